This is an optimization exercise on Yosys and OpenROAD, whose aim is small area, not a production implementation.
At most, simulation tests tie the RTL to the original design; equivalence was not proved.
The runs stand in the order in which they began. Some may have run side by side, so a run need not build on the results above it, and the first need not be the original design.
Some runs may be left out. An edit can pass the tests and still lose a function that they never use.
For runs 4 to 9, only the layout was checked, not whether the RTL still works.
Power figures rest on the tool's default switching activity, not on a simulated workload.

File: design/flow/design.v
module dataGenerator(
    input wire [31:0] pattern,
    input wire        clk,
    input wire        enable_gener,
    input wire        reset,
    output reg [63:0] dataout,
    output reg        dataout_available
);
reg [3:0] id;
reg [7:0] channel;
reg [15:0] amplitude;
reg [35:0] timestamp;
wire [3:0] max_id;
wire [7:0] max_channel;
wire [35:0] max_timestamp;
assign max_id = 4'hF;
assign max_channel = 8'hFF;
assign max_timestamp = 36'hFFFFFFFFF;
reg [63:0] d_out;
reg        d_avail;
always @(posedge clk) begin
    d_out = dataout;
    d_avail = dataout_available;
    if (reset) begin
        d_avail = 0;
        case (pattern)
            3'b000: begin
                d_out[7:0] = -8'h8;;
                d_out[15:8] = -8'h7;
                d_out[23:16] = -8'h6;
                d_out[31:24] = -8'h5; 
                d_out[39:32] = -8'h4; 
                d_out[47:40] = -8'h3; 
                d_out[55:48] = -8'h2; 
                d_out[63:56] = -8'h1; 
            end
            3'b001: d_out = -64'b1;
            3'b010: d_out = 64'b1000000000000000000000000000000000000000000000000000000000000000;
            3'b011: begin
                id = 4'b1;
                channel = 8'b1;
                amplitude = 16'h123;
                timestamp = 36'b1;
            end
        endcase
    end
    if (enable_gener) begin
        d_avail = 1;
        case (pattern)
            3'b000: begin
                d_out[7:0] = d_out[7:0] + 4'b1000;
                d_out[15:8] = d_out[15:8] + 4'b1000;
                d_out[23:16] = d_out[23:16] + 4'b1000;
                d_out[31:24] = d_out[31:24] + 4'b1000;
                d_out[39:32] = d_out[39:32] + 4'b1000;
                d_out[47:40] = d_out[47:40] + 4'b1000;
                d_out[55:48] = d_out[55:48] + 4'b1000;
                d_out[63:56] = d_out[63:56] + 4'b1000;
            end
            3'b001: d_out = d_out + 64'b1;
            3'b010: d_out = {d_out[62:0], d_out[63]};
            3'b011: begin
                d_out = {timestamp[35:0], amplitude[15:0], channel[7:0], id[3:0]};
                amplitude = {amplitude[14:0], amplitude[11] ^ amplitude[5] ^ amplitude[3]};
                if (timestamp == max_timestamp) begin
                    timestamp = 36'b1;
                end else begin
                    timestamp = timestamp + 36'b1;
                end
                if (channel == max_channel) begin
                    channel = 8'b1;
                    id = id + 4'b1;
                end else begin
                    channel = channel + 8'b1;
                end
                if (id == max_id) begin
                    id = 4'b1;
                end
            end
        endcase
    end else begin
        d_avail = 0;
    end
    dataout <= d_out;
    dataout_available <= d_avail;
end
endmodule
module checkData(
    input wire [63:0] data_to_check,
    input wire [31:0] pattern,
    input wire        clk,
    input wire        reset_err_counter,
    input wire        reset_pattern,
    input wire        check_for_errors,
    input wire        enable_pattern,
    output reg [31:0] error_count
);
wire [63:0] correct_data;
always @(posedge clk) begin
    if (reset_err_counter) begin
        error_count <= 32'b0;
    end
    if (check_for_errors) begin
        if (pattern != 3'b011) begin
            if(data_to_check != correct_data) begin
                error_count <= error_count + 1;
            end
        end else begin
            if(data_to_check[27:0] != correct_data[27:0]) begin
                error_count <= error_count + 1;
            end
        end
    end
end
dataGenerator dataGenCheck(
    .clk(clk),
    .enable_gener(enable_pattern),
    .pattern(pattern),
    .reset(reset_pattern),
    .dataout(correct_data)
);
endmodule
module ok_stream_tester(
	input  wire        clk,
	input  wire        rst,
	input  wire        start_timer,
	input  wire        stop_timer,
	input  wire        reset_pattern,
	input  wire [31:0] pattern,
	input  wire        src_almost_full,
	output wire [63:0] src_data,
	output wire        src_valid,
	input  wire        snk_empty,
	output wire        snk_rd_en,
	input  wire        snk_valid,
	input  wire [63:0] snk_data,
	output reg  [63:0] clk_counts,
	output reg         timer_on,
	output wire [31:0] error_count
);
wire [63:0] generated_data;
wire [63:0] data_to_check;
wire        enable_gener;
assign enable_gener  = timer_on & ~src_almost_full;
assign src_data      = {generated_data[31:0], generated_data[63:32]};
assign snk_rd_en     = ~snk_empty;
assign data_to_check = {snk_data[31:0], snk_data[63:32]};
always @(posedge clk) begin
	if (rst) begin
		clk_counts <= 64'd0;
		timer_on   <= 0;
	end
	if (start_timer) begin
		timer_on   <= 1;
		clk_counts <= clk_counts + 1;
	end
	if (timer_on) begin
		clk_counts <= clk_counts + 1;
	end
	if (stop_timer) begin
		timer_on   <= 0;
	end
end
dataGenerator generateData (
	.pattern(pattern),
	.clk(clk),
	.enable_gener(enable_gener),
	.reset(reset_pattern),
	.dataout(generated_data),
	.dataout_available(src_valid)
);
checkData checkDataFromPipeIn (
	.data_to_check(data_to_check),
	.pattern(pattern),
	.clk(clk),
	.reset_err_counter(rst),
	.reset_pattern(reset_pattern),
	.check_for_errors(snk_valid),
	.enable_pattern(snk_rd_en),
	.error_count(error_count)
);
endmodule
File: design/flow/config.mk
export PLATFORM = sky130hd
export DESIGN_NAME = ok_stream_tester
export DESIGN_NICKNAME = ok_stream_tester
export VERILOG_FILES = /design/flow/design.v
export SDC_FILE = /design/flow/constraint.sdc
export NUM_CORES = 4
export LEC_CHECK = 0
export CAP_MARGIN = 20
export CORE_MARGIN = 2
export CORE_UTILIZATION = 40
export SLEW_MARGIN = 20
File: design/flow/constraint.sdc
create_clock -name core_clock -period 10.0 [get_ports {clk}]
set_input_delay 2.0000 -clock core_clock [delete_from_list [all_inputs] [get_ports {clk}]]
set_output_delay 2.0000 -clock core_clock [all_outputs]
set_load 0.01 [all_outputs]
File: design/flow/run.sh
#!/bin/bash
# synth_recipe.tcl (not shown) runs the flow's synth.tcl, then flattens the netlist and writes it again
# the make line also repeats each setting of config.mk as NAME=value (left out here)
make -C /OpenROAD-flow-scripts/flow DESIGN_CONFIG=/design/flow/config.mk WORK_HOME=/design/flow/orfs CLKGATE_MAP_FILE= SYNTH_SCRIPT=/design/flow/synth_recipe.tcl finish
==> flow_metrics.env, run 1 <==
export IMPL_outcome="timing/DRC/antenna clean"
export IMPL_cp_end_kind="register"
export IMPL_critPathMaxFanout=68
export IMPL_post_cts_repair_setup_buffers=0
export IMPL_grt_overflow=0
export IMPL_drt_antenna_violating_nets=0
export IMPL_vias_in_the_first_global_route=25021
export IMPL_cts_root_buffer_cell="clkbuf_16"
export IMPL_count_of_pins_on_the_block_boundary=267
export IMPL_cellPowerDensity_nw_per_um2=122
export IMPL_cp_data_required_time_ns=10.49
export IMPL_final_common_cell="nand2_1"
export IMPL_wl_um=105000
export IMPL_fmax_ghz=0.135
export IMPL_slew_viol_final=0
export IMPL_grt_use_total_pct=33.1
export IMPL_holdCritStartpoint="generateData.amplitude[2]"
export IMPL_numClockSinks=354
export IMPL_vdd_drop_max_mv=0.122
export IMPL_drtPass1Iterations=6
export IMPL_totalNegativeSetupSlack_ns=0
export IMPL_timing_critical_path_slowest_cell_delay_ns=1.03
export IMPL_synthArstFlopShare_pct=0
export IMPL_worst_slew_pin_transition_ns=1.29
export IMPL_m1WireLength_um=43000
export IMPL_yosys_warnings=3
export IMPL_starting_density_of_the_core_pct=40.4
export IMPL_clkSlewWorstSetupHoldPaths_ns=0.06
export IMPL_max_slew_margin_rel_pct=13.5
export IMPL_htreeDepth=2
export IMPL_detail_route_drc_violations=0
export IMPL_arrival_ns=7.90
export IMPL_whs_endpoint="generateData.amplitude[2]"
export IMPL_first_pass_grt_wire_length_um=156000
export IMPL_total_number_of_vias=26824
export IMPL_number_of_antenna_violations_at_the_first_check_in_global_routing=2
export IMPL_post_synth_inst_count=3174
export IMPL_cells_traversed_along_the_worst_timing_path="clkdlybuf4s50_1 -> nor4_2 -> and4_1 -> and2_4 -> a21oi_1 -> inv_1 -> ha_1 -> and2_1 -> nand2_1 -> a211oi_2 -> nand4_4 -> or3_1 -> or4_1 -> o21ai_1 -> a21oi_1"
export IMPL_finish_net_count=3469
export IMPL_most_common_layout_cells="383 x nand2_1, 334 x a21oi_1, 330 x nor2_1"
export IMPL_grt_start_max_net_pins=75
export IMPL_period_needed_ns=7.41
export IMPL_synthesis_nets=3304
export IMPL_clock_insertion_delay_worst_skew_ns=0.60
export IMPL_synth_seq_cells=354
export IMPL_critical_path_slowest_cell="and4_1"
export IMPL_met2RoutedLength_um=44000
export IMPL_die_x_um=248
export IMPL_min_delay_path_class="reg -> reg"
export IMPL_place_congestion=0.985
export IMPL_cts_resized=0
export IMPL_viasPerCell=6.47
export IMPL_maxUsedRoutingLayer="met5"
export IMPL_floorplan_die_area_um2=61400
export IMPL_unrepaired_setup_endpoints_after_global_routing="false"
export IMPL_die_height_um=248
export IMPL_timing_reg2reg_worst_path_depth=9
export IMPL_crit_path_start_kind="input port"
export IMPL_fin_crit_sh_pct=74.1
export IMPL_initialDrtViolationCount=3375
export IMPL_setup_worst_path_class="in -> reg"
export IMPL_synth_edf_count=64
export IMPL_routedWlPerCell_um=25.4
export IMPL_detailed_place_hpwl_um=72800
export IMPL_regToRegEndpoint="checkDataFromPipeIn.error_count[6]"
export IMPL_placement_rows=89
export IMPL_tritoncts_num_buffers=44
export IMPL_wl_met3_um=12200
export IMPL_rrSetupSlack_ns=6.31
export IMPL_synth_area_per_cell_um2=7.49
export IMPL_core_area_um2=58900
export IMPL_synth_flop_cell="dfxtp_1"
export IMPL_final_core_area_utilization_pct=48.6
export IMPL_flow_area_growth_from_synthesis_pct=20.4
export IMPL_post_route_cells_drive_above_1_share_pct=6.11
export IMPL_ctsHoldBuffers=0
export IMPL_ys_types=97
export IMPL_port_buffers=266
export IMPL_tritoncts="built"
export IMPL_timing_hold_violations_final=0
export IMPL_crit_top_cell="a21oi_1"
export IMPL_post_synth_instance_area_um2=23800
export IMPL_critPathLaunch="pattern[26]"
export IMPL_critical_path_reg2reg_startpoint="checkDataFromPipeIn.dataGenCheck.dataout[35]"
export IMPL_static_leakage_power_uw=0.0104
export IMPL_min_path_cells=2
export IMPL_report_final_setup_viol=0
export IMPL_clock_path_buffers=3
export IMPL_finalClockSkew_ns=0.0167
export IMPL_timing_max_cap_violations=0
export IMPL_yosysSeqAreaShare_pct=32.5
-- layer usage --
| metal | track usage, % | vias up |
|---|---|---|
| met5 | 0 | - |
| met4 | 18.0 | 2 |
| li1 | - | 12008 |
| met1 | 44.6 | 12754 |
| met2 | 48.6 | 1694 |
| met3 | 7.64 | 366 |
-- cell families after synthesis --
family	after synthesis	synth area share (%)
multiplexers	47	2.01
XOR/XNOR	205	7.55
buffers and inverters	256	4.23
flip-flops	354	32.5
AO/OA/AOI/OAI	991	25.6
AND/OR/NAND/NOR	1295	26.7
adder cells (fa/ha/maj)	26	1.37
-- where the power goes --
part / switching, uW / total (uW) / internal [uW]
registers: 45.2 / 1540 / 1490
clock network: 685 / 1690 / 1010
logic: 121 / 255 / 134
-- cells in the mapped netlist (64+ instances only) --
master / instances / area (um2)
nand2_1: 387 / 1450
and3_1: 66 / 413
clkbuf_1: 150 / 563
xnor2_1: 85 / 744
nor2_1: 336 / 1260
o21ai_0: 273 / 1370
a21oi_1: 334 / 1670
xor2_1: 120 / 1050
edfxtp_1: 64 / 1920
nor3_1: 74 / 370
dfxtp_1: 290 / 5810
nand3_1: 127 / 636
nand4_1: 85 / 532
-- flip-flops by register name, summed over array words and instances (netlist names) --
register and count:
generateData.amplitude 16, checkDataFromPipeIn.dataGenCheck.timestamp 36, generateData.dataout 64, checkDataFromPipeIn.dataGenCheck.dataout 64
generateData.timestamp 36, generateData.channel 8, clk_counts 64, timer_on 1
checkDataFromPipeIn.error_count 32, checkDataFromPipeIn.dataGenCheck.id 4, generateData.id 4, generateData.dataout_available 1
checkDataFromPipeIn.dataGenCheck.channel 8, checkDataFromPipeIn.dataGenCheck.amplitude 16
-- worst max-delay path by stage --
stage | end | slack (ns) | cells after the start
2_1_floorplan | generateData.dataout[63] | 3.92 | 20
3_3_place_gp | generateData.dataout[63] | 2.33 | 15
3_5_place_dp | generateData.dataout[56] | 2.19 | 15
4_1_cts | generateData.dataout[56] | 2.77 | 15
5_1_grt | generateData.dataout[62] | 2.30 | 15
6_report | generateData.dataout[63] | 2.59 | 15
-- through the flow --
step,cells,instance area [um2],power (uW),hold slack [ns],setup WS [ns]
after floorplan,3174,23800,1660,0.431,3.92
after CTS,4145,28600,3500,0.462,2.77
final,4146,28600,3490,0.460,2.59
after global placement,4066,27100,1820,0.450,2.33
after global routing,4145,28600,3580,0.493,2.30
after detailed placement,4066,27100,1820,0.454,2.19
-- critical path: cells and delay by family --
kind            cells  cell delay [ns]
fa+ha+maj           1             0.27
simple gates        8             3.92
compound gates      4             0.97
buf+inv             2             0.62
-- cell type report --
type,count,area [um2]
tap,773,967
inverter,57,214
clock inverter,9,145
antenna,1,2.50
clock buffer,70,1330
sequential,354,7730
multi-input combinational,2564,15200
fill,5766,30300
timing repair buffer,318,3050
==> run 2, diff against run 1 <==
==> design/flow/design.v (replaced) <==
module dataGenerator(
    input  wire        clk,
    input  wire [3:0]  psel,      
    input  wire        restart,
    input  wire        advance,
    output reg  [63:0] v
);
wire p0 = psel[0];
wire p1 = psel[1];
wire p2 = psel[2];
wire p3 = psel[3];
wire [64:0] c;
assign c[0] = advance & p1;
genvar i;
generate
    for (i = 1; i <= 64; i = i + 1) begin : chain
        if (i % 8 == 0 && i < 64)
            assign c[i] = c[i-1] & v[i-1] & ~p0;
        else if (i % 8 == 3)
            assign c[i] = (c[i-1] & v[i-1]) | (advance & p0);
        else if (i == 4 || i == 28)
            assign c[i] = (c[i-1] & v[i-1]) | (advance & p3);
        else
            assign c[i] = c[i-1] & v[i-1];
    end
endgenerate
wire [63:0] t = v ^ c[63:0];
wire       ch_max   = c[12];           
wire       ts_max   = c[64];           
wire       marker   = ~|v[3:0];        
wire [3:0] id       = v[3:0];
wire [3:0] id_next  = ch_max ? ((id == 4'hE) ? 4'h1 : id + 4'h1) : id;
reg [63:0] n;
always @* begin
    n = t;
    if (advance & p2)
        n = {v[62:0], v[63]};
    if (advance & p3) begin
        n[3:0]   = id_next;
        n[4]     = t[4] | ch_max;
        n[12]    = (v[23] ^ v[17] ^ v[15]) | marker;
        n[27:13] = v[26:12];
        n[28]    = t[28] | ts_max;
    end
end
reg [63:0] k;
always @* begin
    k = 64'd0;
    if (advance) begin
        if (p0) k = 64'h0706050403020100;
        if (p2) k = 64'h0000000000000001;
        if (p3) k = {36'h000000001, 16'h0123, 8'h01, 4'h1};
    end else begin
        if (p0) k = 64'hFFFEFDFCFBFAF9F8;
        if (p1) k = 64'hFFFFFFFFFFFFFFFF;
        if (p2) k = 64'h8000000000000000;
        if (p3) k = {36'hFFFFFFFFF, 16'h8091, 8'hFF, 4'h0};
    end
end
always @(posedge clk)
    v <= (restart & (|psel)) ? k : n;
endmodule
module checkData(
    input  wire        clk,
    input  wire [63:0] data_to_check,
    input  wire [3:0]  psel,
    input  wire        reset_err_counter,
    input  wire        reset_pattern,
    input  wire        check_for_errors,
    input  wire        enable_pattern,
    output reg  [31:0] error_count
);
wire [63:0] correct_data;
wire [63:0] diff = data_to_check ^ correct_data;
wire mismatch = (|diff[27:0]) | (~psel[3] & (|diff[63:28]));
wire inc = check_for_errors & mismatch;
always @(posedge clk) begin
    if (inc)
        error_count <= error_count + 32'd1;
    else if (reset_err_counter)
        error_count <= 32'd0;
end
dataGenerator dataGenCheck(
    .clk(clk),
    .psel(psel),
    .restart(reset_pattern),
    .advance(enable_pattern),
    .v(correct_data)
);
endmodule
module ok_stream_tester(
	input  wire        clk,
	input  wire        rst,
	input  wire        start_timer,
	input  wire        stop_timer,
	input  wire        reset_pattern,
	input  wire [31:0] pattern,
	input  wire        src_almost_full,
	output wire [63:0] src_data,
	output reg         src_valid,
	input  wire        snk_empty,
	output wire        snk_rd_en,
	input  wire        snk_valid,
	input  wire [63:0] snk_data,
	output reg  [63:0] clk_counts,
	output reg         timer_on,
	output wire [31:0] error_count
);
wire [63:0] generated_data;
wire        enable_gener = timer_on & ~src_almost_full;
wire        count        = start_timer | timer_on;
wire        known = ~|pattern[31:2];
wire [3:0]  psel  = {4{known}} & {pattern[1:0] == 2'd3, pattern[1:0] == 2'd2,
                                  pattern[1:0] == 2'd1, pattern[1:0] == 2'd0};
assign src_data  = {generated_data[31:0], generated_data[63:32]};
assign snk_rd_en = ~snk_empty;
always @(posedge clk) begin
	if (count)
		clk_counts <= clk_counts + 64'd1;
	else if (rst)
		clk_counts <= 64'd0;
	timer_on  <= ~stop_timer & (start_timer | (timer_on & ~rst));
	src_valid <= enable_gener;
end
dataGenerator generateData (
	.clk(clk),
	.psel(psel),
	.restart(reset_pattern),
	.advance(enable_gener),
	.v(generated_data)
);
checkData checkDataFromPipeIn (
	.clk(clk),
	.data_to_check({snk_data[31:0], snk_data[63:32]}),
	.psel(psel),
	.reset_err_counter(rst),
	.reset_pattern(reset_pattern),
	.check_for_errors(snk_valid),
	.enable_pattern(snk_rd_en),
	.error_count(error_count)
);
endmodule
==> run 2 against run 1 <==
Net effect:
- the layout now fails its checks (negative setup slack)
- critical path depth is 75 higher
- clock power is about 40% lower
- sequential share of layout area is 0.50 points higher
- worst setup slack worse by 8.0 ns
- power is 31% lower
- sequential cell count is 128 lower
- register-to-register slack worse by 10 ns
- clock skew is 0.0071 ns higher
- count of clock-buffer cells in the layout is 38 lower
- worst hold slack better by 0.058 ns
- synthesized area is 42% lower
- largest cell class unchanged
==> flow_metrics.env, run 2 <==
export IMPL_outcome="finished with violations"
export IMPL_setup_worst_path_class="in -> reg"
export IMPL_netlist_area_leader_share_pct=22.5
export IMPL_static_leakage_power_uw=0.00697
export IMPL_ys_types=51
export IMPL_routedWlPerCell_um=19.1
export IMPL_count_of_pins_on_the_block_boundary=267
export IMPL_final_common_cell="clkdlybuf4s50_1"
export IMPL_synth_edf_count=104
export IMPL_standard_cell_area_after_detailed_placement_um2=18600
export IMPL_critPathMaxFanout=2
export IMPL_synth_seq_cells=226
export IMPL_post_synth_top_count_cell="nand2_1"
export IMPL_crit_top_cell="ha_4"
export IMPL_ys_top_cells_by_area="edfxtp_1 23%, dfxtp_1 18%, ha_1 12%"
export IMPL_timing_critical_path_slowest_cell_delay_ns=0.23
export IMPL_cts_root_buffer_cell="clkbuf_16"
export IMPL_grt_use_total_pct=23.6
export IMPL_starting_density_of_the_core_pct=40.3
export IMPL_count_of_fill_cells_added_during_filler_insertion=2973
export IMPL_crit_path_start_kind="input port"
export IMPL_cp_data_required_time_ns=10.42
export IMPL_reg_largest_list="checkDataFromPipeIn.dataGenCheck.v: 64 flops, clk_counts: 64 flops, generateData.v: 64 flops"
export IMPL_total_non_filler_cell_area_in_the_finished_layout_um2=20200
export IMPL_wl_um=43500
export IMPL_port_buffers=266
export IMPL_min_delay_path_class="reg -> reg"
export IMPL_cp_end_kind="register"
export IMPL_cellPowerDensity_nw_per_um2=119
export IMPL_violations="negative setup slack"
export IMPL_post_route_cells_drive_above_1_share_pct=23.5
export IMPL_initialDrtViolationCount=696
export IMPL_tritoncts_num_buffers=28
export IMPL_flow_area_growth_from_synthesis_pct=45.9
export IMPL_critPathLaunch="pattern[31]"
export IMPL_sequential_cell_area_um2=5570
export IMPL_clkSlewWorstSetupHoldPaths_ns=0.06
export IMPL_detail_route_drc_violations=0
export IMPL_fin_ws_ns=-5.46
export IMPL_finalClockSkew_ns=0.0237
export IMPL_fin_crit_sh_pct=155
export IMPL_unrepaired_setup_endpoints_after_global_routing="true"
export IMPL_timing_hold_violations_final=0
export IMPL_synthArstFlopShare_pct=0
export IMPL_drt_antenna_violating_nets=0
export IMPL_tritoncts="built"
export IMPL_multi_input_comb_area_um2=9780
export IMPL_ys_top_cells_by_count="187 x nand2_1, 143 x nor2_1, 130 x ha_1"
export IMPL_finish_net_count=2032
export IMPL_slew_viol_final=0
export IMPL_fmax_ghz=0.0647
export IMPL_floorplan_die_area_um2=36200
export IMPL_vdd_drop_max_mv=0.124
export IMPL_die_height_um=190
export IMPL_vias_in_the_first_global_route=12666
export IMPL_clock_path_buffers=3
export IMPL_most_common_layout_cells="231 x clkdlybuf4s50_1, 182 x nand2_1, 139 x nor2_1"
export IMPL_final_core_area_utilization_pct=58.9
export IMPL_report_final_setup_viol=58
export IMPL_ctsHoldBuffers=0
export IMPL_viasPerCell=5.55
export IMPL_drtPass1Iterations=5
export IMPL_arrival_ns=15.88
export IMPL_placement_rows=68
export IMPL_yosys_warnings=3
export IMPL_critical_path_slowest_cell="or2_4"
export IMPL_first_pass_grt_wire_length_um=68900
export IMPL_detailed_place_hpwl_um=29300
export IMPL_place_congestion=0.829
export IMPL_total_number_of_vias=12616
export IMPL_post_synth_inst_count=1505
export IMPL_clock_insertion_delay_worst_skew_ns=0.56
export IMPL_grt_overflow=0
export IMPL_yosysSeqAreaShare_pct=40.1
export IMPL_number_of_antenna_violations_at_the_first_check_in_global_routing=2
export IMPL_max_slew_margin_rel_pct=25.8
export IMPL_holdCritStartpoint="generateData.v[31]"
export IMPL_synth_area_per_cell_um2=9.21
export IMPL_worst_slew_pin_transition_ns=1.11
export IMPL_synthesis_nets=1739
export IMPL_numClockSinks=226
export IMPL_die_x_um=190
export IMPL_synth_flop_cell="dfxtp_1"
export IMPL_total_power_uw=2400
export IMPL_synth_area_leader_cell="edfxtp_1"
export IMPL_grt_start_max_net_pins=75
export IMPL_critical_path_reg2reg_startpoint="checkDataFromPipeIn.dataGenCheck.v[0]"
export IMPL_htreeDepth=1
export IMPL_post_synth_instance_area_um2=13900
export IMPL_period_needed_ns=15.46
export IMPL_timing_max_cap_violations=0
export IMPL_core_area_um2=34400
[run 2: area by class of cell]
| cell class | count | area share, % |
|---|---|---|
| Clock inverter | 19 | 0.822 |
| Multi-Input combinational cell | 1165 | 48.3 |
| Timing Repair Buffer | 354 | 16.4 |
| Tap cell | 455 | 2.81 |
| Antenna cell | 1 | 0.0124 |
| Sequential cell | 226 | 27.5 |
| Inverter | 23 | 0.427 |
| Clock buffer | 32 | 3.64 |
[run 2: layer usage]
layer / share of wire, % / track usage [%] / wire (um)
met4: 2.0 / 5.61 / 866
met2: 47 / 39.0 / 20400
met1: 44 / 31.8 / 19300
met3: 6.6 / 4.61 / 2880
met5: 0.028 / 0 / 12
[run 2: power by group]
part | switching, uW | internal (uW) | leakage (uW)
Clock | 417 | 602 | 0.000444
Sequential | 58.6 | 1020 | 0.00215
Combinational | 137 | 162 | 0.00438
Total | 613 | 1790 | 0.00697
[run 2: worst paths after layout]
kind / to / slack, ns / cells past startpoint
max reg2reg: checkDataFromPipeIn.dataGenCheck.v[28] / -3.99 / 85
min: generateData.v[32] / 0.52 / 2
min reg2reg: generateData.v[32] / 0.52 / 2
max: checkDataFromPipeIn.dataGenCheck.v[28] / -5.46 / 90
[run 2: repair_timing]
| action | 4_1_cts | 5_1_grt |
|---|---|---|
| resized for setup | 209 | 52 |
| setup buffers | 9 | 2 |
| pin swaps | 49 | 46 |
| setup endpoints to repair | 62 | 61 |
[run 2: cells by family (layout without fill, tap and decap cells)]
logic type / after synthesis / in the layout / share of synthesized area, %
other: 0 / 1 / 0
XOR/XNOR: 156 / 156 / 9.85
flip-flops: 226 / 226 / 40.1
buffers and inverters: 114 / 428 / 3.18
AO/OA/AOI/OAI: 309 / 309 / 14.6
adder cells (fa/ha/maj): 130 / 130 / 11.7
AND/OR/NAND/NOR: 555 / 555 / 19.4
multiplexers: 15 / 15 / 1.08
[run 2: per-stage QoR]
step           cells  hold WS (ns)  setup slack, ns  TNS [ns]
3_3_place_gp    2212         0.491            -6.34   -224.43
2_1_floorplan   1505         0.513            -5.89   -191.55
3_5_place_dp    2212         0.500            -6.47   -228.72
6_report        2275         0.518            -5.46   -158.42
4_1_cts         2272         0.506            -5.55   -164.57
5_1_grt         2274         0.538            -5.73   -175.35
[run 2: worst max-delay path: cells and delay by family]
family | cells | cell delay, ns
AND/OR/NAND/NOR | 21 | 3.40
adder cells (fa/ha/maj) | 64 | 9.74
AO/OA/AOI/OAI | 4 | 0.59
buffers and inverters | 1 | 0.07
==> run 3, diff against run 2 <==
--- a/design/flow/design.v
+++ b/design/flow/design.v
@@ -10,15 +10,31 @@
 wire p2 = psel[2];
 wire p3 = psel[3];
+wire a0 = advance & p0;
+wire a1 = advance & p1;
+wire a3 = advance & p3;
+wire [3:0] blk_ones;
+genvar i, b;
+generate
+    for (b = 0; b < 4; b = b + 1) begin : ones
+        assign blk_ones[b] = &v[16*b+15:16*b];
+    end
+endgenerate
+wire [4:0] cb;                                  
+assign cb[0] = a1;
+assign cb[1] = cb[0] & blk_ones[0];
+assign cb[2] = (cb[1] & blk_ones[1]) | (a3 & (&v[31:28]));
+assign cb[3] = cb[2] & blk_ones[2];
+assign cb[4] = cb[3] & blk_ones[3];
 wire [64:0] c;
-assign c[0] = advance & p1;
-genvar i;
 generate
-    for (i = 1; i <= 64; i = i + 1) begin : chain
-        if (i % 8 == 0 && i < 64)
+    for (i = 0; i <= 64; i = i + 1) begin : chain
+        if (i % 16 == 0)
+            assign c[i] = cb[i/16];
+        else if (i % 8 == 0)
             assign c[i] = c[i-1] & v[i-1] & ~p0;
         else if (i % 8 == 3)
-            assign c[i] = (c[i-1] & v[i-1]) | (advance & p0);
+            assign c[i] = (c[i-1] & v[i-1]) | a0;
         else if (i == 4 || i == 28)
-            assign c[i] = (c[i-1] & v[i-1]) | (advance & p3);
+            assign c[i] = (c[i-1] & v[i-1]) | a3;
         else
             assign c[i] = c[i-1] & v[i-1];
@@ -69,5 +85,5 @@
     input  wire        check_for_errors,
     input  wire        enable_pattern,
-    output reg  [31:0] error_count
+    output wire [31:0] error_count
 );
 wire [63:0] correct_data;
@@ -75,10 +91,10 @@
 wire mismatch = (|diff[27:0]) | (~psel[3] & (|diff[63:28]));
 wire inc = check_for_errors & mismatch;
-always @(posedge clk) begin
-    if (inc)
-        error_count <= error_count + 32'd1;
-    else if (reset_err_counter)
-        error_count <= 32'd0;
-end
+skip_counter #(.W(32)) errors (
+    .clk(clk),
+    .inc(inc),
+    .clr(reset_err_counter),
+    .q(error_count)
+);
 dataGenerator dataGenCheck(
     .clk(clk),
@@ -103,5 +119,5 @@
 	input  wire        snk_valid,
 	input  wire [63:0] snk_data,
-	output reg  [63:0] clk_counts,
+	output wire [63:0] clk_counts,
 	output reg         timer_on,
 	output wire [31:0] error_count
@@ -115,9 +131,11 @@
 assign src_data  = {generated_data[31:0], generated_data[63:32]};
 assign snk_rd_en = ~snk_empty;
+skip_counter #(.W(64)) timer (
+	.clk(clk),
+	.inc(count),
+	.clr(rst),
+	.q(clk_counts)
+);
 always @(posedge clk) begin
-	if (count)
-		clk_counts <= clk_counts + 64'd1;
-	else if (rst)
-		clk_counts <= 64'd0;
 	timer_on  <= ~stop_timer & (start_timer | (timer_on & ~rst));
 	src_valid <= enable_gener;
@@ -141,2 +159,28 @@
 );
 endmodule
+module skip_counter #(
+	parameter W = 64,
+	parameter B = 16
+) (
+	input  wire         clk,
+	input  wire         inc,
+	input  wire         clr,
+	output reg  [W-1:0] q
+);
+wire [W/B:0] cb;
+wire [W:0]   c;
+assign cb[0] = inc;
+genvar i, b;
+generate
+	for (b = 0; b < W/B; b = b + 1) begin : blk
+		assign cb[b+1] = cb[b] & (&q[B*b+B-1:B*b]);
+		assign c[B*b] = cb[b];
+		for (i = B*b + 1; i < B*b + B; i = i + 1) begin : bt
+			assign c[i] = c[i-1] & q[i-1];
+		end
+	end
+endgenerate
+wire keep = inc | ~clr;
+always @(posedge clk)
+	q <= (q ^ c[W-1:0]) & {W{keep}};
+endmodule
==> run 3 against run 2 <==
Net effect:
- global-route usage down 2.6 points
- sequential share of layout area is 0.44 points higher
- design area down 19%
- now clean on timing, DRC and antenna
- worst setup slack gained 8.2 ns
- utilization down 6.5 points
- via count decreased by 15%
- critical endpoint is now checkDataFromPipeIn.dataGenCheck.v[31]
- clock power is about 10% lower
- clock skew fell by 0.014 ns
==> flow_metrics.env, run 3 <==
export IMPL_final_common_cell="clkdlybuf4s50_1"
export IMPL_cts_resized=0
export IMPL_ys_top_cells_by_area="dfxtp_1 34%, ha_1 21%, xor2_1 4.2%"
export IMPL_vdd_drop_max_mv=0.137
export IMPL_core_area_um2=31500
export IMPL_ys_types=58
export IMPL_number_of_antenna_violations_at_the_first_check_in_global_routing=2
export IMPL_critPathMaxFanout=9
export IMPL_ys_top_cells_by_count="218 x dfxtp_1, 210 x ha_1, 106 x nand2_1"
export IMPL_standard_cell_area_after_detailed_placement_um2=15700
export IMPL_fmax_ghz=0.138
export IMPL_viasPerCell=5.41
export IMPL_count_of_pins_on_the_block_boundary=267
export IMPL_totalNegativeSetupSlack_ns=0
export IMPL_vias_in_the_first_global_route=10310
export IMPL_place_congestion=0.816
export IMPL_unrepaired_setup_endpoints_after_global_routing="false"
export IMPL_wl_um=35800
export IMPL_post_synth_top_count_cell="dfxtp_1"
export IMPL_port_buffers=266
export IMPL_outcome="timing/DRC/antenna clean"
export IMPL_grt_overflow=0
export IMPL_placement_rows=65
export IMPL_clock_path_buffers=3
export IMPL_tritoncts_num_buffers=27
export IMPL_detailed_place_hpwl_um=25800
export IMPL_initialDrtViolationCount=572
export IMPL_worst_slew_pin_transition_ns=0.835
export IMPL_die_height_um=183
export IMPL_grt_start_max_net_pins=75
export IMPL_finalClockSkew_ns=0.00991
export IMPL_post_synth_inst_count=1322
export IMPL_diodes=0
export IMPL_arrival_ns=7.66
export IMPL_synth_area_leader_cell="dfxtp_1"
export IMPL_period_needed_ns=7.27
export IMPL_reg_largest_list="checkDataFromPipeIn.dataGenCheck.v: 64 flops, generateData.v: 64 flops, timer.q: 64 flops"
export IMPL_clock_insertion_delay_worst_skew_ns=0.53
export IMPL_synthArstFlopShare_pct=0
export IMPL_timing_max_cap_violations=0
export IMPL_count_of_fill_cells_added_during_filler_insertion=2881
export IMPL_report_final_setup_viol=0
export IMPL_yosys_warnings=4
export IMPL_starting_density_of_the_core_pct=40.6
export IMPL_die_x_um=183
export IMPL_tritoncts="built"
export IMPL_total_number_of_vias=10676
export IMPL_flow_area_growth_from_synthesis_pct=29.1
export IMPL_synth_edf_count=8
export IMPL_cellPowerDensity_nw_per_um2=123
export IMPL_timing_reg2reg_worst_path_depth=26
export IMPL_ctsHoldBuffers=0
export IMPL_post_synth_instance_area_um2=12800
export IMPL_cp_data_required_time_ns=10.39
export IMPL_synthesis_nets=1636
export IMPL_post_cts_repair_setup_buffers=0
export IMPL_first_pass_grt_wire_length_um=56600
export IMPL_cts_root_buffer_cell="clkbuf_16"
export IMPL_setup_worst_path_class="in -> reg"
export IMPL_detail_route_drc_violations=0
export IMPL_crit_path_start_kind="input port"
export IMPL_drtPass1Iterations=5
export IMPL_grt_use_total_pct=21.0
export IMPL_numClockSinks=226
export IMPL_slew_viol_final=0
export IMPL_floorplan_die_area_um2=33400
export IMPL_synth_area_per_cell_um2=9.66
export IMPL_clkSlewWorstSetupHoldPaths_ns=0.06
export IMPL_min_path_cells=2
export IMPL_post_route_cells_drive_above_1_share_pct=5.98
export IMPL_synth_flop_cell="dfxtp_1"
export IMPL_netlist_area_leader_share_pct=34.2
export IMPL_total_non_filler_cell_area_in_the_finished_layout_um2=16500
export IMPL_routedWlPerCell_um=18.1
export IMPL_timing_hold_violations_final=0
export IMPL_most_common_layout_cells="266 x clkdlybuf4s50_1, 218 x dfxtp_1, 210 x ha_1"
export IMPL_max_slew_margin_rel_pct=44.4
export IMPL_static_leakage_power_uw=0.00758
export IMPL_min_delay_path_class="reg -> reg"
export IMPL_finish_net_count=1870
export IMPL_fin_crit_sh_pct=72.7
export IMPL_yosysSeqAreaShare_pct=36.1
export IMPL_htreeDepth=1
export IMPL_synth_seq_cells=226
export IMPL_cp_end_kind="register"
export IMPL_drt_antenna_violating_nets=0
==> run 3: cell types whose count changed after synthesis, sizes merged, moves of 38 or more <==
cell and change:
dfxtp +96, nor2 -102, nor2b +56, clkbuf -50, nand3 +55, ha +80
edfxtp -96, o221ai -55, a22oi -45, a31oi +38, xnor2 -82, nand2 -81
a21oi -61
==> run 3: cell type report <==
type	count	area, um2	area share (%)
repair buffers	277	2750	16.7
flip-flops and latches	226	4600	27.9
clock buffers	40	786	4.77
well taps	402	503	3.05
multi-input cells	986	7670	46.5
clock inverters	6	30.0	0.182
inverters	38	143	0.866
==> run 3: cells by family after synthesis <==
logic type | synth area share [%]
fa+ha+maj | 20.6
simple gates | 20.7
mux | 3.53
compound gates | 9.42
buf+inv | 4.12
flops | 36.1
xor+xnor | 5.63
==> run 3: worst paths after layout <==
check	startpoint	slack (ns)	end
worst max-delay path	pattern[20]	2.73	checkDataFromPipeIn.dataGenCheck.v[31]
worst min-delay path	generateData.v[24]	0.52	generateData.v[25]
worst max register to register	checkDataFromPipeIn.dataGenCheck.v[1]	4.74	checkDataFromPipeIn.dataGenCheck.v[63]
worst min register to register	generateData.v[24]	0.52	generateData.v[25]
==> run 3: power breakdown <==
group / total (uW) / internal [uW] / switching, uW
combinational: 165 / 92.3 / 72.9
clock: 917 / 537 / 380
sequential: 940 / 923 / 16.9
==> run 3: routing by layer <==
metal  routed length [um]  global-route usage (%)  up-vias
met3                 2830                    5.95       52
met5                   16                   0.148        -
li1                     -                       -     5266
met4                  871                    5.94        2
met1                16100                    28.0     5025
met2                16000                    33.2      331
==> run 3: through the flow <==
stage               utilization (%)  std cells  setup WS (ns)  power (uW)  hold WS (ns)
floorplan                         -       1322           3.41        1020         0.491
global placement               49.8       1929           2.34        1120         0.492
detailed placement             49.8       1929           2.28        1130         0.499
CTS                            52.4       1975           2.78        2050         0.525
global route                   52.4       1975           2.49        2100         0.544
finish                         52.4       1975           2.73        2020         0.521
==> run 3: worst max-delay path: stages <==
cell             delay [ns]
clkdlybuf4s50_1        0.51
nor4_4                 0.07
and4_1                 0.37
nand2_1                0.37
nor2_1                 0.17
and3_1                 0.22
ha_1                   0.18
ha_1                   0.18
ha_1                   0.18
or2_2                  0.30
ha_1                   0.19
ha_1                   0.18
ha_1                   0.18
ha_1                   0.18
ha_1                   0.17
and2_1                 0.13
ha_1                   0.18
ha_1                   0.18
ha_1                   0.18
or2_2                  0.29
ha_1                   0.21
a21o_1                 0.17
ha_1                   0.19
ha_1                   0.18
ha_1                   0.18
xor2_1                 0.14
nand3_1                0.08
nand3_1                0.10
==> run 4, diff against run 3 <==
--- a/design/flow/design.v
+++ b/design/flow/design.v
@@ -12,4 +12,5 @@
 wire a0 = advance & p0;
 wire a1 = advance & p1;
+wire a2 = advance & p2;
 wire a3 = advance & p3;
 wire [3:0] blk_ones;
@@ -21,10 +22,11 @@
 endgenerate
 wire [4:0] cb;                                  
-assign cb[0] = a1;
-assign cb[1] = cb[0] & blk_ones[0];
-assign cb[2] = (cb[1] & blk_ones[1]) | (a3 & (&v[31:28]));
-assign cb[3] = cb[2] & blk_ones[2];
+assign cb[0] = a1 | (a2 & v[63]);
+assign cb[1] = (cb[0] & blk_ones[0]) | (a2 & v[15]);
+assign cb[2] = (cb[1] & blk_ones[1]) | (a2 & v[31]) | (a3 & (&v[31:28]));
+assign cb[3] = (cb[2] & blk_ones[2]) | (a2 & v[47]);
 assign cb[4] = cb[3] & blk_ones[3];
-wire [64:0] c;
+wire [64:0] c;                                  
+wire [63:0] ci = c[63:0] | ({64{a2}} & v);     
 generate
     for (i = 0; i <= 64; i = i + 1) begin : chain
@@ -32,14 +34,14 @@
             assign c[i] = cb[i/16];
         else if (i % 8 == 0)
-            assign c[i] = c[i-1] & v[i-1] & ~p0;
+            assign c[i] = ci[i-1] & v[i-1] & ~p0;
         else if (i % 8 == 3)
-            assign c[i] = (c[i-1] & v[i-1]) | a0;
+            assign c[i] = (ci[i-1] & v[i-1]) | a0;
         else if (i == 4 || i == 28)
-            assign c[i] = (c[i-1] & v[i-1]) | a3;
+            assign c[i] = (ci[i-1] & v[i-1]) | a3;
         else
-            assign c[i] = c[i-1] & v[i-1];
+            assign c[i] = ci[i-1] & v[i-1];
     end
 endgenerate
-wire [63:0] t = v ^ c[63:0];
+wire [63:0] t = v ^ ci;
 wire       ch_max   = c[12];           
 wire       ts_max   = c[64];           
@@ -50,6 +52,4 @@
 always @* begin
     n = t;
-    if (advance & p2)
-        n = {v[62:0], v[63]};
     if (advance & p3) begin
         n[3:0]   = id_next;
==> design/flow/flow/run.sh (new file) <==
#!/bin/bash
# Standard ORFS layout with smaller port buffers and a leaner clock tree.
set -euo pipefail
export BUFFER_PORTS_ARGS="-buffer_cell sky130_fd_sc_hd__buf_1"
export CTS_ARGS="-sink_clustering_enable -repair_clock_nets -dont_use_dummy_load"
bash standard.sh > standard.log 2>&1
==> design/flow/standard.sh (new file) <==
#!/bin/bash
# synth_recipe.tcl (not shown) runs the flow's synth.tcl, then flattens the netlist and writes it again
# the make line also repeats each setting of config.mk as NAME=value (left out here)
make -C /OpenROAD-flow-scripts/flow DESIGN_CONFIG=/design/flow/config.mk WORK_HOME=/design/flow/orfs CLKGATE_MAP_FILE= SYNTH_SCRIPT=/design/flow/synth_recipe.tcl "${@:-finish}"
--- a/design/flow/config.mk
+++ b/design/flow/config.mk
@@ -8,4 +8,4 @@
 export CAP_MARGIN = 20
 export CORE_MARGIN = 2
-export CORE_UTILIZATION = 40
+export CORE_UTILIZATION = 70
 export SLEW_MARGIN = 20
removed: design/flow/run.sh
==> run 4 against run 3 <==
Net effect:
- still clean
- final cell count decreased by 10%
- combinational power is 2% lower
- synthesized area fell by 1.5%
- sequential cell count unchanged
- count of clock-buffer cells in the layout fell by 16
- sequential power grew 3.9%
- fmax is 13% lower
- critical path type unchanged
- largest cell class unchanged
- largest power group unchanged
==> flow_metrics.env, run 4 <==
export IMPL_synth_area_per_cell_um2=9.64
export IMPL_ys_types=57
export IMPL_grt_use_total_pct=33.0
export IMPL_vias_in_the_first_global_route=10483
export IMPL_starting_density_of_the_core_pct=70.7
export IMPL_post_cts_repair_setup_buffers=0
export IMPL_holdWs_ns=0.542
export IMPL_cp_data_required_time_ns=10.37
export IMPL_post_synth_instance_area_um2=12600
export IMPL_cts_resized=0
export IMPL_count_of_fill_cells_added_during_filler_insertion=1253
export IMPL_grt_overflow=0
export IMPL_synth_seq_cells=226
export IMPL_synth_edf_count=8
export IMPL_ys_top_cells_by_count="218 x dfxtp_1, 210 x ha_1, 162 x nand2_1"
export IMPL_fmax_ghz=0.120
export IMPL_min_path_cells=2
export IMPL_totalNegativeSetupSlack_ns=0
export IMPL_post_synth_top_count_cell="dfxtp_1"
export IMPL_clock_path_buffers=3
export IMPL_cts_root_buffer_cell="clkbuf_16"
export IMPL_reg_largest_list="checkDataFromPipeIn.dataGenCheck.v: 64 flops, generateData.v: 64 flops, timer.q: 64 flops"
export IMPL_detailed_place_hpwl_um=23400
export IMPL_crit_path_start_kind="input port"
export IMPL_crit_top_cell="ha_1"
export IMPL_count_of_pins_on_the_block_boundary=267
export IMPL_timing_critical_path_slowest_cell_delay_ns=0.77
export IMPL_post_synth_inst_count=1304
export IMPL_regToRegEndpoint="generateData.v[63]"
export IMPL_clkSlewWorstSetupHoldPaths_ns=0.06
export IMPL_vdd_drop_max_mv=0.129
export IMPL_synth_area_leader_cell="dfxtp_1"
export IMPL_drtPass1Iterations=7
export IMPL_clock_insertion_delay_worst_skew_ns=0.51
export IMPL_timing_reg2reg_worst_path_depth=39
export IMPL_timing_max_cap_violations=0
export IMPL_ctsHoldBuffers=0
export IMPL_worst_slew_pin_transition_ns=1.09
export IMPL_unrepaired_setup_endpoints_after_global_routing="false"
export IMPL_core_area_um2=17800
export IMPL_cellPowerDensity_nw_per_um2=132
export IMPL_report_final_setup_viol=0
export IMPL_first_pass_grt_wire_length_um=52500
export IMPL_routedWlPerCell_um=18.1
export IMPL_post_route_cells_drive_above_1_share_pct=4.02
export IMPL_period_needed_ns=8.31
export IMPL_number_of_antenna_violations_at_the_first_check_in_global_routing=2
export IMPL_holdCritStartpoint="timer_on"
export IMPL_critPathMaxFanout=10
export IMPL_finish_net_count=1857
export IMPL_placement_rows=49
export IMPL_wl_um=32100
export IMPL_static_leakage_power_uw=0.00785
export IMPL_most_common_layout_cells="266 x buf_1, 218 x dfxtp_1, 210 x ha_1"
export IMPL_htreeDepth=1
export IMPL_rrSetupSlack_ns=3.00
export IMPL_die_height_um=138
export IMPL_initialDrtViolationCount=816
export IMPL_setup_worst_path_class="in -> reg"
export IMPL_final_common_cell="buf_1"
export IMPL_yosysSeqAreaShare_pct=36.6
export IMPL_netlist_area_leader_share_pct=34.7
export IMPL_viasPerCell=6.09
export IMPL_max_slew_margin_rel_pct=26.9
export IMPL_whs_endpoint="timer_on"
export IMPL_floorplan_die_area_um2=19100
export IMPL_ys_top_cells_by_area="dfxtp_1 35%, ha_1 21%, a21o_1 5.1%"
export IMPL_critical_path_slowest_cell="or3_1"
export IMPL_synthArstFlopShare_pct=0
export IMPL_yosys_warnings=4
export IMPL_tritoncts_num_buffers=24
export IMPL_numClockSinks=226
export IMPL_grt_start_max_net_pins=68
export IMPL_total_number_of_vias=10779
export IMPL_slew_viol_final=0
export IMPL_detail_route_drc_violations=0
export IMPL_synth_flop_cell="dfxtp_1"
export IMPL_timing_hold_violations_final=0
export IMPL_place_congestion=0.880
export IMPL_min_delay_path_class="reg -> reg"
export IMPL_finalClockSkew_ns=0.0300
export IMPL_critical_path_reg2reg_startpoint="timer_on"
export IMPL_port_buffers=266
export IMPL_fin_crit_sh_pct=83.1
export IMPL_arrival_ns=8.68
export IMPL_cp_end_kind="register"
export IMPL_drt_antenna_violating_nets=0
export IMPL_die_x_um=138
export IMPL_outcome="timing/DRC/antenna clean"
export IMPL_flow_area_growth_from_synthesis_pct=14.0
export IMPL_tritoncts="built"
export IMPL_synthesis_nets=1618
-- run 4: cell count changes after synthesis, sizes merged, moves of 20 or more --
cell    delta
a21o      +82
a31oi     -72
nand3     -67
nand2     +57
xor2      -37
xnor2     +30
inv       -28
buf       -27
mux2i     -26
and2      +22
clkbuf    +22
a211o     +20
-- run 4: logic make-up after synthesis --
family                     after synthesis  synth area share [%]
AOI/OAI and AO/OA                      244                  13.3
adders and majority gates              210                  20.9
xor gates and xnor gates                75                  5.22
muxes                                   20                  1.60
and+or+nand+nor                        453                  19.9
buffers and inverters                   76                  2.45
DFF                                    226                  36.6
-- run 4: cell type report --
| cell class | count | area (um2) | share of cell area (%) |
|---|---|---|---|
| multi-input cells | 1002 | 7690 | 53.7 |
| flip-flops and latches | 226 | 4600 | 32.1 |
| repair buffers | 280 | 1110 | 7.75 |
| clock buffers | 24 | 601 | 4.19 |
| well taps | 229 | 287 | 2.00 |
| inverters | 9 | 33.8 | 0.236 |
| diodes | 1 | 2.50 | 0.0175 |
-- run 4: power by group --
group	total, uW	internal [uW]	switching (uW)
sequential	977	937	40.2
combinational	161	76.2	85.3
clock	749	420	329
-- run 4: through the flow --
stage | setup WS, ns | cells | power [uW] | utilization (%) | area (um2)
final | 1.69 | 1771 | 1890 | 80.6 | 14300
after global routing | 1.32 | 1770 | 1950 | 80.6 | 14300
after floorplan | 1.66 | 1304 | 1090 | - | 12600
after detailed placement | 1.27 | 1745 | 1150 | 77.1 | 13700
after global placement | 1.40 | 1745 | 1150 | 77.1 | 13700
after CTS | 1.74 | 1769 | 1890 | 80.5 | 14300
-- run 4: worst max-delay path, delay by kind of cell --
kind	cells	cell delay, ns
AOI/OAI and AO/OA	14	2.58
and+or+nand+nor	5	1.62
buffers and inverters	1	0.20
adders and majority gates	12	2.30
-- run 4: how the worst max path moves through the flow --
stage	from	to	slack, ns	depth (start not counted)
floorplan	pattern[1]	checkDataFromPipeIn.dataGenCheck.v[14]	1.66	38
global placement	pattern[0]	checkDataFromPipeIn.dataGenCheck.v[31]	1.40	39
detailed placement	src_almost_full	generateData.v[63]	1.27	40
CTS	pattern[0]	checkDataFromPipeIn.dataGenCheck.v[31]	1.74	39
global route	pattern[0]	checkDataFromPipeIn.dataGenCheck.v[63]	1.32	39
finish	pattern[9]	checkDataFromPipeIn.dataGenCheck.v[14]	1.69	32
-- run 4: metal layers --
layer | track usage (%) | up-vias | routed length [um]
met1 | 43.2 | 5099 | 13500
met4 | 10.5 | 2 | 867
met2 | 55.1 | 421 | 15100
met3 | 6.86 | 73 | 2610
met5 | 0 | - | 10
li1 | - | 5184 | -
==> run 5, diff against run 4 <==
==> design/flow/run.sh (new file) <==
#!/bin/bash
# synth_recipe.tcl (not shown) runs the flow's synth.tcl, then flattens the netlist and writes it again
# the make line also repeats each setting of config.mk as NAME=value (left out here)
make -C /OpenROAD-flow-scripts/flow DESIGN_CONFIG=/design/flow/config.mk WORK_HOME=/design/flow/orfs CLKGATE_MAP_FILE= SYNTH_SCRIPT=/design/flow/synth_recipe.tcl finish
removed: design/flow/flow/run.sh
removed: design/flow/standard.sh
==> run 5 against run 4 <==
Net effect:
- sequential cell count unchanged
- largest cell class unchanged
- clock skew down 0.015 ns
- highest routed layer unchanged
- synthesized cell count unchanged
- global-route usage up 7.7 points
- final cell count up 0.90%
==> flow_metrics.env, run 5 <==
export IMPL_detailed_place_hpwl_um=25900
export IMPL_cp_end_kind="register"
export IMPL_final_core_area_utilization_pct=90.8
export IMPL_synthArstFlopShare_pct=0
export IMPL_number_of_antenna_violations_at_the_first_check_in_global_routing=2
export IMPL_flow_area_growth_from_synthesis_pct=28.3
export IMPL_starting_density_of_the_core_pct=70.7
export IMPL_placement_rows=49
export IMPL_place_congestion=0.908
export IMPL_vdd_drop_max_mv=0.120
export IMPL_cp_num_cells=38
export IMPL_critPathMaxFanout=34
export IMPL_tritoncts_num_buffers=24
export IMPL_ctsHoldBuffers=0
export IMPL_first_pass_grt_wire_length_um=63300
export IMPL_synth_seq_cells=226
export IMPL_initialDrtViolationCount=1222
export IMPL_yosys_warnings=4
export IMPL_synth_edf_count=8
export IMPL_globalRouteMet1Util_pct=45.9
export IMPL_totalNegativeSetupSlack_ns=0
export IMPL_groute_layer_met3_usage_pct=9.77
export IMPL_fmax_ghz=0.109
export IMPL_die_x_um=138
export IMPL_tritoncts="built"
export IMPL_post_route_cells_drive_above_1_share_pct=4.63
export IMPL_finalClockSkew_ns=0.0152
export IMPL_count_of_pins_on_the_block_boundary=267
export IMPL_total_non_filler_cell_area_in_the_finished_layout_um2=16100
export IMPL_synth_flop_cell="dfxtp_1"
export IMPL_timing_hold_violations_final=0
export IMPL_ys_top_cells_by_area="dfxtp_1 35%, ha_1 21%, a21o_1 5.1%"
export IMPL_core_area_um2=17800
export IMPL_grt_start_max_net_pins=64
export IMPL_clock_path_buffers=3
export IMPL_worst_slew_pin_transition_ns=1.02
export IMPL_synth_area_leader_cell="dfxtp_1"
export IMPL_fin_crit_sh_pct=92.0
export IMPL_wl_um=40400
export IMPL_post_layout_nonfiller_instances=1787
export IMPL_reg_largest_list="checkDataFromPipeIn.dataGenCheck.v: 64 flops, generateData.v: 64 flops, timer.q: 64 flops"
export IMPL_htreeDepth=1
export IMPL_worst_path_buf_inv=2
export IMPL_drt_antenna_violating_nets=0
export IMPL_die_height_um=138
export IMPL_dp_cells=1745
export IMPL_slew_viol_final=0
export IMPL_cts_resized=0
export IMPL_static_leakage_power_uw=0.00857
export IMPL_holdWs_ns=0.517
export IMPL_routedWlPerCell_um=22.6
export IMPL_timing_max_cap_violations=0
export IMPL_post_synth_instance_area_um2=12600
export IMPL_numClockSinks=226
export IMPL_outcome="timing/DRC/antenna clean"
export IMPL_final_common_cell="clkdlybuf4s50_1"
export IMPL_viasPerCell=6.55
export IMPL_drtPass1Iterations=5
export IMPL_min_delay_path_class="reg -> reg"
export IMPL_post_synth_inst_count=1304
export IMPL_grtUsageMet2_pct=71.7
export IMPL_total_number_of_vias=11697
export IMPL_post_cts_repair_setup_buffers=0
export IMPL_vias_in_the_first_global_route=11882
export IMPL_timing_critical_path_slowest_cell_delay_ns=0.84
export IMPL_floorplan_die_area_um2=19100
export IMPL_ys_top_cells_by_count="218 x dfxtp_1, 210 x ha_1, 162 x nand2_1"
export IMPL_period_needed_ns=9.20
export IMPL_arrival_ns=9.61
export IMPL_finish_net_count=1857
export IMPL_port_buffers=266
export IMPL_clkSlewWorstSetupHoldPaths_ns=0.06
export IMPL_netlist_area_leader_share_pct=34.7
export IMPL_setup_worst_path_class="in -> reg"
export IMPL_yosysSeqAreaShare_pct=36.6
export IMPL_crit_path_start_kind="input port"
export IMPL_detail_route_drc_violations=0
export IMPL_clock_insertion_delay_worst_skew_ns=0.53
export IMPL_cellPowerDensity_nw_per_um2=128
export IMPL_synthesis_nets=1618
export IMPL_ys_types=57
export IMPL_min_path_cells=2
export IMPL_timing_reg2reg_worst_path_depth=38
export IMPL_cts_root_buffer_cell="clkbuf_16"
export IMPL_cp_data_required_time_ns=10.41
export IMPL_standard_cell_area_after_detailed_placement_um2=15400
export IMPL_post_synth_top_count_cell="dfxtp_1"
export IMPL_report_final_setup_viol=0
export IMPL_synth_area_per_cell_um2=9.64
export IMPL_grt_overflow=0
export IMPL_critical_path_top_delay_family="compound AO/OA/AOI/OAI gates"
export IMPL_globalRoute_busiestLayer="met2"
export IMPL_unrepaired_setup_endpoints_after_global_routing="false"
export IMPL_grt_use_total_pct=40.7
export IMPL_crit_top_cell="ha_1"
export IMPL_most_common_layout_cells="266 x clkdlybuf4s50_1, 218 x dfxtp_1, 210 x ha_1"
export IMPL_critical_path_slowest_cell="clkdlybuf4s50_1"
export IMPL_max_slew_margin_rel_pct=31.6
run 5: worst paths after layout:
path	from	slack (ns)	end
max	pattern[0]	0.80	generateData.v[31]
min	timer.q[63]	0.52	timer.q[63]
max reg2reg	timer_on	2.83	generateData.v[63]
min reg2reg	timer.q[63]	0.52	timer.q[63]
run 5: area by class of cell:
cell class	instances	area, um2
diodes	2	5.00
clock buffers	31	657
clock inverters	8	82.6
fillers	775	1640
inverters	9	33.8
multi-input cells	1002	7690
flip-flops and latches	226	4600
well taps	229	287
repair buffers	280	2780
run 5: cells by family (layout without fill, tap and decap cells):
kind of cell | Yosys count | in the layout | synth area share (%)
AO/OA/AOI/OAI | 244 | 244 | 13.3
buffers and inverters | 76 | 328 | 2.45
AND/OR/NAND/NOR | 453 | 453 | 19.9
adder cells (fa/ha/maj) | 210 | 210 | 20.9
flip-flops | 226 | 226 | 36.6
other | 0 | 2 | 0
XOR/XNOR | 75 | 75 | 5.22
multiplexers | 20 | 20 | 1.60
run 5: through the flow:
stage / setup slack [ns] / power [uW]
2_1_floorplan: 1.66 / 1090
3_3_place_gp: 0.965 / 1200
3_5_place_dp: 0.714 / 1210
4_1_cts: 0.943 / 2060
5_1_grt: 0.471 / 2110
6_report: 0.797 / 2070
run 5: worst min-delay path, delay by kind of cell (launching register included):
kind / cells / cell delay [ns]
XOR/XNOR: 1 / 0.07
flip-flops: 1 / 0.34
AND/OR/NAND/NOR: 1 / 0.07
run 5: report_power, final:
part	internal [uW]	switching, uW
combinational	124	98.2
clock	488	377
sequential	936	42.5
run 5: per-layer routing:
metal / vias up / share of wire, %
met1: 5531 / 36
met5: - / 0.032
met3: 188 / 10
met4: 2 / 5.4
li1: 5187 / -
met2: 789 / 49
==> run 6, diff against run 5 <==
==> design/flow/flow/run.sh (new file) <==
#!/bin/bash
# Standard ORFS layout with smaller port buffers and a leaner clock tree.
set -euo pipefail
export BUFFER_PORTS_ARGS="-buffer_cell sky130_fd_sc_hd__buf_1"
export CTS_ARGS="-sink_clustering_enable -repair_clock_nets -dont_use_dummy_load -buf_list sky130_fd_sc_hd__clkbuf_8"
bash standard.sh > standard.log 2>&1
==> design/flow/standard.sh (new file) <==
#!/bin/bash
# synth_recipe.tcl (not shown) runs the flow's synth.tcl, then flattens the netlist and writes it again
# the make line also repeats each setting of config.mk as NAME=value (left out here)
make -C /OpenROAD-flow-scripts/flow DESIGN_CONFIG=/design/flow/config.mk WORK_HOME=/design/flow/orfs CLKGATE_MAP_FILE= SYNTH_SCRIPT=/design/flow/synth_recipe.tcl "${@:-finish}"
--- a/design/flow/config.mk
+++ b/design/flow/config.mk
@@ -8,4 +8,4 @@
 export CAP_MARGIN = 20
 export CORE_MARGIN = 2
-export CORE_UTILIZATION = 70
+export CORE_UTILIZATION = 40
 export SLEW_MARGIN = 20
removed: design/flow/run.sh
==> run 6 against run 5 <==
Net effect:
- still clean
- count of clock-buffer cells in the layout increased by 13
- critical path depth unchanged
- design area decreased by 9.8%
- via count decreased by 11%
- power decreased by 9.2%
- combinational power decreased by 29%
- fmax increased by 12%
- die area increased by 73%
- clock power decreased by 15%
- register-to-register slack improved by 0.29 ns
- utilization decreased by 43 points
- final cell count increased by 9.6%
- highest routed layer is now met4
==> flow_metrics.env, run 6 <==
export IMPL_totalNegativeSetupSlack_ns=0
export IMPL_synthArstFlopShare_pct=0
export IMPL_power_switching_uw=477
export IMPL_report_final_setup_viol=0
export IMPL_internal_power_uw=1400
export IMPL_cellPowerDensity_nw_per_um2=129
export IMPL_detailed_place_hpwl_um=25600
export IMPL_post_place_ws_ns=1.24
export IMPL_tritoncts_num_buffers=44
export IMPL_synth_flop_cell="dfxtp_1"
export IMPL_place_congestion=0.827
export IMPL_starting_density_of_the_core_pct=40.9
export IMPL_p_sw_share_pct=25.4
export IMPL_finalClockSkew_ns=0.0638
export IMPL_timing_critical_path_slowest_cell_delay_ns=0.45
export IMPL_setup_worst_path_class="in -> reg"
export IMPL_numClockSinks=226
export IMPL_drtPass1Iterations=5
export IMPL_viasPerCell=5.32
export IMPL_ys_types=57
export IMPL_cp_end_kind="register"
export IMPL_flow_area_growth_from_synthesis_pct=15.7
export IMPL_cts_root_buffer_cell="clkbuf_8"
export IMPL_detail_route_drc_violations=0
export IMPL_final_common_cell="buf_1"
export IMPL_cts_resized=0
export IMPL_crit_path_start_kind="input port"
export IMPL_routedWlPerCell_um=17.5
export IMPL_post_synth_instance_area_um2=12600
export IMPL_htreeDepth=2
export IMPL_cp_data_required_time_ns=10.45
export IMPL_fmax_ghz=0.122
export IMPL_synthesis_nets=1618
export IMPL_arrival_ns=8.67
export IMPL_slew_viol_final=0
export IMPL_count_of_fill_cells_added_during_filler_insertion=3000
export IMPL_combPwrFrac_pct=8.4
export IMPL_outcome="timing/DRC/antenna clean"
export IMPL_first_pass_grt_wire_length_um=54900
export IMPL_timing_hold_violations_final=0
export IMPL_core_area_um2=30700
export IMPL_sequential_cell_area_um2=4600
export IMPL_number_of_antenna_violations_at_the_first_check_in_global_routing=0
export IMPL_holdCritStartpoint="timer.q[63]"
export IMPL_post_synth_inst_count=1304
export IMPL_post_synth_top_count_cell="dfxtp_1"
export IMPL_synth_edf_count=8
export IMPL_critical_path_reg2reg_startpoint="generateData.v[0]"
export IMPL_synth_seq_cells=226
export IMPL_timing_max_cap_violations=0
export IMPL_critPathLaunch="pattern[0]"
export IMPL_standard_cell_area_after_detailed_placement_um2=13900
export IMPL_clkSlewWorstSetupHoldPaths_ns=0.05
export IMPL_critPathMaxFanout=16
export IMPL_reg_largest_list="checkDataFromPipeIn.dataGenCheck.v: 64 flops, generateData.v: 64 flops, timer.q: 64 flops"
export IMPL_count_of_pins_on_the_block_boundary=267
export IMPL_most_common_layout_cells="266 x buf_1, 218 x dfxtp_1, 210 x ha_1"
export IMPL_post_cts_repair_setup_buffers=0
export IMPL_grt_use_total_pct=20.7
export IMPL_ys_top_cells_by_area="dfxtp_1 35%, ha_1 21%, a21o_1 5.1%"
export IMPL_unrepaired_setup_endpoints_after_global_routing="false"
export IMPL_static_leakage_power_uw=0.00788
export IMPL_min_delay_path_class="reg -> reg"
export IMPL_diodes=0
export IMPL_multi_input_comb_area_um2=7690
export IMPL_yosys_warnings=4
export IMPL_fin_crit_sh_pct=82.2
export IMPL_grt_overflow=0
export IMPL_crit_top_cell="ha_1"
export IMPL_netlist_area_leader_share_pct=34.7
export IMPL_critical_path_slowest_cell="nand2b_1"
export IMPL_ctsHoldBuffers=0
export IMPL_yosysSeqAreaShare_pct=36.6
export IMPL_initialDrtViolationCount=591
export IMPL_seqPwrFrac_pct=52.4
export IMPL_placement_rows=64
export IMPL_vias_in_the_first_global_route=9983
export IMPL_period_needed_ns=8.22
export IMPL_ys_top_cells_by_count="218 x dfxtp_1, 210 x ha_1, 162 x nand2_1"
export IMPL_fin_ws_ns=1.78
export IMPL_worst_slew_pin_transition_ns=0.891
export IMPL_finish_net_count=1878
export IMPL_drt_antenna_violating_nets=0
export IMPL_clock_insertion_delay_worst_skew_ns=0.55
export IMPL_total_non_filler_cell_area_in_the_finished_layout_um2=14600
export IMPL_port_buffers=266
export IMPL_grt_start_max_net_pins=64
export IMPL_tritoncts="built"
export IMPL_synth_area_per_cell_um2=9.64
export IMPL_total_power_uw=1880
export IMPL_clock_path_buffers=3
export IMPL_wl_um=34200
export IMPL_total_number_of_vias=10411
export IMPL_vdd_drop_max_mv=0.103
export IMPL_pwr_share_clk_pct=39.2
export IMPL_synth_area_leader_cell="dfxtp_1"
export IMPL_floorplan_die_area_um2=32900
export IMPL_post_route_cells_drive_above_1_share_pct=5.25
export IMPL_max_slew_margin_rel_pct=40.4
export IMPL_die_height_um=181
export IMPL_die_x_um=181
==> run 6: cell count changes in the layout (fill, tap and decap cells not counted) <==
cell	change
clkdlybuf4s50_1	-266
clkbuf_8	+41
buf_12	+1
inv_6	-1
clkinvlp_4	-1
buf_8	-1
clkbuf_1	-4
buf_4	+1
buf_1	+266
clkbuf_16	-24
bufinv_16	-1
clkinv_2	-4
diode_2	-2
clkinv_8	-1
==> run 6: critical path: cells and delay by family <==
kind / cells / cell delay [ns]
adders and majority gates: 15 / 2.63
buffers and inverters: 2 / 0.28
and+or+nand+nor: 4 / 1.13
muxes: 1 / 0.08
AOI/OAI and AO/OA: 16 / 2.57
==> run 6: path summary, 6_finish.rpt <==
check | slack (ns) | to | depth (start not counted)
setup reg to reg | 3.12 | generateData.v[63] | 37
hold / removal | 0.50 | timer.q[63] | 2
hold reg to reg | 0.50 | timer.q[63] | 2
setup / recovery | 1.78 | generateData.v[63] | 38
==> run 6: cells by family (layout without fill, tap and decap cells) <==
group | count (synthesis) | in the layout | share of synthesized area, %
mux | 20 | 20 | 1.60
buf+inv | 76 | 334 | 2.45
fa+ha+maj | 210 | 210 | 20.9
flops | 226 | 226 | 36.6
compound gates | 244 | 244 | 13.3
xor+xnor | 75 | 75 | 5.22
simple gates | 453 | 453 | 19.9
==> run 6: area by class of cell <==
type / count / area share (%)
multi-input cells: 1002 / 52.8
repair buffers: 281 / 7.75
well taps: 396 / 3.40
inverters: 9 / 0.232
clock buffers: 44 / 4.16
flip-flops and latches: 226 / 31.6
==> run 6: power groups by stage <==
| stage | clock network, uW | registers [uW] | logic [uW] |
|---|---|---|---|
| final | 736 | 983 | 157 |
| after global routing | 808 | 985 | 177 |
| after CTS | 763 | 982 | 159 |
| after detailed placement | 0 | 1000 | 158 |
| after global placement | 0 | 999 | 154 |
| after floorplan | 0 | 992 | 95.0 |
==> run 6: routing by layer <==
metal / vias to the layer above / global-route usage [%] / share of wire [%]
met5: - / 0 / 0
li1: 5207 / - / -
met2: 334 / 33.1 / 45
met4: 0 / 6.24 / 2.6
met1: 4808 / 27.6 / 44
met3: 62 / 5.18 / 7.7
==> run 6: metrics by stage <==
step	instances	util [%]	hold slack (ns)
floorplan	1304	-	0.508
global placement	1913	45.3	0.490
detailed placement	1913	45.3	0.495
CTS	1957	47.3	0.511
global route	1958	47.3	0.541
finish	1958	47.3	0.502
==> run 7, diff against run 6 <==
==> design/flow/flow/run.sh (replaced) <==
#!/bin/bash
# Standard ORFS layout with smaller port buffers and a leaner clock tree.
set -euo pipefail
export BUFFER_PORTS_ARGS="-buffer_cell sky130_fd_sc_hd__buf_1"
export CTS_ARGS="-sink_clustering_enable -repair_clock_nets -dont_use_dummy_load -buf_list sky130_fd_sc_hd__clkbuf_4"
bash standard.sh > standard.log 2>&1
==> run 7 against run 6 <==
Net effect:
- still clean on timing, DRC and antenna
- critical path depth unchanged
- clock power fell by 9.5%
- synthesized cell count unchanged
- utilization is 0.29 points lower
- wire length rose by 1.2%
- worst setup slack gained 0.085 ns
- critical path type unchanged
- critical endpoint is now generateData.v[47]
==> flow_metrics.env, run 7 <==
export IMPL_reg_largest_list="checkDataFromPipeIn.dataGenCheck.v: 64 flops, generateData.v: 64 flops, timer.q: 64 flops"
export IMPL_clock_path_buffers=3
export IMPL_cp_data_required_time_ns=10.56
export IMPL_setup_worst_path_class="in -> reg"
export IMPL_cellPowerDensity_nw_per_um2=125
export IMPL_synth_seq_cells=226
export IMPL_holdCritStartpoint="timer.q[63]"
export IMPL_wl_um=34600
export IMPL_first_pass_grt_wire_length_um=55300
export IMPL_crit_top_cell="ha_1"
export IMPL_final_common_cell="buf_1"
export IMPL_drtPass1Iterations=5
export IMPL_post_synth_inst_count=1304
export IMPL_flow_area_growth_from_synthesis_pct=15.0
export IMPL_synthArstFlopShare_pct=0
export IMPL_yosys_warnings=4
export IMPL_routedWlPerCell_um=17.5
export IMPL_grt_overflow=0
export IMPL_synth_flop_cell="dfxtp_1"
export IMPL_post_route_cells_drive_above_1_share_pct=6.68
export IMPL_clkSlewWorstSetupHoldPaths_ns=0.06
export IMPL_most_common_layout_cells="266 x buf_1, 218 x dfxtp_1, 210 x ha_1"
export IMPL_worst_slew_pin_transition_ns=0.887
export IMPL_timing_reg2reg_worst_path_depth=38
export IMPL_fin_crit_sh_pct=81.3
export IMPL_ys_top_cells_by_area="dfxtp_1 35%, ha_1 21%, a21o_1 5.1%"
export IMPL_tritoncts="built"
export IMPL_synth_edf_count=8
export IMPL_finalClockSkew_ns=0.0643
export IMPL_yosysSeqAreaShare_pct=36.6
export IMPL_cts_root_buffer_cell="clkbuf_4"
export IMPL_fmax_ghz=0.123
export IMPL_number_of_antenna_violations_at_the_first_check_in_global_routing=1
export IMPL_numClockSinks=226
export IMPL_initialDrtViolationCount=580
export IMPL_ys_types=57
export IMPL_critPathLaunch="pattern[0]"
export IMPL_place_congestion=0.827
export IMPL_floorplan_die_area_um2=32900
export IMPL_final_core_area_utilization_pct=47.0
export IMPL_cts_resized=0
export IMPL_synthesis_nets=1618
export IMPL_cp_end_kind="register"
export IMPL_vdd_drop_max_mv=0.0863
export IMPL_starting_density_of_the_core_pct=40.9
export IMPL_critPathMaxFanout=31
export IMPL_timing_critical_path_slowest_cell_delay_ns=0.45
export IMPL_post_synth_instance_area_um2=12600
export IMPL_port_buffers=266
export IMPL_period_needed_ns=8.13
export IMPL_timing_hold_violations_final=0
export IMPL_viasPerCell=5.35
export IMPL_htreeDepth=3
export IMPL_post_synth_top_count_cell="dfxtp_1"
export IMPL_synth_area_per_cell_um2=9.64
export IMPL_timing_max_cap_violations=0
export IMPL_ys_top_cells_by_count="218 x dfxtp_1, 210 x ha_1, 162 x nand2_1"
export IMPL_grt_use_total_pct=21.0
export IMPL_count_of_pins_on_the_block_boundary=267
export IMPL_crit_path_start_kind="input port"
export IMPL_finish_net_count=1902
export IMPL_min_path_cells=2
export IMPL_synth_area_leader_cell="dfxtp_1"
export IMPL_grt_start_max_net_pins=64
export IMPL_drt_antenna_violating_nets=0
export IMPL_critical_path_reg2reg_startpoint="timer_on"
export IMPL_netlist_area_leader_share_pct=34.7
export IMPL_placement_rows=64
export IMPL_totalNegativeSetupSlack_ns=0
export IMPL_unrepaired_setup_endpoints_after_global_routing="false"
export IMPL_die_x_um=181
export IMPL_arrival_ns=8.69
export IMPL_ctsHoldBuffers=0
export IMPL_die_height_um=181
export IMPL_min_delay_path_class="reg -> reg"
export IMPL_core_area_um2=30700
export IMPL_post_cts_repair_setup_buffers=0
export IMPL_vias_in_the_first_global_route=10220
export IMPL_total_number_of_vias=10605
export IMPL_detailed_place_hpwl_um=25600
export IMPL_static_leakage_power_uw=0.00788
export IMPL_clock_insertion_delay_worst_skew_ns=0.68
export IMPL_report_final_setup_viol=0
export IMPL_slew_viol_final=0
export IMPL_critical_path_slowest_cell="nand2b_1"
export IMPL_outcome="timing/DRC/antenna clean"
export IMPL_tritoncts_num_buffers=68
export IMPL_max_slew_margin_rel_pct=40.6
export IMPL_detail_route_drc_violations=0
[run 7: cell counts after synthesis]
No cell type changed its count.
[run 7: report_power, final]
| part | internal (uW) | total [uW] | switching (uW) |
|---|---|---|---|
| logic | 75.5 | 158 | 82.4 |
| clock network | 308 | 666 | 359 |
| registers | 938 | 983 | 45.0 |
[run 7: final cells by class]
| cell class | count | area [um2] |
|---|---|---|
| well taps | 396 | 495 |
| repair buffers | 281 | 1130 |
| multi-input cells | 1002 | 7690 |
| inverters | 9 | 33.8 |
| clock buffers | 68 | 510 |
| fillers | 3028 | 16300 |
| flip-flops and latches | 226 | 4600 |
| diodes | 2 | 5.00 |
[run 7: stage by stage]
| step | total power (uW) | instance area (um2) | setup WS (ns) | instances | hold WS [ns] |
|---|---|---|---|---|---|
| 2_1_floorplan | 1090 | 12600 | 1.66 | 1304 | 0.508 |
| 3_3_place_gp | 1150 | 13900 | 1.31 | 1913 | 0.490 |
| 3_5_place_dp | 1160 | 13900 | 1.24 | 1913 | 0.495 |
| 4_1_cts | 1840 | 14400 | 1.91 | 1981 | 0.512 |
| 5_1_grt | 1900 | 14500 | 1.53 | 1984 | 0.542 |
| 6_report | 1810 | 14500 | 1.87 | 1984 | 0.503 |
[run 7: cell families (layout without fill, tap and decap cells)]
kind of cell | after synthesis | in the layout | share of synthesized area [%]
buf+inv | 76 | 358 | 2.45
xor+xnor | 75 | 75 | 5.22
simple gates | 453 | 453 | 19.9
flops | 226 | 226 | 36.6
other cells | 0 | 2 | 0
mux | 20 | 20 | 1.60
compound gates | 244 | 244 | 13.3
fa+ha+maj | 210 | 210 | 20.9
[run 7: final timing paths]
kind / end / slack (ns)
min reg2reg: timer.q[63] / 0.50
max: generateData.v[47] / 1.87
max reg2reg: generateData.v[63] / 3.09
min: timer.q[63] / 0.50
[run 7: layer usage]
layer	GRT usage [%]	wire length, um
met5	0	0
met3	5.95	2560
met4	8.33	1060
met1	26.9	15300
met2	33.5	15800
[run 7: critical path, delay by kind of cell]
kind                       cells  cell delay [ns]
AOI/OAI and AO/OA             16             2.69
adders and majority gates     15             2.64
buffers and inverters          3             0.55
muxes                          1             0.08
and+or+nand+nor                3             0.69
==> run 8, diff against run 7 <==
==> design/flow/flow/run.sh (replaced) <==
#!/bin/bash
# Standard ORFS layout with smaller port buffers and a leaner clock tree.
set -euo pipefail
export BUFFER_PORTS_ARGS="-buffer_cell sky130_fd_sc_hd__buf_1"
export CTS_ARGS="-sink_clustering_enable -repair_clock_nets -dont_use_dummy_load -buf_list sky130_fd_sc_hd__clkbuf_16 -sink_clustering_size 30 -sink_clustering_max_diameter 80"
bash standard.sh > standard.log 2>&1
==> run 8 against run 7 <==
Net effect:
- power shrank 3.8%
- utilization shrank 0.37 points
- still clean
- combinational power is essentially flat
- critical endpoint unchanged
- count of clock-buffer cells in the layout shrank 52
==> flow_metrics.env, run 8 <==
export IMPL_outcome="timing/DRC/antenna clean"
export IMPL_drt_antenna_violating_nets=0
export IMPL_maxUsedRoutingLayer="met4"
export IMPL_whs_endpoint="timer.q[63]"
export IMPL_clock_path_buffers=3
export IMPL_critical_path_slowest_cell="nand2b_1"
export IMPL_met2RoutedLength_um=15500
export IMPL_crit_path_start_kind="input port"
export IMPL_core_area_um2=30700
export IMPL_static_leakage_power_uw=0.00776
export IMPL_cp_data_required_time_ns=10.39
export IMPL_placement_rows=64
export IMPL_holdCritStartpoint="timer.q[63]"
export IMPL_grt_use_total_pct=20.4
export IMPL_setup_worst_path_class="in -> reg"
export IMPL_timing_max_cap_violations=0
export IMPL_wl_met3_um=2360
export IMPL_standard_cell_area_after_detailed_placement_um2=13900
export IMPL_synth_edf_count=8
export IMPL_ys_top_cells_by_count="218 x dfxtp_1, 210 x ha_1, 162 x nand2_1"
export IMPL_yosys_warnings=4
export IMPL_critical_path_reg2reg_startpoint="generateData.v[0]"
export IMPL_number_of_antenna_violations_at_the_first_check_in_global_routing=0
export IMPL_initialDrtViolationCount=589
export IMPL_final_common_cell="buf_1"
export IMPL_ctsHoldBuffers=0
export IMPL_synth_seq_cells=226
export IMPL_synthesis_nets=1618
export IMPL_numClockSinks=226
export IMPL_period_needed_ns=8.25
export IMPL_ys_top_cells_by_area="dfxtp_1 35%, ha_1 21%, a21o_1 5.1%"
export IMPL_floorplan_die_area_um2=32900
export IMPL_fmax_ghz=0.121
export IMPL_vias_in_the_first_global_route=9748
export IMPL_arrival_ns=8.64
export IMPL_grt_start_max_net_pins=64
export IMPL_drtPass1Iterations=6
export IMPL_timing_hold_violations_final=0
export IMPL_count_of_fill_cells_added_during_filler_insertion=3003
export IMPL_total_number_of_vias=10310
export IMPL_flow_area_growth_from_synthesis_pct=14.1
export IMPL_detail_route_drc_violations=0
export IMPL_total_non_filler_cell_area_in_the_finished_layout_um2=14400
export IMPL_yosysSeqAreaShare_pct=36.6
export IMPL_crit_top_cell="ha_1"
export IMPL_post_route_cells_drive_above_1_share_pct=3.52
export IMPL_synthArstFlopShare_pct=0
export IMPL_tritoncts="built"
export IMPL_synth_area_leader_cell="dfxtp_1"
export IMPL_reg_largest_list="checkDataFromPipeIn.dataGenCheck.v: 64 flops, generateData.v: 64 flops, timer.q: 64 flops"
export IMPL_most_common_layout_cells="266 x buf_1, 218 x dfxtp_1, 210 x ha_1"
export IMPL_cts_resized=0
export IMPL_total_power_uw=1740
export IMPL_finish_net_count=1850
export IMPL_post_cts_repair_setup_buffers=0
export IMPL_min_delay_path_class="reg -> reg"
export IMPL_holdWs_ns=0.510
export IMPL_starting_density_of_the_core_pct=40.9
export IMPL_slew_viol_final=0
export IMPL_clock_insertion_delay_worst_skew_ns=0.51
export IMPL_m1WireLength_um=15500
export IMPL_report_final_setup_viol=0
export IMPL_tritoncts_num_buffers=16
export IMPL_worst_slew_pin_transition_ns=0.885
export IMPL_final_core_area_utilization_pct=46.7
export IMPL_cp_end_kind="register"
export IMPL_viasPerCell=5.34
export IMPL_cts_root_buffer_cell="clkbuf_16"
export IMPL_grt_overflow=0
export IMPL_place_congestion=0.827
export IMPL_multi_input_comb_area_um2=7690
export IMPL_min_path_cells=2
export IMPL_post_synth_top_count_cell="dfxtp_1"
export IMPL_htreeDepth=1
export IMPL_timing_critical_path_slowest_cell_delay_ns=0.45
export IMPL_die_height_um=181
export IMPL_fin_crit_sh_pct=82.5
export IMPL_netlist_area_leader_share_pct=34.7
export IMPL_critPathMaxFanout=31
export IMPL_totalNegativeSetupSlack_ns=0
export IMPL_finalClockSkew_ns=0.0529
export IMPL_count_of_pins_on_the_block_boundary=267
export IMPL_cellPowerDensity_nw_per_um2=121
export IMPL_max_slew_margin_rel_pct=40.8
export IMPL_port_buffers=266
export IMPL_wl_um=34000
export IMPL_first_pass_grt_wire_length_um=54300
export IMPL_detailed_place_hpwl_um=25600
export IMPL_vdd_drop_max_mv=0.110
export IMPL_regToRegEndpoint="generateData.v[63]"
export IMPL_timing_reg2reg_worst_path_depth=37
export IMPL_sequential_cell_area_um2=4600
export IMPL_unrepaired_setup_endpoints_after_global_routing="false"
export IMPL_diodes=0
export IMPL_synth_flop_cell="dfxtp_1"
export IMPL_clkSlewWorstSetupHoldPaths_ns=0.08
export IMPL_ys_types=57
export IMPL_routedWlPerCell_um=17.6
export IMPL_post_synth_inst_count=1304
export IMPL_synth_area_per_cell_um2=9.64
export IMPL_post_synth_instance_area_um2=12600
export IMPL_die_x_um=181
export IMPL_rrSetupSlack_ns=3.12
==> run 8: cell types whose count changed in the layout (fill, tap and decap cells not counted), sizes merged <==
cell | before | now
clkbuf | 68 | 16
diode | 2 | 0
==> run 8: cell families after synthesis <==
group | count (synthesis) | share of synthesized area (%)
simple gates | 453 | 19.9
compound gates | 244 | 13.3
flops | 226 | 36.6
fa+ha+maj | 210 | 20.9
buf+inv | 76 | 2.45
xor+xnor | 75 | 5.22
mux | 20 | 1.60
==> run 8: layer usage <==
metal	vias up	GRT usage (%)
met5	-	0
met4	0	5.11
met3	38	4.17
met2	306	33.1
met1	4818	27.7
li1	5148	-
==> run 8: critical path: cells and delay by family <==
family,cells,cell delay (ns)
fa+ha+maj,15,2.65
simple gates,3,0.68
mux,1,0.07
compound gates,16,2.68
buf+inv,3,0.54
==> run 8: area by class of cell <==
cell class / instances / share of cell area, %
flip-flops and latches: 226 / 32.1
clock buffers: 16 / 2.79
repair buffers: 281 / 7.86
well taps: 396 / 3.45
multi-input cells: 1002 / 53.6
inverters: 9 / 0.235
==> run 8: metrics by stage <==
stage / std cells / setup WS (ns)
after CTS: 1929 / 1.74
final: 1930 / 1.75
after global routing: 1930 / 1.36
after detailed placement: 1913 / 1.24
after floorplan: 1304 / 1.66
after global placement: 1913 / 1.31
==> run 8: power breakdown <==
part           internal, uW  switching [uW]
Combinational          75.5            82.3
Clock                   286             314
Sequential              936            45.4
Total                  1300             442
==> run 8: worst max-delay path by stage <==
| stage | start | end |
|---|---|---|
| floorplan | pattern[1] | checkDataFromPipeIn.dataGenCheck.v[14] |
| global placement | pattern[0] | generateData.v[47] |
| detailed placement | pattern[0] | generateData.v[47] |
| CTS | pattern[0] | generateData.v[47] |
| global route | pattern[0] | generateData.v[47] |
| finish | pattern[0] | generateData.v[47] |
==> run 9, diff against run 8 <==
==> design/flow/flow/run.sh (replaced) <==
#!/bin/bash
# Standard ORFS layout with smaller port buffers and a leaner clock tree.
set -euo pipefail
export BUFFER_PORTS_ARGS="-buffer_cell sky130_fd_sc_hd__buf_1"
export CTS_ARGS="-sink_clustering_enable -repair_clock_nets -dont_use_dummy_load -buf_list sky130_fd_sc_hd__clkbuf_8 -sink_clustering_size 18 -sink_clustering_max_diameter 50"
bash standard.sh > standard.log 2>&1
==> run 9 against run 8 <==
Net effect:
- clock power rose by 5.7%
- sequential cell count did not move
- utilization rose by 0.22 points
- synthesized cell count did not move
- largest power group unchanged
- first-iteration DRC count rose by 12%
- die area did not move
- worst hold slack got worse by 0.0098 ns
- sequential share of layout area fell by 0.15 points
- clock skew rose by 0.0055 ns
- critical endpoint is now generateData.v[63]
- combinational power barely moved
==> flow_metrics.env, run 9 <==
export IMPL_cts_root_buffer_cell="clkbuf_8"
export IMPL_wl_um=34200
export IMPL_synth_seq_cells=226
export IMPL_worst_slew_pin_transition_ns=0.884
export IMPL_core_area_um2=30700
export IMPL_setup_worst_path_class="in -> reg"
export IMPL_numClockSinks=226
export IMPL_standard_cell_area_after_detailed_placement_um2=13900
export IMPL_floorplan_die_area_um2=32900
export IMPL_timing_hold_violations_final=0
export IMPL_grt_start_max_net_pins=64
export IMPL_post_layout_nonfiller_instances=1948
export IMPL_die_height_um=181
export IMPL_arrival_ns=8.66
export IMPL_vdd_drop_max_mv=0.0898
export IMPL_yosysSeqAreaShare_pct=36.6
export IMPL_flow_area_growth_from_synthesis_pct=14.6
export IMPL_post_synth_inst_count=1304
export IMPL_count_of_pins_on_the_block_boundary=267
export IMPL_synth_area_per_cell_um2=9.64
export IMPL_cp_data_required_time_ns=10.43
export IMPL_synth_area_leader_cell="dfxtp_1"
export IMPL_drt_antenna_violating_nets=0
export IMPL_drtPass1Iterations=5
export IMPL_first_pass_grt_wire_length_um=54700
export IMPL_ys_top_cells_by_count="218 x dfxtp_1, 210 x ha_1, 162 x nand2_1"
export IMPL_routedWlPerCell_um=17.6
export IMPL_final_common_cell="buf_1"
export IMPL_fmax_ghz=0.122
export IMPL_tritoncts="built"
export IMPL_critical_path_slowest_cell="or3b_2"
export IMPL_die_x_um=181
export IMPL_clock_path_buffers=3
export IMPL_max_slew_margin_rel_pct=40.8
export IMPL_holdWs_ns=0.500
export IMPL_count_of_fill_cells_added_during_filler_insertion=3010
export IMPL_reg_largest_list="checkDataFromPipeIn.dataGenCheck.v: 64 flops, generateData.v: 64 flops, timer.q: 64 flops"
export IMPL_outcome="timing/DRC/antenna clean"
export IMPL_critPathMaxFanout=16
export IMPL_cp_end_kind="register"
export IMPL_synth_edf_count=8
export IMPL_port_buffers=266
export IMPL_grt_use_total_pct=20.7
export IMPL_number_of_antenna_violations_at_the_first_check_in_global_routing=0
export IMPL_netlist_area_leader_share_pct=34.7
export IMPL_viasPerCell=5.37
export IMPL_report_final_setup_viol=0
export IMPL_ctsHoldBuffers=0
export IMPL_post_cts_repair_setup_buffers=0
export IMPL_timing_max_cap_violations=0
export IMPL_crit_top_cell="ha_1"
export IMPL_unrepaired_setup_endpoints_after_global_routing="false"
export IMPL_post_synth_instance_area_um2=12600
export IMPL_post_synth_top_count_cell="dfxtp_1"
export IMPL_min_delay_path_class="reg -> reg"
export IMPL_timing_critical_path_slowest_cell_delay_ns=0.45
export IMPL_tritoncts_num_buffers=34
export IMPL_diodes=0
export IMPL_clkSlewWorstSetupHoldPaths_ns=0.05
export IMPL_finalClockSkew_ns=0.0583
export IMPL_cts_resized=0
export IMPL_synth_flop_cell="dfxtp_1"
export IMPL_finish_net_count=1868
export IMPL_initialDrtViolationCount=661
export IMPL_static_leakage_power_uw=0.00781
export IMPL_detailed_place_hpwl_um=25600
export IMPL_place_congestion=0.827
export IMPL_sequential_cell_area_um2=4600
export IMPL_htreeDepth=2
export IMPL_total_non_filler_cell_area_in_the_finished_layout_um2=14400
export IMPL_ys_top_cells_by_area="dfxtp_1 35%, ha_1 21%, a21o_1 5.1%"
export IMPL_most_common_layout_cells="266 x buf_1, 218 x dfxtp_1, 210 x ha_1"
export IMPL_fin_crit_sh_pct=82.3
export IMPL_placement_rows=64
export IMPL_multi_input_comb_area_um2=7690
export IMPL_cellPowerDensity_nw_per_um2=123
export IMPL_total_number_of_vias=10453
export IMPL_vias_in_the_first_global_route=9915
export IMPL_dp_cells=1913
export IMPL_grt_overflow=0
export IMPL_period_needed_ns=8.23
export IMPL_post_route_cells_drive_above_1_share_pct=4.64
export IMPL_synthArstFlopShare_pct=0
export IMPL_detail_route_drc_violations=0
export IMPL_synthesis_nets=1618
export IMPL_starting_density_of_the_core_pct=40.9
export IMPL_crit_path_start_kind="input port"
export IMPL_yosys_warnings=4
export IMPL_final_core_area_utilization_pct=46.9
export IMPL_slew_viol_final=0
export IMPL_ys_types=57
export IMPL_totalNegativeSetupSlack_ns=0
export IMPL_clock_insertion_delay_worst_skew_ns=0.54
==> run 9: cell counts after synthesis <==
Identical to the previous run, type by type.
==> run 9: per-layer routing <==
| metal | track usage [%] | wire length, um | up-vias |
|---|---|---|---|
| met5 | 0 | 0 | - |
| met4 | 6.15 | 893 | 0 |
| met3 | 4.90 | 2610 | 56 |
| met2 | 33.2 | 15500 | 372 |
| met1 | 27.5 | 15200 | 4846 |
| li1 | - | - | 5179 |
==> run 9: worst max-delay path, delay by kind of cell <==
family | cells | cell delay, ns
adders and majority gates | 15 | 2.63
AOI/OAI and AO/OA | 16 | 2.57
and+or+nand+nor | 4 | 1.12
buffers and inverters | 2 | 0.28
muxes | 1 | 0.08
==> run 9: cell families after synthesis <==
kind of cell               count (synthesis)  share of synthesized area (%)
buffers and inverters                     76                           2.45
muxes                                     20                           1.60
xor gates and xnor gates                  75                           5.22
and+or+nand+nor                          453                           19.9
AOI/OAI and AO/OA                        244                           13.3
DFF                                      226                           36.6
adders and majority gates                210                           20.9
==> run 9: power by group <==
part,leakage [uW],internal (uW),switching [uW]
combinational,0.00571,75.5,82.5
sequential,0.00186,937,44.6
clock,0.000244,301,332
==> run 9: stage by stage <==
step	setup WS [ns]	power, uW
floorplan	1.66	1090
global placement	1.31	1150
detailed placement	1.24	1160
CTS	1.78	1800
global route	1.41	1860
finish	1.77	1770
==> run 9: area by class of cell <==
class,instances,area share (%)
inverter,9,0.234
sequential,226,31.9
multi-input combinational,1002,53.3
timing repair buffer,281,7.82
tap,396,3.44
clock buffer,34,3.25
==> run 9: worst paths after layout <==
path                     start                  to  slack [ns]  depth (start not counted)
min reg2reg        timer.q[63]         timer.q[63]        0.50                          2
max reg2reg  generateData.v[3]  generateData.v[63]        3.13                         37
min                timer.q[63]         timer.q[63]        0.50                          2
max                 pattern[0]  generateData.v[63]        1.77                         38
==> run 10, diff against run 9 <==
--- a/design/flow/design.v
+++ b/design/flow/design.v
@@ -23,10 +23,10 @@
 wire [4:0] cb;                                  
 assign cb[0] = a1 | (a2 & v[63]);
-assign cb[1] = (cb[0] & blk_ones[0]) | (a2 & v[15]);
+assign cb[1] = cb[0] & blk_ones[0];
 assign cb[2] = (cb[1] & blk_ones[1]) | (a2 & v[31]) | (a3 & (&v[31:28]));
 assign cb[3] = (cb[2] & blk_ones[2]) | (a2 & v[47]);
 assign cb[4] = cb[3] & blk_ones[3];
 wire [64:0] c;                                  
-wire [63:0] ci = c[63:0] | ({64{a2}} & v);     
+wire [63:0] ci = c[63:0] | ({{36{a2}}, 15'd0, {13{a2}}} & v);  
 generate
     for (i = 0; i <= 64; i = i + 1) begin : chain
@@ -37,6 +37,8 @@
         else if (i % 8 == 3)
             assign c[i] = (ci[i-1] & v[i-1]) | a0;
-        else if (i == 4 || i == 28)
+        else if (i == 4)
             assign c[i] = (ci[i-1] & v[i-1]) | a3;
+        else if (i == 28)
+            assign c[i] = (ci[i-1] & v[i-1]) | (a2 & v[27]) | a3;
         else
             assign c[i] = ci[i-1] & v[i-1];
@@ -52,9 +54,10 @@
 always @* begin
     n = t;
-    if (advance & p3) begin
+    if (a2 | a3)
+        n[27:13] = v[26:12];
+    if (a3) begin
         n[3:0]   = id_next;
         n[4]     = t[4] | ch_max;
         n[12]    = (v[23] ^ v[17] ^ v[15]) | marker;
-        n[27:13] = v[26:12];
         n[28]    = t[28] | ts_max;
     end
==> design/flow/flow/run.sh (replaced) <==
#!/bin/bash
# Standard ORFS layout with smaller port buffers and a leaner clock tree.
set -euo pipefail
export BUFFER_PORTS_ARGS="-buffer_cell sky130_fd_sc_hd__buf_1"
export CTS_ARGS="-sink_clustering_enable -repair_clock_nets -dont_use_dummy_load -buf_list sky130_fd_sc_hd__clkbuf_16 -sink_clustering_size 30 -sink_clustering_max_diameter 80"
bash standard.sh > standard.log 2>&1
--- a/design/flow/config.mk
+++ b/design/flow/config.mk
@@ -6,4 +6,5 @@
 export NUM_CORES = 4
 export LEC_CHECK = 0
+export ABC_AREA = 1
 export CAP_MARGIN = 20
 export CORE_MARGIN = 2
==> run 10 against run 9 <==
Net effect:
- power shrank 9.3%
- critical endpoint is now checkDataFromPipeIn.dataGenCheck.v[63]
- combinational power shrank 46%
- critical path type unchanged
- clock skew grew 0.0023 ns
- largest cell class unchanged
==> flow_metrics.env, run 10 <==
export IMPL_detailed_place_hpwl_um=23000
export IMPL_crit_top_cell="ha_1"
export IMPL_rrSetupSlack_ns=3.30
export IMPL_critical_path_reg2reg_startpoint="checkDataFromPipeIn.dataGenCheck.v[0]"
export IMPL_post_route_cells_drive_above_1_share_pct=3.63
export IMPL_setup_worst_path_class="in -> reg"
export IMPL_fin_ws_ns=1.50
export IMPL_post_layout_nonfiller_instances=2105
export IMPL_total_number_of_vias=10364
export IMPL_ys_top_cells_by_count="261 x nand2_1, 218 x dfxtp_1, 210 x ha_1"
export IMPL_critPathMaxFanout=12
export IMPL_synthArstFlopShare_pct=0
export IMPL_core_area_um2=30600
export IMPL_place_congestion=0.842
export IMPL_die_height_um=180
export IMPL_timing_max_cap_violations=0
export IMPL_clkSlewWorstSetupHoldPaths_ns=0.08
export IMPL_total_non_filler_cell_area_in_the_finished_layout_um2=14200
export IMPL_seqPwrFrac_pct=57.8
export IMPL_initialDrtViolationCount=479
export IMPL_clock_insertion_delay_worst_skew_ns=0.51
export IMPL_whs_endpoint="checkDataFromPipeIn.errors.q[31]"
export IMPL_reg_largest_list="checkDataFromPipeIn.dataGenCheck.v: 64 flops, generateData.v: 64 flops, timer.q: 64 flops"
export IMPL_die_x_um=180
export IMPL_vias_in_the_first_global_route=9936
export IMPL_synth_flop_cell="dfxtp_1"
export IMPL_p_sw_share_pct=23.0
export IMPL_cts_root_buffer_cell="clkbuf_16"
export IMPL_grt_overflow=0
export IMPL_max_slew_margin_rel_pct=30.6
export IMPL_post_synth_instance_area_um2=12400
export IMPL_netlist_area_leader_share_pct=35.1
export IMPL_totalNegativeSetupSlack_ns=0
export IMPL_synth_area_per_cell_um2=8.51
export IMPL_min_delay_path_class="reg -> reg"
export IMPL_clock_path_buffers=3
export IMPL_report_final_setup_viol=0
export IMPL_timing_reg2reg_worst_path_depth=40
export IMPL_first_pass_grt_wire_length_um=50600
export IMPL_placement_rows=64
export IMPL_post_synth_inst_count=1459
export IMPL_synth_area_leader_cell="dfxtp_1"
export IMPL_unrepaired_setup_endpoints_after_global_routing="false"
export IMPL_fin_crit_sh_pct=85.0
export IMPL_outcome="timing/DRC/antenna clean"
export IMPL_tritoncts_num_buffers=16
export IMPL_total_power_uw=1610
export IMPL_post_synth_top_count_cell="nand2_1"
export IMPL_cp_end_kind="register"
export IMPL_regToRegEndpoint="checkDataFromPipeIn.dataGenCheck.v[63]"
export IMPL_slew_viol_final=0
export IMPL_port_buffers=266
export IMPL_final_common_cell="buf_1"
export IMPL_post_place_ws_ns=1.04
export IMPL_ys_top_cells_by_area="dfxtp_1 35%, ha_1 21%, nand2_1 7.9%"
export IMPL_flow_area_growth_from_synthesis_pct=14.2
export IMPL_ys_types=50
export IMPL_viasPerCell=4.92
export IMPL_standard_cell_area_after_detailed_placement_um2=13800
export IMPL_pwr_share_clk_pct=36.9
export IMPL_wl_um=30400
export IMPL_grt_use_total_pct=18.6
export IMPL_diodes=0
export IMPL_critical_path_slowest_cell="buf_1"
export IMPL_count_of_pins_on_the_block_boundary=267
export IMPL_starting_density_of_the_core_pct=40.6
export IMPL_yosysSeqAreaShare_pct=37.1
export IMPL_ctsHoldBuffers=0
export IMPL_min_path_cells=2
export IMPL_holdCritStartpoint="checkDataFromPipeIn.errors.q[31]"
export IMPL_most_common_layout_cells="266 x buf_1, 261 x nand2_1, 218 x dfxtp_1"
export IMPL_arrival_ns=8.92
export IMPL_finalClockSkew_ns=0.0607
export IMPL_drtPass1Iterations=5
export IMPL_detail_route_drc_violations=0
export IMPL_worst_slew_pin_transition_ns=1.04
export IMPL_finish_net_count=2025
export IMPL_cts_resized=0
export IMPL_routedWlPerCell_um=14.5
export IMPL_cp_data_required_time_ns=10.42
export IMPL_period_needed_ns=8.50
export IMPL_fmax_ghz=0.118
export IMPL_dp_cells=2089
export IMPL_htreeDepth=1
export IMPL_synthesis_nets=1773
export IMPL_cellPowerDensity_nw_per_um2=113
export IMPL_static_leakage_power_uw=0.00779
export IMPL_count_of_fill_cells_added_during_filler_insertion=3119
export IMPL_yosys_warnings=4
export IMPL_floorplan_die_area_um2=32500
export IMPL_internal_power_uw=1240
export IMPL_synth_edf_count=8
export IMPL_timing_hold_violations_final=0
export IMPL_synth_seq_cells=226
export IMPL_combPwrFrac_pct=5.3
export IMPL_drt_antenna_violating_nets=0
export IMPL_numClockSinks=226
export IMPL_number_of_antenna_violations_at_the_first_check_in_global_routing=0
export IMPL_power_switching_uw=370
export IMPL_tritoncts="built"
export IMPL_post_cts_repair_setup_buffers=0
export IMPL_timing_critical_path_slowest_cell_delay_ns=0.51
export IMPL_grt_start_max_net_pins=101
export IMPL_vdd_drop_max_mv=0.118
export IMPL_crit_path_start_kind="input port"
[run 10: worst max path at each step]
stage / slack, ns / to / from
after CTS: 1.51 / checkDataFromPipeIn.dataGenCheck.v[63] / pattern[0]
final: 1.50 / checkDataFromPipeIn.dataGenCheck.v[63] / pattern[0]
after global routing: 0.97 / checkDataFromPipeIn.dataGenCheck.v[63] / pattern[0]
after global placement: 1.15 / checkDataFromPipeIn.dataGenCheck.v[14] / pattern[0]
after detailed placement: 1.04 / generateData.v[63] / pattern[0]
after floorplan: 1.90 / generateData.v[63] / pattern[31]
[run 10: critical path: cells and delay by family]
kind,cells,cell delay [ns]
compound gates,14,2.41
xor+xnor,1,0.15
fa+ha+maj,15,2.60
buf+inv,2,0.71
simple gates,9,1.04
[run 10: cell type report]
class	instances	area (um2)	share of cell area, %
multi-input combinational	1031	7000	49.3
sequential	226	4600	32.5
timing repair buffer	276	1080	7.62
inverter	160	607	4.28
tap	396	495	3.49
clock buffer	16	400	2.82
[run 10: layer usage]
layer	track usage, %	share of wire, %	wire length (um)	vias up
li1	-	-	-	5357
met1	25.8	48	14600	4748
met4	5.03	2.7	831	0
met2	30.0	45	13500	213
met3	3.07	4.7	1420	46
met5	0	0	0	-
[run 10: power by group through the flow]
stage                     Clock, uW  Sequential (uW)  Combinational [uW]
after global routing            652              932                98.8
after CTS                       615              929                87.5
after floorplan                   0              954                43.1
after detailed placement          0              950                87.3
final                           593              929                85.6
after global placement            0              950                85.1
[run 10: cell families after synthesis]
family          count (synthesis)  share of synthesized area (%)
compound gates                186                           10.0
simple gates                  566                           20.2
buf+inv                       202                           6.63
flops                         226                           37.1
xor+xnor                       69                           4.87
fa+ha+maj                     210                           21.2
[run 10: metrics by stage]
stage / hold slack, ns / util, %
after floorplan: 0.522 / -
after global placement: 0.506 / 45.0
after detailed placement: 0.519 / 45.1
after CTS: 0.537 / 46.4
after global routing: 0.577 / 46.4
final: 0.532 / 46.4
==> run 11, diff against run 10 <==
==> design/flow/flow/run.sh (replaced) <==
#!/bin/bash
# Standard ORFS layout with smaller port buffers and a leaner clock tree.
set -euo pipefail
export BUFFER_PORTS_ARGS="-buffer_cell sky130_fd_sc_hd__buf_1"
export CTS_ARGS="-sink_clustering_enable -repair_clock_nets -dont_use_dummy_load -buf_list sky130_fd_sc_hd__clkbuf_8 -sink_clustering_size 24 -sink_clustering_max_diameter 60"
bash standard.sh > standard.log 2>&1
==> run 11 against run 10 <==
Net effect:
- critical endpoint unchanged
- still clean
- design area decreased by 0.49%
- critical path type unchanged
- worst setup slack gained 0.045 ns
- combinational power about the same
- die area stayed put
- highest routed layer unchanged
- register-to-register slack about the same
- fmax up 0.53%
==> flow_metrics.env, run 11 <==
export IMPL_totalNegativeSetupSlack_ns=0
export IMPL_synthArstFlopShare_pct=0
export IMPL_timing_critical_path_slowest_cell_delay_ns=0.51
export IMPL_reg_largest_list="checkDataFromPipeIn.dataGenCheck.v: 64 flops, generateData.v: 64 flops, timer.q: 64 flops"
export IMPL_count_of_pins_on_the_block_boundary=267
export IMPL_die_height_um=180
export IMPL_place_congestion=0.842
export IMPL_viasPerCell=4.92
export IMPL_drtPass1Iterations=5
export IMPL_cts_root_buffer_cell="clkbuf_8"
export IMPL_die_x_um=180
export IMPL_clkSlewWorstSetupHoldPaths_ns=0.08
export IMPL_finalClockSkew_ns=0.0924
export IMPL_vdd_drop_max_mv=0.0758
export IMPL_grt_start_max_net_pins=101
export IMPL_netlist_area_leader_share_pct=35.1
export IMPL_cp_end_kind="register"
export IMPL_vias_in_the_first_global_route=9971
export IMPL_initialDrtViolationCount=518
export IMPL_timing_max_cap_violations=0
export IMPL_post_cts_repair_setup_buffers=0
export IMPL_synth_area_leader_cell="dfxtp_1"
export IMPL_yosysSeqAreaShare_pct=37.1
export IMPL_crit_top_cell="ha_1"
export IMPL_setup_worst_path_class="in -> reg"
export IMPL_synth_flop_cell="dfxtp_1"
export IMPL_post_synth_inst_count=1459
export IMPL_routedWlPerCell_um=14.5
export IMPL_cts_resized=0
export IMPL_grt_overflow=0
export IMPL_tritoncts_num_buffers=24
export IMPL_ctsHoldBuffers=0
export IMPL_first_pass_grt_wire_length_um=50800
export IMPL_unrepaired_setup_endpoints_after_global_routing="false"
export IMPL_finish_net_count=2033
export IMPL_numClockSinks=226
export IMPL_final_common_cell="buf_1"
export IMPL_critical_path_slowest_cell="buf_1"
export IMPL_fin_ws_ns=1.55
export IMPL_drt_antenna_violating_nets=0
export IMPL_outcome="timing/DRC/antenna clean"
export IMPL_post_place_ws_ns=1.04
export IMPL_number_of_antenna_violations_at_the_first_check_in_global_routing=0
export IMPL_diodes=0
export IMPL_synth_seq_cells=226
export IMPL_yosys_warnings=4
export IMPL_most_common_layout_cells="266 x buf_1, 261 x nand2_1, 218 x dfxtp_1"
export IMPL_detail_route_drc_violations=0
export IMPL_post_route_cells_drive_above_1_share_pct=4.08
export IMPL_fmax_ghz=0.118
export IMPL_placement_rows=64
export IMPL_arrival_ns=8.91
export IMPL_cellPowerDensity_nw_per_um2=109
export IMPL_min_delay_path_class="reg -> reg"
export IMPL_floorplan_die_area_um2=32500
export IMPL_static_leakage_power_uw=0.00776
export IMPL_count_of_fill_cells_added_during_filler_insertion=3126
export IMPL_tritoncts="built"
export IMPL_ys_top_cells_by_count="261 x nand2_1, 218 x dfxtp_1, 210 x ha_1"
export IMPL_synth_edf_count=8
export IMPL_port_buffers=266
export IMPL_clock_insertion_delay_worst_skew_ns=0.58
export IMPL_slew_viol_final=0
export IMPL_post_synth_top_count_cell="nand2_1"
export IMPL_total_number_of_vias=10398
export IMPL_htreeDepth=1
export IMPL_critPathMaxFanout=12
export IMPL_crit_path_start_kind="input port"
export IMPL_timing_hold_violations_final=0
export IMPL_max_slew_margin_rel_pct=30.9
export IMPL_cp_data_required_time_ns=10.46
export IMPL_starting_density_of_the_core_pct=40.6
export IMPL_wl_um=30600
export IMPL_report_final_setup_viol=0
export IMPL_grt_use_total_pct=18.7
export IMPL_clock_path_buffers=3
export IMPL_ys_top_cells_by_area="dfxtp_1 35%, ha_1 21%, nand2_1 7.9%"
export IMPL_detailed_place_hpwl_um=23000
export IMPL_synth_area_per_cell_um2=8.51
export IMPL_period_needed_ns=8.45
export IMPL_worst_slew_pin_transition_ns=1.04
export IMPL_fin_crit_sh_pct=84.5
export IMPL_post_synth_instance_area_um2=12400
export IMPL_flow_area_growth_from_synthesis_pct=13.7
export IMPL_synthesis_nets=1773
export IMPL_core_area_um2=30600
export IMPL_ys_types=50
## run 11: changes by cell type in the layout (fill, tap and decap cells not counted), sizes merged
| cell | before | now |
|---|---|---|
| clkbuf | 16 | 24 |
## run 11: area by class of cell
class	instances	area (um2)	area share (%)
multi-input cells	1031	7000	49.6
flip-flops and latches	226	4600	32.6
repair buffers	276	1080	7.66
inverters	160	607	4.30
well taps	396	495	3.51
clock buffers	24	330	2.34
## run 11: cell families after synthesis
| logic type | after synthesis | synth area share [%] |
|---|---|---|
| simple gates | 566 | 20.2 |
| flops | 226 | 37.1 |
| fa+ha+maj | 210 | 21.2 |
| buf+inv | 202 | 6.63 |
| compound gates | 186 | 10.0 |
| xor+xnor | 69 | 4.87 |
## run 11: routing by layer
metal	GRT usage [%]	part of all wire, %
met5	0	0
met4	5.19	2.8
met3	3.09	5.3
met2	30.2	44
met1	25.7	47
## run 11: path summary, 6_finish.rpt
kind	start	endpoint	slack (ns)	cells after the start
worst max-delay path	pattern[0]	checkDataFromPipeIn.dataGenCheck.v[63]	1.55	41
worst min-delay path	checkDataFromPipeIn.errors.q[31]	checkDataFromPipeIn.errors.q[31]	0.53	2
worst max register to register	checkDataFromPipeIn.dataGenCheck.v[0]	checkDataFromPipeIn.dataGenCheck.v[63]	3.29	40
worst min register to register	checkDataFromPipeIn.errors.q[31]	checkDataFromPipeIn.errors.q[31]	0.53	2
## run 11: report_power, final
group          total, uW  switching [uW]  internal (uW)
sequential           929            11.6            918
clock                525             312            213
combinational       85.7            50.5           35.2
total               1540             374           1170
## run 11: critical path: cells and delay by family
kind | cells | cell delay, ns
buffers and inverters | 2 | 0.72
AOI/OAI and AO/OA | 14 | 2.39
and+or+nand+nor | 9 | 1.05
adders and majority gates | 15 | 2.59
xor gates and xnor gates | 1 | 0.14
## run 11: stage by stage
| stage | power, uW | cell area [um2] | hold WS (ns) | instances | utilization [%] |
|---|---|---|---|---|---|
| after CTS | 1570 | 14100 | 0.537 | 2113 | 46.1 |
| after detailed placement | 1040 | 13800 | 0.519 | 2089 | 45.1 |
| after floorplan | 997 | 12400 | 0.522 | 1459 | - |
| after global placement | 1030 | 13800 | 0.506 | 2088 | 45.0 |
| final | 1540 | 14100 | 0.531 | 2113 | 46.1 |
| after global routing | 1620 | 14100 | 0.580 | 2113 | 46.1 |
==> run 12, diff against run 11 <==
--- a/design/flow/config.mk
+++ b/design/flow/config.mk
@@ -6,5 +6,5 @@
 export NUM_CORES = 4
 export LEC_CHECK = 0
-export ABC_AREA = 1
+export ABC_AREA = 0
 export CAP_MARGIN = 20
 export CORE_MARGIN = 2
==> run 12 against run 11 <==
Net effect:
- still clean
- fmax rose by 5.0%
- critical endpoint is now generateData.v[63]
- non-clock buffer count rose by 9
- power rose by 9.0%
- sequential share of layout area fell by 0.83 points
- global-route usage rose by 1.8 points
- sequential cell count did not move
- clock skew fell by 0.028 ns
- combinational power rose by 87%
- utilization barely moved
==> flow_metrics.env, run 12 <==
export IMPL_outcome="timing/DRC/antenna clean"
export IMPL_yosys_warnings=4
export IMPL_cts_resized=0
export IMPL_timing_critical_path_slowest_cell_delay_ns=0.33
export IMPL_finish_net_count=1884
export IMPL_diodes=0
export IMPL_cp_end_kind="register"
export IMPL_placement_rows=65
export IMPL_ys_top_cells_by_area="dfxtp_1 34%, ha_1 21%, a21o_1 5.6%"
export IMPL_finalClockSkew_ns=0.0641
export IMPL_totalNegativeSetupSlack_ns=0
export IMPL_first_pass_grt_wire_length_um=54800
export IMPL_p_sw_share_pct=26.5
export IMPL_combPwrFrac_pct=9.5
export IMPL_fin_crit_sh_pct=80.5
export IMPL_timing_reg2reg_worst_path_depth=38
export IMPL_synth_area_per_cell_um2=9.57
export IMPL_cellPowerDensity_nw_per_um2=116
export IMPL_cp_data_required_time_ns=10.51
export IMPL_clock_insertion_delay_worst_skew_ns=0.59
export IMPL_cts_root_buffer_cell="clkbuf_8"
export IMPL_place_congestion=0.865
export IMPL_clock_path_buffers=3
export IMPL_pwr_share_clk_pct=33.2
export IMPL_standard_cell_area_after_detailed_placement_um2=14100
export IMPL_starting_density_of_the_core_pct=40.5
export IMPL_most_common_layout_cells="266 x buf_1, 218 x dfxtp_1, 210 x ha_1"
export IMPL_unrepaired_setup_endpoints_after_global_routing="false"
export IMPL_port_buffers=266
export IMPL_ys_types=59
export IMPL_core_area_um2=31400
export IMPL_drt_antenna_violating_nets=0
export IMPL_post_synth_top_count_cell="dfxtp_1"
export IMPL_htreeDepth=1
export IMPL_ctsHoldBuffers=0
export IMPL_viasPerCell=5.42
export IMPL_min_path_cells=2
export IMPL_synthArstFlopShare_pct=0
export IMPL_max_slew_margin_rel_pct=25.1
export IMPL_floorplan_die_area_um2=33200
export IMPL_routedWlPerCell_um=17.5
export IMPL_min_delay_path_class="reg -> reg"
export IMPL_wl_um=34500
export IMPL_report_final_setup_viol=0
export IMPL_power_switching_uw=444
export IMPL_internal_power_uw=1230
export IMPL_synthesis_nets=1642
export IMPL_detailed_place_hpwl_um=25400
export IMPL_tritoncts_num_buffers=27
export IMPL_post_synth_inst_count=1328
export IMPL_critical_path_reg2reg_startpoint="timer_on"
export IMPL_holdCritStartpoint="timer.q[63]"
export IMPL_post_synth_instance_area_um2=12700
export IMPL_detail_route_drc_violations=0
export IMPL_worst_slew_pin_transition_ns=1.12
export IMPL_static_leakage_power_uw=0.00780
export IMPL_setup_worst_path_class="in -> reg"
export IMPL_synth_seq_cells=226
export IMPL_critPathMaxFanout=26
export IMPL_drtPass1Iterations=5
export IMPL_number_of_antenna_violations_at_the_first_check_in_global_routing=1
export IMPL_critical_path_slowest_cell="buf_4"
export IMPL_netlist_area_leader_share_pct=34.3
export IMPL_ys_top_cells_by_count="218 x dfxtp_1, 210 x ha_1, 126 x nand2_1"
export IMPL_synth_area_leader_cell="dfxtp_1"
export IMPL_seqPwrFrac_pct=57.2
export IMPL_total_non_filler_cell_area_in_the_finished_layout_um2=14500
export IMPL_flow_area_growth_from_synthesis_pct=13.9
export IMPL_arrival_ns=8.56
export IMPL_numClockSinks=226
export IMPL_crit_path_start_kind="input port"
export IMPL_grt_start_max_net_pins=65
export IMPL_vdd_drop_max_mv=0.105
export IMPL_reg_largest_list="checkDataFromPipeIn.dataGenCheck.v: 64 flops, generateData.v: 64 flops, timer.q: 64 flops"
export IMPL_crit_top_cell="ha_1"
export IMPL_synth_flop_cell="dfxtp_1"
export IMPL_clkSlewWorstSetupHoldPaths_ns=0.10
export IMPL_count_of_fill_cells_added_during_filler_insertion=3132
export IMPL_fmax_ghz=0.124
export IMPL_vias_in_the_first_global_route=10143
export IMPL_slew_viol_final=0
export IMPL_period_needed_ns=8.05
export IMPL_final_common_cell="buf_1"
export IMPL_die_x_um=182
export IMPL_post_cts_repair_setup_buffers=0
export IMPL_holdWs_ns=0.532
export IMPL_whs_endpoint="timer.q[63]"
export IMPL_yosysSeqAreaShare_pct=36.2
export IMPL_count_of_pins_on_the_block_boundary=267
export IMPL_timing_hold_violations_final=0
export IMPL_grt_overflow=0
export IMPL_total_number_of_vias=10672
export IMPL_post_route_cells_drive_above_1_share_pct=4.46
export IMPL_synth_edf_count=8
export IMPL_regToRegEndpoint="generateData.v[63]"
export IMPL_grt_use_total_pct=20.5
export IMPL_die_height_um=182
export IMPL_initialDrtViolationCount=572
export IMPL_tritoncts="built"
export IMPL_rrSetupSlack_ns=3.23
export IMPL_timing_max_cap_violations=0
-- run 12: changes by cell type after synthesis, moves of 21 or more --
cell,previous run,this run
a31oi_1,2,32
a21o_1,52,95
nor2_1,163,39
nor4_1,11,32
o21ai_0,57,34
nand2_1,261,126
a21oi_1,7,38
nor2b_1,0,67
clkbuf_1,18,51
xor2_1,25,67
inv_1,148,40
mux2i_1,0,27
xnor2_1,44,9
-- run 12: cell families after synthesis --
logic type | after synthesis | synth area share, %
simple gates | 395 | 17.1
compound gates | 281 | 15.0
flops | 226 | 36.2
fa+ha+maj | 210 | 20.7
buf+inv | 113 | 3.63
xor+xnor | 76 | 5.24
mux | 27 | 2.13
-- run 12: area by class of cell --
cell class | instances | area [um2] | area share, %
Sequential cell | 226 | 4600 | 31.8
Multi-Input combinational cell | 989 | 7710 | 53.2
Clock buffer | 27 | 372 | 2.57
Inverter | 41 | 154 | 1.06
Timing Repair Buffer | 285 | 1140 | 7.88
Tap cell | 402 | 503 | 3.47
-- run 12: how the worst max path moves through the flow --
stage / cells after the start / start / slack [ns] / to
detailed placement: 39 / pattern[1] / 1.34 / generateData.v[63]
CTS: 39 / pattern[1] / 1.96 / generateData.v[63]
global placement: 39 / pattern[1] / 1.41 / generateData.v[63]
floorplan: 38 / pattern[0] / 1.81 / generateData.v[63]
finish: 39 / pattern[1] / 1.95 / generateData.v[63]
global route: 39 / pattern[1] / 1.56 / generateData.v[63]
-- run 12: metrics by stage --
step                worst slack, ns  total power (uW)  instances  utilization [%]
floorplan                      1.81              1070       1328                -
detailed placement             1.34              1140       1943             44.9
global route                   1.56              1760       1970             46.1
CTS                            1.96              1710       1970             46.1
finish                         1.95              1680       1970             46.1
global placement               1.41              1140       1943             44.9
-- run 12: critical path: cells and delay by family --
| family | cells | cell delay (ns) |
|---|---|---|
| adder cells (fa/ha/maj) | 15 | 2.65 |
| AO/OA/AOI/OAI | 17 | 2.79 |
| AND/OR/NAND/NOR | 5 | 0.57 |
| buffers and inverters | 2 | 0.51 |
-- run 12: power groups by stage --
stage          logic, uW  clock network, uW  registers, uW
6_report             160                558            961
5_1_grt              182                615            965
4_1_cts              162                583            961
3_5_place_dp         161                  0            982
3_3_place_gp         158                  0            981
2_1_floorplan       86.8                  0            984
-- run 12: metal layers --
metal | track usage [%] | vias to the layer above | wire [um]
met4 | 5.42 | 2 | 848
met3 | 3.99 | 50 | 2280
met2 | 33.2 | 308 | 15600
met5 | 0 | - | 16
met1 | 27.8 | 5035 | 15700
li1 | - | 5277 | -
==> run 13, diff against run 12 <==
==> design/flow/flow/run.sh (replaced) <==
#!/bin/bash
# Standard ORFS layout with smaller port buffers and a leaner clock tree.
set -euo pipefail
export BUFFER_PORTS_ARGS="-buffer_cell sky130_fd_sc_hd__buf_1"
export CTS_ARGS="-sink_clustering_enable -repair_clock_nets -dont_use_dummy_load -buf_list sky130_fd_sc_hd__clkbuf_16 -sink_clustering_size 30 -sink_clustering_max_diameter 150"
bash standard.sh > standard.log 2>&1
--- a/design/flow/config.mk
+++ b/design/flow/config.mk
@@ -6,7 +6,7 @@
 export NUM_CORES = 4
 export LEC_CHECK = 0
-export ABC_AREA = 0
-export CAP_MARGIN = 20
+export ABC_AREA = 1
+export CAP_MARGIN = 0
 export CORE_MARGIN = 2
 export CORE_UTILIZATION = 40
-export SLEW_MARGIN = 20
+export SLEW_MARGIN = 0
==> run 13 against run 12 <==
Net effect:
- non-clock buffer count down 10
- still clean
- via count down 3.5%
- highest routed layer is now met4
- sequential share of layout area up 1.0 points
- count of clock-buffer cells in the layout down 16
- utilization down 0.23 points
- worst setup slack worse by 0.44 ns
- power down 10%
- wire length down 12%
- first-iteration DRC count down 12%
==> flow_metrics.env, run 13 <==
export IMPL_clock_path_buffers=3
export IMPL_count_of_fill_cells_added_during_filler_insertion=3156
export IMPL_critical_path_reg2reg_startpoint="checkDataFromPipeIn.dataGenCheck.v[0]"
export IMPL_reg_largest_list="checkDataFromPipeIn.dataGenCheck.v: 64 flops, generateData.v: 64 flops, timer.q: 64 flops"
export IMPL_grt_use_total_pct=18.4
export IMPL_vdd_drop_max_mv=0.0863
export IMPL_cp_data_required_time_ns=10.36
export IMPL_wl_um=30200
export IMPL_timing_critical_path_slowest_cell_delay_ns=0.51
export IMPL_total_power_uw=1500
export IMPL_unrepaired_setup_endpoints_after_global_routing="false"
export IMPL_vias_in_the_first_global_route=9674
export IMPL_placement_rows=64
export IMPL_timing_max_cap_violations=0
export IMPL_period_needed_ns=8.49
export IMPL_crit_path_start_kind="input port"
export IMPL_post_route_cells_drive_above_1_share_pct=3.29
export IMPL_report_final_setup_viol=0
export IMPL_totalNegativeSetupSlack_ns=0
export IMPL_synth_edf_count=8
export IMPL_port_buffers=266
export IMPL_netlist_area_leader_share_pct=35.1
export IMPL_rrSetupSlack_ns=3.32
export IMPL_synth_area_per_cell_um2=8.51
export IMPL_grt_start_max_net_pins=101
export IMPL_diodes=0
export IMPL_timing_hold_violations_final=0
export IMPL_min_path_cells=2
export IMPL_ys_top_cells_by_area="dfxtp_1 35%, ha_1 21%, nand2_1 7.9%"
export IMPL_finalClockSkew_ns=0.0402
export IMPL_grt_overflow=0
export IMPL_routedWlPerCell_um=14.4
export IMPL_timing_reg2reg_worst_path_depth=40
export IMPL_die_height_um=180
export IMPL_flow_area_growth_from_synthesis_pct=13.1
export IMPL_cts_root_buffer_cell="clkbuf_16"
export IMPL_synth_area_leader_cell="dfxtp_1"
export IMPL_yosysSeqAreaShare_pct=37.1
export IMPL_max_slew_margin_rel_pct=26.2
export IMPL_critical_path_slowest_cell="buf_1"
export IMPL_first_pass_grt_wire_length_um=50000
export IMPL_standard_cell_area_after_detailed_placement_um2=13800
export IMPL_detail_route_drc_violations=0
export IMPL_place_congestion=0.842
export IMPL_synth_flop_cell="dfxtp_1"
export IMPL_most_common_layout_cells="266 x buf_1, 261 x nand2_1, 218 x dfxtp_1"
export IMPL_regToRegEndpoint="checkDataFromPipeIn.dataGenCheck.v[63]"
export IMPL_fmax_ghz=0.118
export IMPL_outcome="timing/DRC/antenna clean"
export IMPL_post_synth_top_count_cell="nand2_1"
export IMPL_post_synth_instance_area_um2=12400
export IMPL_slew_viol_final=0
export IMPL_numClockSinks=226
export IMPL_cp_end_kind="register"
export IMPL_ys_top_cells_by_count="261 x nand2_1, 218 x dfxtp_1, 210 x ha_1"
export IMPL_finish_net_count=2019
export IMPL_initialDrtViolationCount=501
export IMPL_multi_input_comb_area_um2=7000
export IMPL_worst_slew_pin_transition_ns=1.10
export IMPL_final_common_cell="buf_1"
export IMPL_final_core_area_utilization_pct=45.9
export IMPL_tritoncts="built"
export IMPL_viasPerCell=4.91
export IMPL_core_area_um2=30600
export IMPL_holdCritStartpoint="checkDataFromPipeIn.errors.q[31]"
export IMPL_clock_insertion_delay_worst_skew_ns=0.48
export IMPL_setup_worst_path_class="in -> reg"
export IMPL_tritoncts_num_buffers=11
export IMPL_clkSlewWorstSetupHoldPaths_ns=0.12
export IMPL_ys_types=50
export IMPL_post_synth_inst_count=1459
export IMPL_static_leakage_power_uw=0.00772
export IMPL_crit_top_cell="ha_1"
export IMPL_fin_crit_sh_pct=84.9
export IMPL_sequential_cell_area_um2=4600
export IMPL_whs_endpoint="checkDataFromPipeIn.errors.q[31]"
export IMPL_htreeDepth=1
export IMPL_cellPowerDensity_nw_per_um2=107
export IMPL_min_delay_path_class="reg -> reg"
export IMPL_starting_density_of_the_core_pct=40.6
export IMPL_number_of_antenna_violations_at_the_first_check_in_global_routing=0
export IMPL_synth_seq_cells=226
export IMPL_die_x_um=180
export IMPL_count_of_pins_on_the_block_boundary=267
export IMPL_synthesis_nets=1773
export IMPL_cts_resized=0
export IMPL_total_non_filler_cell_area_in_the_finished_layout_um2=14000
export IMPL_synthArstFlopShare_pct=0
export IMPL_arrival_ns=8.85
export IMPL_detailed_place_hpwl_um=22900
export IMPL_post_cts_repair_setup_buffers=0
export IMPL_drt_antenna_violating_nets=0
export IMPL_critPathMaxFanout=19
export IMPL_drtPass1Iterations=5
export IMPL_floorplan_die_area_um2=32500
export IMPL_yosys_warnings=4
export IMPL_total_number_of_vias=10302
export IMPL_ctsHoldBuffers=0
## run 13: worst max-delay path by stage
stage / start / to
floorplan: pattern[31] / generateData.v[63]
global placement: pattern[0] / checkDataFromPipeIn.dataGenCheck.v[14]
detailed placement: pattern[0] / checkDataFromPipeIn.dataGenCheck.v[14]
CTS: pattern[0] / checkDataFromPipeIn.dataGenCheck.v[14]
global route: pattern[0] / generateData.v[63]
finish: pattern[0] / checkDataFromPipeIn.dataGenCheck.v[14]
## run 13: critical path: cells and delay by family
kind	cells	cell delay [ns]
compound gates	14	2.22
fa+ha+maj	15	2.76
buf+inv	4	0.98
simple gates	6	0.89
## run 13: through the flow
stage          hold WS, ns  setup WS [ns]  std cells
5_1_grt              0.576          0.986       2099
3_3_place_gp         0.506           1.15       2088
3_5_place_dp         0.516           1.02       2088
2_1_floorplan        0.522           1.90       1459
4_1_cts              0.541           1.53       2099
6_report             0.539           1.51       2099
## run 13: where the power goes
part	switching (uW)	internal [uW]
Combinational	50.5	35.2
Sequential	11.6	918
Clock	288	200
Total	350	1150
## run 13: layout make-up
cell class	count	area share [%]
inverters	160	4.32
repair buffers	275	7.59
clock buffers	11	1.96
well taps	396	3.53
flip-flops and latches	226	32.8
multi-input cells	1031	49.8
## run 13: cells by family (layout without fill, tap and decap cells)
family / Yosys count / in the layout / share of synthesized area [%]
buf+inv: 202 / 446 / 6.63
simple gates: 566 / 566 / 20.2
compound gates: 186 / 186 / 10.0
flops: 226 / 226 / 37.1
fa+ha+maj: 210 / 210 / 21.2
xor+xnor: 69 / 69 / 4.87
## run 13: layer usage
| metal | GRT usage, % | wire, um | vias up |
|---|---|---|---|
| met1 | 26.0 | 14700 | 4736 |
| met5 | 0 | 0 | - |
| li1 | - | - | 5334 |
| met3 | 2.53 | 1450 | 26 |
| met2 | 30.2 | 13600 | 206 |
| met4 | 3.45 | 432 | 0 |
==> run 14, diff against run 13 <==
==> design/flow/flow/run.sh (replaced) <==
#!/bin/bash
# Standard ORFS layout with smaller port buffers and a leaner clock tree.
set -euo pipefail
export BUFFER_PORTS_ARGS="-buffer_cell sky130_fd_sc_hd__buf_1"
export CTS_ARGS="-sink_clustering_enable -repair_clock_nets -dont_use_dummy_load -buf_list sky130_fd_sc_hd__clkbuf_8 -sink_clustering_size 24 -sink_clustering_max_diameter 60"
bash standard.sh > standard.log 2>&1
==> run 14 against run 13 <==
Net effect:
- highest routed layer unchanged
- critical endpoint unchanged
- critical path type unchanged
- non-clock buffer count unchanged
- final cell count grew 0.62%
- register-to-register slack barely moved
- fmax up 0.24%
- first-iteration DRC count decreased by 2.4%
- synthesized area did not move
- still clean
- design area is 0.39% higher
- utilization rose by 0.18 points
==> flow_metrics.env, run 14 <==
export IMPL_outcome="timing/DRC/antenna clean"
export IMPL_place_congestion=0.842
export IMPL_synthArstFlopShare_pct=0
export IMPL_fin_crit_sh_pct=84.7
export IMPL_cp_data_required_time_ns=10.39
export IMPL_synth_top_family_by_area="adder cells"
export IMPL_globalRouteMet1Util_pct=25.9
export IMPL_clkSlewWorstSetupHoldPaths_ns=0.09
export IMPL_totalNegativeSetupSlack_ns=0
export IMPL_vdd_drop_max_mv=0.0846
export IMPL_first_pass_grt_wire_length_um=50600
export IMPL_ys_top_cells_by_count="261 x nand2_1, 218 x dfxtp_1, 210 x ha_1"
export IMPL_initialDrtViolationCount=489
export IMPL_groute_layer_met3_usage_pct=3.05
export IMPL_cp_end_kind="register"
export IMPL_cellPowerDensity_nw_per_um2=109
export IMPL_ctsHoldBuffers=0
export IMPL_die_height_um=180
export IMPL_grt_start_max_net_pins=101
export IMPL_placement_rows=64
export IMPL_static_leakage_power_uw=0.00775
export IMPL_total_number_of_vias=10381
export IMPL_floorplan_die_area_um2=32500
export IMPL_diodes=0
export IMPL_numClockSinks=226
export IMPL_port_buffers=266
export IMPL_timing_hold_violations_final=0
export IMPL_detailed_place_hpwl_um=22900
export IMPL_clock_insertion_delay_worst_skew_ns=0.58
export IMPL_report_final_setup_viol=0
export IMPL_synth_compound_gate_area_share_pct=10.0
export IMPL_min_delay_path_class="reg -> reg"
export IMPL_grt_use_total_pct=18.7
export IMPL_final_core_area_utilization_pct=46.1
export IMPL_synth_xor_xnor_area_share_pct=4.87
export IMPL_slew_viol_final=0
export IMPL_core_area_um2=30600
export IMPL_yosys_warnings=4
export IMPL_htreeDepth=1
export IMPL_synth_simple_gate_area_share_pct=20.2
export IMPL_viasPerCell=4.92
export IMPL_tritoncts_num_buffers=24
export IMPL_reg_largest_list="checkDataFromPipeIn.dataGenCheck.v: 64 flops, generateData.v: 64 flops, timer.q: 64 flops"
export IMPL_synth_flop_cell="dfxtp_1"
export IMPL_number_of_antenna_violations_at_the_first_check_in_global_routing=0
export IMPL_grt_overflow=0
export IMPL_area_share_of_fa_ha_maj_cells_after_synthesis_pct=21.2
export IMPL_post_synth_top_count_cell="nand2_1"
export IMPL_critPathMaxFanout=19
export IMPL_post_layout_nonfiller_instances=2112
export IMPL_post_place_ws_ns=1.02
export IMPL_globalRoute_busiestLayer="met2"
export IMPL_yosysSeqAreaShare_pct=37.1
export IMPL_count_of_fill_cells_added_during_filler_insertion=3163
export IMPL_synth_area_per_cell_um2=8.51
export IMPL_timing_critical_path_slowest_cell_delay_ns=0.51
export IMPL_vias_in_the_first_global_route=9788
export IMPL_fmax_ghz=0.118
export IMPL_yosys_mux_area_fraction_pct=0
export IMPL_crit_top_cell="ha_1"
export IMPL_routedWlPerCell_um=14.5
export IMPL_synth_seq_cells=226
export IMPL_drt_antenna_violating_nets=0
export IMPL_post_synth_instance_area_um2=12400
export IMPL_finish_net_count=2032
export IMPL_netlist_area_leader_share_pct=35.1
export IMPL_synth_edf_count=8
export IMPL_critical_path_slowest_cell="buf_1"
export IMPL_timing_max_cap_violations=0
export IMPL_grtUsageMet2_pct=30.6
export IMPL_total_power_uw=1540
export IMPL_multi_input_comb_area_um2=7000
export IMPL_final_common_cell="buf_1"
export IMPL_most_common_layout_cells="266 x buf_1, 261 x nand2_1, 218 x dfxtp_1"
export IMPL_unrepaired_setup_endpoints_after_global_routing="false"
export IMPL_period_needed_ns=8.47
export IMPL_dp_cells=2088
export IMPL_post_cts_repair_setup_buffers=0
export IMPL_post_route_cells_drive_above_1_share_pct=4.02
export IMPL_arrival_ns=8.86
export IMPL_ys_top_cells_by_area="dfxtp_1 35%, ha_1 21%, nand2_1 7.9%"
export IMPL_crit_path_start_kind="input port"
export IMPL_cts_root_buffer_cell="clkbuf_8"
export IMPL_starting_density_of_the_core_pct=40.6
export IMPL_fin_ws_ns=1.53
export IMPL_synthesis_nets=1773
export IMPL_worst_slew_pin_transition_ns=1.10
export IMPL_setup_worst_path_class="in -> reg"
export IMPL_flow_area_growth_from_synthesis_pct=13.6
export IMPL_ys_types=50
export IMPL_drtPass1Iterations=4
export IMPL_sequential_cell_area_um2=4600
export IMPL_wl_um=30600
export IMPL_cts_resized=0
export IMPL_clock_path_buffers=3
export IMPL_post_synth_inst_count=1459
export IMPL_detail_route_drc_violations=0
export IMPL_max_slew_margin_rel_pct=26.7
export IMPL_synth_area_leader_cell="dfxtp_1"
export IMPL_tritoncts="built"
export IMPL_count_of_pins_on_the_block_boundary=267
export IMPL_finalClockSkew_ns=0.0689
export IMPL_die_x_um=180
-- run 14: cell counts after synthesis --
Identical to the previous run, type by type.
-- run 14: final timing paths --
path / startpoint / end / slack (ns) / cells after the start
setup / recovery: pattern[0] / checkDataFromPipeIn.dataGenCheck.v[14] / 1.53 / 39
hold / removal: checkDataFromPipeIn.errors.q[31] / checkDataFromPipeIn.errors.q[31] / 0.53 / 2
hold reg to reg: checkDataFromPipeIn.errors.q[31] / checkDataFromPipeIn.errors.q[31] / 0.53 / 2
setup reg to reg: checkDataFromPipeIn.dataGenCheck.v[0] / checkDataFromPipeIn.dataGenCheck.v[63] / 3.33 / 40
-- run 14: report_power, final --
| group | internal (uW) | leakage, uW | switching [uW] |
|---|---|---|---|
| Combinational | 35.2 | 0.00572 | 50.5 |
| Sequential | 918 | 0.00186 | 11.7 |
| Clock | 213 | 0.000173 | 310 |
| Total | 1170 | 0.00775 | 372 |
-- run 14: cell families after synthesis --
group	count (synthesis)
simple gates	566
flops	226
fa+ha+maj	210
buf+inv	202
compound gates	186
xor+xnor	69
-- run 14: final cells by class --
class                   instances  area share [%]
multi-input cells            1031            49.6
flip-flops and latches        226            32.7
repair buffers                275            7.56
inverters                     160            4.30
well taps                     396            3.51
clock buffers                  24            2.34
-- run 14: metrics by stage --
step	hold slack, ns	instance area (um2)
after floorplan	0.522	12400
after global placement	0.506	13800
after detailed placement	0.516	13800
after CTS	0.536	14100
after global routing	0.570	14100
final	0.532	14100
-- run 14: worst max-delay path, delay by kind of cell --
family,cells,cell delay [ns]
AO/OA/AOI/OAI,14,2.21
adder cells (fa/ha/maj),15,2.76
buffers and inverters,4,0.99
AND/OR/NAND/NOR,6,0.89
-- run 14: metal layers --
layer  part of all wire, %  vias up
met5                     0        -
met4                   2.0        0
met3                   4.9       35
met2                    45      218
met1                    48     4772
li1                      -     5356
==> run 15, diff against run 14 <==
==> design/flow/flow/run.sh (replaced) <==
#!/bin/bash
# Standard ORFS layout with smaller port buffers and a leaner clock tree.
set -euo pipefail
export BUFFER_PORTS_ARGS="-buffer_cell sky130_fd_sc_hd__buf_1"
export CTS_ARGS="-sink_clustering_enable -repair_clock_nets -dont_use_dummy_load -buf_list sky130_fd_sc_hd__clkbuf_4 -sink_clustering_size 10 -sink_clustering_max_diameter 40"
bash standard.sh > standard.log 2>&1
==> run 15 against run 14 <==
Net effect:
- still clean
- worst setup slack improved by 0.089 ns
- combinational power barely moved
- fmax grew 1.1%
- final cell count rose by 0.85%
- die area is the same
- register-to-register slack better by 0.03 ns
- sequential share of layout area about the same
- critical path type unchanged
- critical endpoint unchanged
- largest cell class unchanged
==> flow_metrics.env, run 15 <==
export IMPL_outcome="timing/DRC/antenna clean"
export IMPL_ctsHoldBuffers=0
export IMPL_unrepaired_setup_endpoints_after_global_routing="false"
export IMPL_most_common_layout_cells="266 x buf_1, 261 x nand2_1, 218 x dfxtp_1"
export IMPL_synth_seq_cells=226
export IMPL_tritoncts_num_buffers=41
export IMPL_numClockSinks=226
export IMPL_sequential_cell_area_um2=4600
export IMPL_timing_max_cap_violations=0
export IMPL_netlist_area_leader_share_pct=35.1
export IMPL_ys_top_cells_by_count="261 x nand2_1, 218 x dfxtp_1, 210 x ha_1"
export IMPL_post_cts_repair_setup_buffers=0
export IMPL_report_final_setup_viol=0
export IMPL_ys_top_cells_by_area="dfxtp_1 35%, ha_1 21%, nand2_1 7.9%"
export IMPL_grt_overflow=0
export IMPL_drt_antenna_violating_nets=0
export IMPL_standard_cell_area_after_detailed_placement_um2=13800
export IMPL_vdd_drop_max_mv=0.0924
export IMPL_holdWs_ns=0.532
export IMPL_max_slew_margin_rel_pct=27.0
export IMPL_post_synth_instance_area_um2=12400
export IMPL_whs_endpoint="checkDataFromPipeIn.errors.q[31]"
export IMPL_slew_viol_final=0
export IMPL_clock_path_buffers=3
export IMPL_place_congestion=0.842
export IMPL_synth_edf_count=8
export IMPL_initialDrtViolationCount=516
export IMPL_tritoncts="built"
export IMPL_fin_crit_sh_pct=83.8
export IMPL_wl_um=30700
export IMPL_ys_types=50
export IMPL_viasPerCell=4.92
export IMPL_worst_slew_pin_transition_ns=1.09
export IMPL_core_area_um2=30600
export IMPL_synth_flop_cell="dfxtp_1"
export IMPL_post_synth_top_count_cell="nand2_1"
export IMPL_final_common_cell="buf_1"
export IMPL_cellPowerDensity_nw_per_um2=108
export IMPL_grt_start_max_net_pins=101
export IMPL_floorplan_die_area_um2=32500
export IMPL_timing_reg2reg_worst_path_depth=38
export IMPL_vias_in_the_first_global_route=9912
export IMPL_finish_net_count=2049
export IMPL_post_place_ws_ns=1.02
export IMPL_total_number_of_vias=10482
export IMPL_synthArstFlopShare_pct=0
export IMPL_crit_path_start_kind="input port"
export IMPL_rrSetupSlack_ns=3.36
export IMPL_synth_area_per_cell_um2=8.51
export IMPL_regToRegEndpoint="generateData.v[62]"
export IMPL_routedWlPerCell_um=14.4
export IMPL_fmax_ghz=0.119
export IMPL_timing_critical_path_slowest_cell_delay_ns=0.51
export IMPL_cp_data_required_time_ns=10.48
export IMPL_port_buffers=266
export IMPL_clkSlewWorstSetupHoldPaths_ns=0.08
export IMPL_count_of_pins_on_the_block_boundary=267
export IMPL_synth_area_leader_cell="dfxtp_1"
export IMPL_number_of_antenna_violations_at_the_first_check_in_global_routing=1
export IMPL_static_leakage_power_uw=0.00777
export IMPL_starting_density_of_the_core_pct=40.6
export IMPL_setup_worst_path_class="in -> reg"
export IMPL_critPathMaxFanout=19
export IMPL_holdCritStartpoint="checkDataFromPipeIn.errors.q[31]"
export IMPL_post_layout_nonfiller_instances=2130
export IMPL_reg_largest_list="checkDataFromPipeIn.dataGenCheck.v: 64 flops, generateData.v: 64 flops, timer.q: 64 flops"
export IMPL_cts_resized=0
export IMPL_crit_top_cell="ha_1"
export IMPL_htreeDepth=2
export IMPL_critical_path_reg2reg_startpoint="timer_on"
export IMPL_dp_cells=2088
export IMPL_totalNegativeSetupSlack_ns=0
export IMPL_yosysSeqAreaShare_pct=37.1
export IMPL_die_x_um=180
export IMPL_yosys_warnings=4
export IMPL_placement_rows=64
export IMPL_post_synth_inst_count=1459
export IMPL_min_path_cells=2
export IMPL_cp_end_kind="register"
export IMPL_grt_use_total_pct=18.8
export IMPL_drtPass1Iterations=5
export IMPL_finalClockSkew_ns=0.0687
export IMPL_detailed_place_hpwl_um=22900
export IMPL_timing_hold_violations_final=0
export IMPL_total_non_filler_cell_area_in_the_finished_layout_um2=14100
export IMPL_arrival_ns=8.86
export IMPL_synthesis_nets=1773
export IMPL_min_delay_path_class="reg -> reg"
export IMPL_post_route_cells_drive_above_1_share_pct=4.96
export IMPL_flow_area_growth_from_synthesis_pct=13.4
export IMPL_detail_route_drc_violations=0
export IMPL_fin_ws_ns=1.62
export IMPL_multi_input_comb_area_um2=7000
export IMPL_die_height_um=180
export IMPL_first_pass_grt_wire_length_um=50700
export IMPL_clock_insertion_delay_worst_skew_ns=0.65
export IMPL_cts_root_buffer_cell="clkbuf_4"
export IMPL_period_needed_ns=8.38
export IMPL_critical_path_slowest_cell="buf_1"
export IMPL_count_of_fill_cells_added_during_filler_insertion=3176
[run 15: critical path: cells and delay by family]
kind                     cells  cell delay [ns]
buffers and inverters        4             0.98
adder cells (fa/ha/maj)     15             2.76
AO/OA/AOI/OAI               14             2.23
AND/OR/NAND/NOR              6             0.89
[run 15: per-stage QoR]
stage	total power, uW	util [%]
2_1_floorplan	997	-
3_3_place_gp	1030	45.0
3_5_place_dp	1040	45.0
4_1_cts	1550	46.0
5_1_grt	1610	46.0
6_report	1520	46.0
[run 15: how the worst max path moves through the flow]
stage,start,end,slack (ns)
after floorplan,pattern[31],generateData.v[63],1.90
final,pattern[0],checkDataFromPipeIn.dataGenCheck.v[14],1.62
after global placement,pattern[0],checkDataFromPipeIn.dataGenCheck.v[14],1.15
after CTS,pattern[0],checkDataFromPipeIn.dataGenCheck.v[14],1.70
after global routing,pattern[0],generateData.v[62],1.17
after detailed placement,pattern[0],checkDataFromPipeIn.dataGenCheck.v[14],1.02
[run 15: cell families (layout without fill, tap and decap cells)]
logic type	count (synthesis)	count (layout)	share of synthesized area [%]
DFF	226	226	37.1
AOI/OAI and AO/OA	186	186	10.0
other	0	1	0
xor gates and xnor gates	69	69	4.87
and+or+nand+nor	566	566	20.2
adders and majority gates	210	210	21.2
buffers and inverters	202	476	6.63
[run 15: cell type report]
type / instances / share of cell area (%)
clock buffers: 41 / 2.19
well taps: 396 / 3.52
repair buffers: 275 / 7.57
flip-flops and latches: 226 / 32.7
diodes: 1 / 0.0178
multi-input cells: 1031 / 49.7
inverters: 160 / 4.31
[run 15: per-layer routing]
metal,global-route usage (%),wire [um]
met1,25.7,14700
met2,30.2,13600
met3,3.74,1700
met4,5.32,723
met5,0,0
[run 15: report_power, final]
| group | internal, uW | switching, uW |
|---|---|---|
| Sequential | 918 | 11.7 |
| Combinational | 35.2 | 50.6 |
| Clock | 187 | 316 |
| Total | 1140 | 378 |

==> port drivers added, routing unchanged <==
How much do the figures lean on ideal ports? The routed layouts below were timed once more, with nothing changed but the port constraints.
Step 1 sets driving cells, clkbuf_16 on the clock port and buf_2 on the other inputs (assumed; they add their load-dependent delay and slew).
Step 2 adds t to the input delays and takes it off the output delays; t is the mean of the earliest and latest rising clock arrival at the registers after step 1. Input paths then give back, and output paths get back, about the clock's delay inside the block.
Three values: ideal ports, drivers, drivers and shift; two values: the first two.
| run | shift t [ns] | setup WS [ns] | slew at the worst register clock pin (ns) |
|---|---|---|---|
| run 1 | 0.655 | 2.591 / 2.629 / 1.974 | 0.07 / 0.07 |
| run 2 | 0.601 | -5.456 / -5.441 / -6.042 | 0.07 / 0.07 |
| run 3 | 0.579 | 2.732 / 2.754 / 2.176 | 0.06 / 0.06 |
| run 4 | 0.548 | 1.688 / 1.650 / 1.101 | 0.06 / 0.06 |
| run 5 | 0.565 | 0.797 / 0.817 / 0.252 | 0.07 / 0.07 |
| run 6 | 0.570 | 1.781 / 1.804 / 1.235 | 0.06 / 0.06 |
| run 7 | 0.691 | 1.865 / 1.889 / 1.198 | 0.07 / 0.07 |
| run 8 | 0.528 | 1.745 / 1.771 / 1.243 | 0.11 / 0.11 |
| run 9 | 0.554 | 1.770 / 1.793 / 1.239 | 0.09 / 0.09 |
| run 10 | 0.533 | 1.501 / 1.499 / 0.965 | 0.10 / 0.10 |
| run 11 | 0.582 | 1.546 / 1.532 / 0.950 | 0.11 / 0.11 |
| run 12 | 0.606 | 1.947 / 1.968 / 1.362 | 0.10 / 0.10 |
| run 13 | 0.510 | 1.511 / 1.503 / 0.993 | 0.12 / 0.12 |
| run 14 | 0.583 | 1.531 / 1.523 / 0.940 | 0.10 / 0.10 |
| run 15 | 0.665 | 1.619 / 1.607 / 0.941 | 0.11 / 0.11 |
For run 15, which loses most, drivers alone change the setup slack by -0.012 ns; drivers and shift together by -0.678 ns.
